This is an optimization exercise on Yosys and OpenROAD, whose aim is small area, a short achievable clock period and few clock cycles per item, not a production implementation.
At most, simulation tests tie the RTL to the original design; equivalence was not proved.
Order is by start time. A run may have started before the one above it ended, and the first run may already hold edits.
Some runs may be left out. An edit can pass the tests and still lose a function that they never use.
Only the layout flow was run in run 2; the RTL was not checked for function there.
Power figures rest on the tool's default switching activity, not on a simulated workload.

## flow/run.sh

```bash
#!/bin/bash
# synth_recipe.tcl (not shown) runs the flow's synth.tcl, then flattens the netlist and writes it again
# the make line also repeats each setting of config.mk as NAME=value (left out here)
make -C /OpenROAD-flow-scripts/flow DESIGN_CONFIG=/design/flow/config.mk WORK_HOME=/design/flow/orfs CLKGATE_MAP_FILE= SYNTH_SCRIPT=/design/flow/synth_recipe.tcl finish
```

## flow/config.mk

```make
export PLATFORM = sky130hd
export DESIGN_NAME = calcpos
export DESIGN_NICKNAME = calcpos
export VERILOG_FILES = /design/flow/design.v
export SDC_FILE = /design/flow/constraint.sdc
export NUM_CORES = 4
export LEC_CHECK = 0
export CAP_MARGIN = 20
export CORE_MARGIN = 2
export CORE_UTILIZATION = 40
export SLEW_MARGIN = 20
```

## flow/constraint.sdc

```tcl
create_clock -name core_clock -period 15.0 [get_ports {clk}]
set_input_delay 3.0000 -clock core_clock [delete_from_list [all_inputs] [get_ports {clk}]]
set_output_delay 3.0000 -clock core_clock [all_outputs]
set_load 0.01 [all_outputs]
```

## flow/design.v

```verilog
module calcpos (
    input             clk,
    input             reset,
    input             sample_valid,
    input             trig,
    input      [19:0] adc_a,
    input      [19:0] adc_b,
    input      [19:0] adc_c,
    input      [19:0] adc_d,
    input      [15:0] cha_gain,
    input      [15:0] chb_gain,
    input      [15:0] chc_gain,
    input      [15:0] chd_gain,
    input      [31:0] cha_offset,
    input      [31:0] chb_offset,
    input      [31:0] chc_offset,
    input      [31:0] chd_offset,
    input      [31:0] divide,
    input      [31:0] kx,
    input      [31:0] ky,
    input      [31:0] xpos_offset,
    input      [31:0] ypos_offset,
    output reg        data_rdy,
    output reg [31:0] trignum,
    output reg [31:0] cha_mag,
    output reg [31:0] chb_mag,
    output reg [31:0] chc_mag,
    output reg [31:0] chd_mag,
    output reg [31:0] sum,
    output reg [31:0] xpos,
    output reg [31:0] ypos
);
  wire signed [47:0] adca_raw_wgain = $signed({{12{adc_a[19]}}, adc_a}) * $signed(cha_gain);
  wire signed [47:0] adcb_raw_wgain = $signed({{12{adc_b[19]}}, adc_b}) * $signed(chb_gain);
  wire signed [47:0] adcc_raw_wgain = $signed({{12{adc_c[19]}}, adc_c}) * $signed(chc_gain);
  wire signed [47:0] adcd_raw_wgain = $signed({{12{adc_d[19]}}, adc_d}) * $signed(chd_gain);
  wire [31:0] adca_corr = adca_raw_wgain[46:15] - cha_offset;
  wire [31:0] adcb_corr = adcb_raw_wgain[46:15] - chb_offset;
  wire [31:0] adcc_corr = adcc_raw_wgain[46:15] - chc_offset;
  wire [31:0] adcd_corr = adcd_raw_wgain[46:15] - chd_offset;
  wire [39:0] adc_data0 = {{8{adca_corr[31]}}, adca_corr};
  wire [39:0] adc_data1 = {{8{adcb_corr[31]}}, adcb_corr};
  wire [39:0] adc_data2 = {{8{adcc_corr[31]}}, adcc_corr};
  wire [39:0] adc_data3 = {{8{adcd_corr[31]}}, adcd_corr};
  reg [39:0] adc_sum0, adc_sum1, adc_sum2, adc_sum3;
  reg [39:0] adc_lat0, adc_lat1, adc_lat2, adc_lat3;
  reg [31:0] trigcnt;
  wire start = sample_valid & trig;
  always @(posedge clk) begin
    if (reset) begin
      trigcnt  <= 32'd0;
      adc_sum0 <= 40'd0;
      adc_sum1 <= 40'd0;
      adc_sum2 <= 40'd0;
      adc_sum3 <= 40'd0;
      adc_lat0 <= 40'd0;
      adc_lat1 <= 40'd0;
      adc_lat2 <= 40'd0;
      adc_lat3 <= 40'd0;
    end else if (sample_valid) begin
      if (trig) begin
        trigcnt  <= trigcnt + 32'd1;
        adc_lat0 <= adc_sum0;
        adc_lat1 <= adc_sum1;
        adc_lat2 <= adc_sum2;
        adc_lat3 <= adc_sum3;
        adc_sum0 <= adc_data0;
        adc_sum1 <= adc_data1;
        adc_sum2 <= adc_data2;
        adc_sum3 <= adc_data3;
      end else begin
        adc_sum0 <= adc_sum0 + adc_data0;
        adc_sum1 <= adc_sum1 + adc_data1;
        adc_sum2 <= adc_sum2 + adc_data2;
        adc_sum3 <= adc_sum3 + adc_data3;
      end
    end
  end
  localparam S_IDLE = 3'd0;
  localparam S_MAG  = 3'd1;   
  localparam S_SUMS = 3'd2;   
  localparam S_POS  = 3'd3;   
  localparam S_MUL  = 3'd4;   
  reg [2:0]  state;
  reg [1:0]  ch;         
  reg        axis;       
  reg [5:0]  bitcnt;     
  reg [31:0] rem;
  reg [39:0] dsr;        
  reg [31:0] dvs;        
  reg        qneg;       
  wire [32:0] trial    = {rem, dsr[39]} - {1'b0, dvs};
  wire        trial_ok = ~trial[32];
  wire [31:0] rem_next = trial_ok ? trial[31:0] : {rem[30:0], dsr[39]};
  wire [39:0] dsr_next = {dsr[38:0], trial_ok};
  reg [31:0] mag0, mag1, mag2, mag3;
  reg [31:0] sum_r, xnum, ynum;
  reg [31:0] fract;
  reg [1:0]  sat;        
  reg [39:0] lat_sel;
  always @(*) begin
    case (ch)
      2'd0: lat_sel = adc_lat0;
      2'd1: lat_sel = adc_lat1;
      2'd2: lat_sel = adc_lat2;
      default: lat_sel = adc_lat3;
    endcase
  end
  wire [39:0] lat_abs = lat_sel[39] ? (40'd0 - lat_sel) : lat_sel;
  wire [39:0] q_signed = qneg ? (40'd0 - dsr_next) : dsr_next;
  wire [31:0] num     = axis ? ynum : xnum;
  wire [31:0] num_abs = num[31] ? (32'd0 - num) : num;
  wire [31:0] sum_abs = sum_r[31] ? (32'd0 - sum_r) : sum_r;
  wire        pos_neg = num[31] ^ sum_r[31];
  wire [31:0] kmul = axis ? ky : kx;
  wire [31:0] pofs = axis ? ypos_offset : xpos_offset;
  wire signed [63:0] prod = $signed(fract) * $signed(kmul);
  reg  [31:0] pos_val;
  always @(*) begin
    case (sat)
      2'b01:   pos_val = kmul;
      2'b11:   pos_val = 32'd0 - kmul;
      2'b10:   pos_val = 32'd0;
      default: pos_val = prod[62:31] + pofs;
    endcase
  end
  always @(posedge clk) begin
    if (reset) begin
      state    <= S_IDLE;
      data_rdy <= 1'b0;
      ch       <= 2'd0;
      axis     <= 1'b0;
      bitcnt   <= 6'd0;
    end else begin
      data_rdy <= 1'b0;
      case (state)
        S_IDLE: begin
          if (start) begin
            state <= S_MAG;
            ch    <= 2'd0;
          end
          bitcnt <= 6'd0;
        end
        S_MAG: begin
          if (bitcnt == 6'd0) begin
            rem    <= 32'd0;
            dsr    <= lat_abs;
            dvs    <= divide;
            qneg   <= lat_sel[39];
            bitcnt <= 6'd40;
          end else begin
            rem    <= rem_next;
            dsr    <= dsr_next;
            bitcnt <= bitcnt - 6'd1;
            if (bitcnt == 6'd1) begin
              case (ch)
                2'd0: mag0 <= q_signed[31:0];
                2'd1: mag1 <= q_signed[31:0];
                2'd2: mag2 <= q_signed[31:0];
                default: mag3 <= q_signed[31:0];
              endcase
              ch <= ch + 2'd1;
              if (ch == 2'd3) state <= S_SUMS;
            end
          end
        end
        S_SUMS: begin
          ynum  <= (mag0 + mag1) - (mag2 + mag3);
          xnum  <= (mag0 + mag3) - (mag1 + mag2);
          sum_r <= mag0 + mag1 + mag2 + mag3;
          axis  <= 1'b0;
          state <= S_POS;
        end
        S_POS: begin
          if (bitcnt == 6'd0) begin
            if (sum_r == 32'd0) begin
              sat   <= 2'b10;
              state <= S_MUL;
            end else if (num_abs >= sum_abs) begin
              sat   <= pos_neg ? 2'b11 : 2'b01;
              state <= S_MUL;
            end else begin
              sat    <= 2'b00;
              rem    <= num_abs;
              dsr    <= 40'd0;
              dvs    <= sum_abs;
              qneg   <= pos_neg;
              bitcnt <= 6'd31;
            end
          end else begin
            rem    <= rem_next;
            dsr    <= dsr_next;
            bitcnt <= bitcnt - 6'd1;
            if (bitcnt == 6'd1) begin
              fract <= q_signed[31:0];
              state <= S_MUL;
            end
          end
        end
        S_MUL: begin
          bitcnt <= 6'd0;
          if (axis == 1'b0) begin
            xpos  <= pos_val;
            axis  <= 1'b1;
            state <= S_POS;
          end else begin
            ypos     <= pos_val;
            cha_mag  <= mag0;
            chb_mag  <= mag1;
            chc_mag  <= mag2;
            chd_mag  <= mag3;
            sum      <= sum_r;
            trignum  <= trigcnt;
            data_rdy <= 1'b1;
            state    <= S_IDLE;
          end
        end
        default: state <= S_IDLE;
      endcase
    end
  end
endmodule
```

==> flow_metrics.py, run 1 <==
metrics = {
    "yosys": {
        "synth_top_area_share": 0.338,
        "postSynthNetCount": 19900,
        "avgSynthCellArea_um2": 9.19,
        "synth_top_area_cell": "fa_1",
        "async_reset_ff_frac": 0,
        "netlist_top_cells_area": "fa_1, edfxtp_1, ha_1, inv_1, nand2_1",
        "post_synth_instance_area_um2": 146000,
        "synth_enable_flop_cells": 619,
        "synth.yosys.seq_area_share": 0.177,
        "synth-seq-cells": 984,
        "yosysMostFrequentCell": "inv_1",
        "postSynthCellCount": 15900,
        "synth-main-ff-cell": "edfxtp_1",
        "synth_cell_types": 105,
        "yosysWarnings": 1,
        "synthTopCellsByCount": "inv_1, fa_1, nand2_1, ha_1, a21oi_1",
    },
    "global_routing": {
        "grt_use_total": 0.239,
        "grt_pass1_vias": 114000,
        "grt-ovfl-total": 0,
        "antenna_found_initial": 35,
        "grt_pass1_wl_um": 685000,
        "grt_max_degree": 172,
    },
    "placement": {
        "numPortBuffers": 692,
        "dpl_worst_slack_ns": -0.0159,
        "place_congestion": 0.930,
        "dpl-instance-area_um2": 160000,
        "hpwl_um": 359000,
    },
    "worst_setup_path": {
        "worst-setup-path-type": "in -> reg",
        "crit_fanout": 22,
        "worst_ep_required_time_ns": 15.52,
        "cp-end-kind": "register",
        "slowest_stage": "mux2_2",
        "path_common_cell": "fa_1",
        "cp.arrival_ns": 14.71,
        "slowest_delay_ns": 0.68,
        "start_kind": "primary input",
    },
    "finish": {
        "fin_nets": 20500,
        "syn_to_final_growth_pct": 12.1,
        "n_fill_cell": 35600,
        "design_area_um2": 164000,
        "drive_gt1_frac": 0.0484,
    },
    "timing": {
        "slew_headroom": 0.103,
        "clock.fmax_ghz": 0.0705,
        "hold_violations": 0,
        "slew_viol_final": 0,
        "grt_setup_unrepaired": "no",
        "worstMarginPinSlew_ns": 1.34,
        "finalCriticalPeriod_ns": 14.18,
        "setup_viol": 0,
        "fin_worst_skew_ns": 0.0736,
        "setup_tns_ns": 0,
        "finalCritPeriodShare": 0.945,
        "setup_ws_ns": 0.818,
    },
    "cts": {
        "cts.clk_slew.worst_paths_ns": 0.06,
        "htreeDepth": 3,
        "cts_sinks": 984,
        "cts_tree": "yes",
        "root_buffer": "clkbuf_16",
        "hold_buffers": 0,
        "clock_path_buffers": 3,
        "cts_inserted_buffers": 108,
        "clk_latency_ns": 0.78,
    },
    "flow_run": {
        "cap_viol_max_count": 0,
    },
    "floorplanning": {
        "initial_utilization": 0.401,
        "coreArea_um2": 365000,
        "die_area_um2": 371000,
        "die_w_um": 609,
        "die_height_um": 609,
        "rows": 222,
        "io_pins": 693,
    },
    "drt": {
        "wl_per_cell_um": 20.6,
        "drc": 0,
        "drt-total-wl_um": 442000,
        "via_count": 111000,
        "drt-pass1-iter-count": 8,
        "drtIter0Drc": 8809,
        "antenna_left": 0,
        "vias_per_cell": 5.20,
    },
    "hold_path": {
        "hp-class": "reg -> reg",
    },
    "run_status": {
        "status": "finished clean",
    },
}
-- cell families after synthesis --
logic type	share of synthesized area
AO/OA/AOI/OAI	0.103
XOR/XNOR	0.0426
adder cells (fa/ha/maj)	0.429
buffers and inverters	0.0937
flip-flops	0.177
multiplexers	0.0101
AND/OR/NAND/NOR	0.144
-- path summary, 6_finish.rpt --
check,endpoint,slack [ns],startpoint,cells past startpoint
worst max-delay path,ypos[31],0.82,ky[7],46
worst min-delay path,chc_mag[31],0.42,mag2[31],0
worst max register to register,ypos[31],2.25,axis,42
worst min register to register,chc_mag[31],0.42,mag2[31],0
-- layer usage --
metal  up-vias  track usage  routed length (um)
met2      3466        0.388              203000
met1     55900        0.323              189000
li1      51400            -                   -
met5         -            0                 110
met3       609       0.0332               29900
met4        16       0.0926               19900
-- metrics by stage --
stage | instances | hold WS [ns] | utilization
final | 21400 | 0.420 | 0.450
after detailed placement | 21200 | 0.446 | 0.439
after floorplan | 15900 | 0.429 | -
after global placement | 21200 | 0.442 | 0.439
after CTS | 21400 | 0.425 | 0.450
after global routing | 21400 | 0.457 | 0.450
-- cells in the final DEF, fill, tap and decap left out, types with 401 or more instances in the layout --
master | netlist | final
xnor2_1 | 464 | 459
and2_1 | 700 | 698
buf_4 | 2 | 401
nand2_1 | 2183 | 2181
o21ai_0 | 440 | 439
a21oi_1 | 788 | 788
clkdlybuf4s50_1 | 0 | 688
nor2_1 | 673 | 671
fa_1 | 2476 | 2476
edfxtp_1 | 619 | 619
inv_1 | 2994 | 2993
ha_1 | 1064 | 1064
-- layout make-up --
type                    count  area (um2)  share of cell area
clock buffers             135        2900              0.0176
multi-input cells       11300      107000               0.652
well taps                4816        6030              0.0367
repair buffers           1101       10100              0.0616
flip-flops and latches    984       25900               0.158
inverters                2999       11300              0.0686
clock inverters            68         898             0.00547
diodes                     20        50.0            0.000305
-- flip-flops by register name (all words and copies together), names as in the netlist, 40 cells and up --
register	flops
adc_lat2	40
adc_sum1	40
adc_lat3	40
dsr	40
adc_sum0	40
adc_lat1	40
adc_sum3	40
adc_lat0	40
adc_sum2	40
-- critical path, delay by kind of cell --
family | cells | cell delay, ns
adder cells (fa/ha/maj) | 10 | 4.56
AO/OA/AOI/OAI | 16 | 3.64
XOR/XNOR | 2 | 0.27
AND/OR/NAND/NOR | 8 | 0.91
multiplexers | 1 | 0.68
buffers and inverters | 9 | 1.59
-- timing repair --
action,4_1_cts,5_1_grt
hold endpoints to repair,0,0
setup buffers,0,0
setup endpoints to repair,0,1
gates resized for setup,0,2
Testbench counts, summed over its fixed seeds: cycles 89,122, items 384.
Power of run 1 is left out: the tool's default activity adds up to more than one toggle a clock period on the data nets, which glitch-free logic cannot reach.
==> run 2: changes to the inputs <==
==> flow/design.v (replaced) <==
module calcpos (
    input             clk,
    input             reset,
    input             sample_valid,
    input             trig,
    input      [19:0] adc_a,
    input      [19:0] adc_b,
    input      [19:0] adc_c,
    input      [19:0] adc_d,
    input      [15:0] cha_gain,
    input      [15:0] chb_gain,
    input      [15:0] chc_gain,
    input      [15:0] chd_gain,
    input      [31:0] cha_offset,
    input      [31:0] chb_offset,
    input      [31:0] chc_offset,
    input      [31:0] chd_offset,
    input      [31:0] divide,
    input      [31:0] kx,
    input      [31:0] ky,
    input      [31:0] xpos_offset,
    input      [31:0] ypos_offset,
    output reg        data_rdy,
    output     [31:0] trignum,
    output     [31:0] cha_mag,
    output     [31:0] chb_mag,
    output     [31:0] chc_mag,
    output     [31:0] chd_mag,
    output     [31:0] sum,
    output     [31:0] xpos,
    output     [31:0] ypos
);
  localparam NB = 2;    
  localparam NG = 4;    
  reg        v1, t1, v2, t2;
  reg [31:0] trigcnt;
  wire       start = v1 & t1 & ~reset;    
  always @(posedge clk) begin
    if (reset) begin
      v1 <= 1'b0;
      t1 <= 1'b0;
      v2 <= 1'b0;
      t2 <= 1'b0;
      trigcnt <= 32'd0;
    end else begin
      v1 <= sample_valid;
      t1 <= trig;
      v2 <= v1;
      t2 <= t1;
      if (sample_valid & trig) trigcnt <= trigcnt + 32'd1;
    end
  end
  assign trignum = trigcnt;
  wire [19:0] adc_in [0:3];
  wire [15:0] gain_in [0:3];
  wire [31:0] ofs_in [0:3];
  assign adc_in[0] = adc_a;  assign gain_in[0] = cha_gain;  assign ofs_in[0] = cha_offset;
  assign adc_in[1] = adc_b;  assign gain_in[1] = chb_gain;  assign ofs_in[1] = chb_offset;
  assign adc_in[2] = adc_c;  assign gain_in[2] = chc_gain;  assign ofs_in[2] = chc_offset;
  assign adc_in[3] = adc_d;  assign gain_in[3] = chd_gain;  assign ofs_in[3] = chd_offset;
  localparam S_IDLE = 3'd0;
  localparam S_NORM = 3'd1;   
  localparam S_DIV  = 3'd2;   
  localparam S_FIX  = 3'd3;   
  localparam S_SUMS = 3'd4;   
  localparam S_ABS  = 3'd5;   
  localparam S_POS  = 3'd6;   
  localparam S_TAIL = 3'd7;   
  reg [2:0] state;
  reg [4:0] cnt;
  reg [31:0] dvs;             
  wire st_norm = (state == S_NORM);
  wire st_div  = (state == S_DIV);
  wire st_fix  = (state == S_FIX);
  wire st_sums = (state == S_SUMS);
  wire st_abs  = (state == S_ABS);
  wire st_pos  = (state == S_POS);
  wire st_tail = (state == S_TAIL);
  wire pos_first = st_pos & (cnt == 5'd16);
  wire pos_last  = st_pos & (cnt == 5'd1);
  wire [39:0] lat_v [0:3];      
  wire [71:0] lat_x [0:3];      
  wire [31:0] mag [0:3];
  wire [31:0] remq [0:3];
  wire [NB-1:0] qd [0:3];
  wire [31:0] rem_step [0:3];
  wire [31:0] num_w [0:1];      
  function [5:0] bitlen40(input [39:0] x);
    integer i;
    begin
      bitlen40 = 6'd0;
      for (i = 0; i < 40; i = i + 1)
        if (x[i]) bitlen40 = i + 1;
    end
  endfunction
  function [5:0] bitlen32(input [31:0] x);
    integer i;
    begin
      bitlen32 = 6'd0;
      for (i = 0; i < 32; i = i + 1)
        if (x[i]) bitlen32 = i + 1;
    end
  endfunction
  wire [5:0] len_d = bitlen40(lat_v[0] | lat_v[1] | lat_v[2] | lat_v[3]);
  wire [5:0] len_v = bitlen32(dvs);
  wire [6:0] nsteps = {1'b0, len_d} + 7'd1 - {1'b0, len_v};    
  wire [5:0] nsteps_r = nsteps[6] ? 6'd0 : ((nsteps[5:0] + NG - 1) & ~(NG - 1));
  wire [5:0] nshift = 6'd40 - nsteps_r;
  genvar g, j;
  generate
    for (g = 0; g < 4; g = g + 1) begin : chn
      reg [19:0] adc_r;
      reg [15:0] gain_r;
      reg [31:0] ofs_r;
      reg [31:0] corr;
      reg [39:0] acc;
      reg [39:0] dsr;     
      reg [31:0] rem;
      reg        qneg;
      always @(posedge clk) begin
        adc_r  <= adc_in[g];
        gain_r <= gain_in[g];
        ofs_r  <= ofs_in[g];
      end
      wire signed [35:0] prod = $signed(adc_r) * $signed(gain_r);
      always @(posedge clk) corr <= {{11{prod[35]}}, prod[35:15]} - ofs_r;
      wire [39:0] corr40 = {{8{corr[31]}}, corr};
      wire [39:0] acc_d = v2 ? (t2 ? corr40 : acc + corr40) : acc;
      always @(posedge clk) begin
        if (reset) acc <= 40'd0;
        else       acc <= acc_d;
      end
      assign lat_v[g] = dsr[39] ? {~dsr[38:0], 1'b1} : dsr;
      wire [39:0] lat_abs = dsr[39] ? (40'd0 - dsr) : dsr;
      assign lat_x[g] = {32'd0, lat_abs};
      wire [71:0] norm = lat_x[g] << nshift;
      wire [31:0] r [0:NB];
      wire [NB-1:0] q;
      assign r[0] = rem;
      for (j = 0; j < NB; j = j + 1) begin : stp
        wire bin = st_pos ? 1'b0 : dsr[39-j];
        wire [32:0] trial = {r[j], bin} - {1'b0, dvs};
        assign q[NB-1-j] = ~trial[32];
        assign r[j+1] = trial[32] ? {r[j][30:0], bin} : trial[31:0];
      end
      assign qd[g] = q;
      assign rem_step[g] = r[NB];
      assign remq[g] = rem;
      assign mag[g] = dsr[31:0];
      always @(posedge clk) begin
        if (start)
          dsr <= acc_d;
        else if (st_norm) begin
          dsr  <= norm[39:0];
          qneg <= dsr[39];
        end else if (st_div)
          dsr <= {dsr[39-NB:0], q};
        else if (st_fix)
          dsr <= {8'd0, qneg ? (32'd0 - dsr[31:0]) : dsr[31:0]};
      end
      if (g >= 2) begin : rg
        always @(posedge clk) begin
          if (st_norm) rem <= norm[71:40];
          else if (st_div) rem <= r[NB];
        end
      end else begin : rp
        always @(posedge clk) begin
          if (st_norm) rem <= norm[71:40];
          else if (st_div | st_pos) rem <= r[NB];
          else if (st_sums) rem <= num_w[g];
          else if (st_abs) rem <= rem[31] ? (32'd0 - rem) : rem;
        end
      end
    end
  endgenerate
  reg [31:0] sum_r;
  reg        negx, negy, zero;
  reg [32:0] kxr, kyr;          
  reg [63:0] bx, by;            
  reg [NB-1:0] dx, dy;
  wire [31:0] ma = mag[0], mb = mag[1], mc = mag[2], md = mag[3];
  wire [31:0] rx = remq[0], ry = remq[1];
  assign num_w[0] = (ma + md) - (mb + mc);
  assign num_w[1] = (ma + mb) - (mc + md);
  wire satx = (rx >= dvs);
  wire saty = (ry >= dvs);
  wire [32:0] kxs = negx ? (33'd0 - kxr) : kxr;
  wire [32:0] kys = negy ? (33'd0 - kyr) : kyr;
  always @(posedge clk) begin
    if (start) dvs <= divide;
    else if (st_abs) dvs <= sum_r[31] ? (32'd0 - sum_r) : sum_r;
  end
  always @(posedge clk) begin
    if (st_sums) sum_r <= ma + mb + mc + md;
    if (st_abs) begin
      negx <= rx[31] ^ sum_r[31];
      negy <= ry[31] ^ sum_r[31];
      zero <= (sum_r == 32'd0);
      kxr  <= {kx[31], kx};
      kyr  <= {ky[31], ky};
    end
    if (pos_first) begin
      kxr <= (zero | satx) ? 33'd0 : kxs;
      kyr <= (zero | saty) ? 33'd0 : kys;
      bx  <= {32'd0, zero ? 32'd0 : satx ? kxs[31:0] : xpos_offset};
      by  <= {32'd0, zero ? 32'd0 : saty ? kys[31:0] : ypos_offset};
    end else if ((st_pos | st_tail)) begin
      bx <= {bx[61:0], 2'b00} + {{29{tx[34]}}, tx};
      by <= {by[61:0], 2'b00} + {{29{ty[34]}}, ty};
    end
    if (st_pos) begin
      dx <= pos_last ? {qd[0][1], 1'b0} : qd[0];
      dy <= pos_last ? {qd[1][1], 1'b0} : qd[1];
    end
  end
  wire [34:0] kx2 = {kxr[32], kxr, 1'b0};
  wire [34:0] ky2 = {kyr[32], kyr, 1'b0};
  wire [34:0] tx = (dx[1] ? kx2 : 35'd0) + (dx[0] ? {{2{kxr[32]}}, kxr} : 35'd0);
  wire [34:0] ty = (dy[1] ? ky2 : 35'd0) + (dy[0] ? {{2{kyr[32]}}, kyr} : 35'd0);
  assign cha_mag = ma;
  assign chb_mag = mb;
  assign chc_mag = mc;
  assign chd_mag = md;
  assign sum  = sum_r;
  assign xpos = bx[63:32];
  assign ypos = by[63:32];
  always @(posedge clk) begin
    if (reset) begin
      state    <= S_IDLE;
      data_rdy <= 1'b0;
      cnt      <= 5'd0;
    end else begin
      data_rdy <= 1'b0;
      case (state)
        S_IDLE: if (start) state <= S_NORM;
        S_NORM: begin
          cnt   <= nsteps_r[5:1];
          state <= (nsteps_r == 6'd0) ? S_FIX : S_DIV;
        end
        S_DIV: begin
          cnt <= cnt - 5'd1;
          if (cnt == 5'd1) state <= S_FIX;
        end
        S_FIX:  state <= S_SUMS;
        S_SUMS: state <= S_ABS;
        S_ABS: begin
          state <= S_POS;
          cnt   <= 5'd16;
        end
        S_POS: begin
          cnt <= cnt - 5'd1;
          if (cnt == 5'd1) state <= S_TAIL;
        end
        default: begin   
          data_rdy <= 1'b1;
          state    <= S_IDLE;
        end
      endcase
    end
  end
endmodule
==> flow_metrics.py, run 2 <==
metrics = {
    "global_routing": {
        "antenna_found_initial": 50,
        "grt-ovfl-total": 0,
        "grt_pass1_vias": 133000,
        "grt_max_degree": 168,
        "grt_pass1_wl_um": 915000,
        "grt_use_total": 0.314,
    },
    "placement": {
        "numPortBuffers": 692,
        "place_congestion": 1.07,
        "hpwl_um": 497000,
    },
    "timing": {
        "setup_tns_ns": 0,
        "hold_slack_ns": 0.456,
        "finalCritPeriodShare": 0.750,
        "setup_viol": 0,
        "hold_violations": 0,
        "finalCriticalPeriod_ns": 11.25,
        "grt_setup_unrepaired": "no",
        "slew_headroom": 0.151,
        "clock.fmax_ghz": 0.0889,
        "worstMarginPinSlew_ns": 1.26,
        "slew_viol_final": 0,
        "fin_worst_skew_ns": 0.0717,
    },
    "cts": {
        "cts_inserted_buffers": 157,
        "htreeDepth": 4,
        "clock_path_buffers": 4,
        "cts_resized": 0,
        "clk_latency_ns": 0.92,
        "cts.clk_slew.worst_paths_ns": 0.07,
        "cts_tree": "yes",
        "cts_sinks": 1162,
        "hold_buffers": 0,
        "post_cts_buffers": 0,
        "root_buffer": "clkbuf_16",
    },
    "yosys": {
        "synth_top_area_share": 0.183,
        "post_synth_instance_area_um2": 154000,
        "synthTopCellsByCount": "nand2_1, inv_1, fa_1, ha_1, a21oi_1",
        "yosysMostFrequentCell": "nand2_1",
        "postSynthCellCount": 18400,
        "synth_cell_types": 108,
        "synth_enable_flop_cells": 493,
        "avgSynthCellArea_um2": 8.37,
        "postSynthNetCount": 21600,
        "yosysWarnings": 1,
        "synth_top_area_cell": "fa_1",
        "synth-main-ff-cell": "dfxtp_1",
        "netlist_top_cells_area": "fa_1, ha_1, edfxtp_1, dfxtp_1, nand2_1",
        "synth.yosys.seq_area_share": 0.183,
        "async_reset_ff_frac": 0,
        "synth-seq-cells": 1162,
    },
    "drt": {
        "wl_per_cell_um": 26.6,
        "drc": 0,
        "drt-pass1-iter-count": 9,
        "drtIter0Drc": 15000,
        "drt-total-wl_um": 631000,
        "vias_per_cell": 5.88,
        "via_count": 139000,
        "antenna_left": 0,
    },
    "worst_setup_path": {
        "ff2ff_path_depth": 33,
        "slowest_delay_ns": 0.84,
        "cp-endpoint": "chn[2].dsr[1]",
        "worst_ep_required_time_ns": 15.76,
        "crit_start": "chn[0].dsr[39]",
        "crit-reg2reg-launch": "chn[0].dsr[39]",
        "worst-setup-path-type": "reg -> reg",
        "slowest_stage": "edfxtp_1",
        "start_kind": "register",
        "rr_endpoint": "chn[2].dsr[1]",
        "cp-end-kind": "register",
        "crit_fanout": 60,
        "cp.arrival_ns": 12.01,
        "reg2reg_slack_ns": 3.75,
    },
    "finish": {
        "drive_gt1_frac": 0.0493,
        "largestRegisters": "chn.acc: 160 flops, chn.dsr: 160 flops",
        "syn_to_final_growth_pct": 10.7,
        "fin_nets": 21700,
        "layout_common_cells": "nand2_1, inv_1, fa_1",
        "mostFrequentLayoutCell": "nand2_1",
    },
    "floorplanning": {
        "die_height_um": 625,
        "die_area_um2": 391000,
        "coreArea_um2": 385000,
        "io_pins": 693,
        "rows": 228,
        "die_w_um": 625,
        "initial_utilization": 0.401,
    },
    "hold_path": {
        "hp-class": "reg -> reg",
    },
    "run_status": {
        "status": "finished clean",
    },
    "flow_run": {
        "cap_viol_max_count": 0,
    },
}
## run 2: changes by cell type after synthesis, sizes merged, moves of 221 or more
cell	previous run	this run
ha	1064	1286
mux2i	73	305
clkbuf	564	785
fa	2476	1415
nor2	673	1132
inv	2997	1954
a21oi	792	1180
dfxtp	365	669
o21ai	457	1129
## run 2: worst min path at each step
| stage | start | to | cells past startpoint |
|---|---|---|---|
| floorplan | chn[1].dsr[39] | chn[1].qneg | 0 |
| global placement | by[62] | by[62] | 2 |
| detailed placement | by[62] | by[62] | 2 |
| CTS | by[62] | by[62] | 2 |
| global route | by[63] | by[63] | 1 |
| finish | by[62] | by[62] | 2 |
## run 2: layout make-up
type	count	area, um2
fillers	38300	214000
multi-input cells	14200	115000
flip-flops and latches	1162	28200
repair buffers	998	9280
inverters	1960	7370
well taps	5060	6330
clock buffers	203	4410
clock inverters	80	746
diodes	18	45.0
## run 2: kinds of logic (layout without fill, tap and decap cells)
group	Yosys count	count (layout)	synth area share
AO/OA/AOI/OAI	4493	4493	0.186
XOR/XNOR	1098	1098	0.0628
adder cells (fa/ha/maj)	2702	2702	0.288
buffers and inverters	3039	3241	0.0788
flip-flops	1162	1162	0.183
multiplexers	464	464	0.0347
other	0	18	0
AND/OR/NAND/NOR	5486	5486	0.168
## run 2: per-stage QoR
stage | instances | cell area, um2 | utilization | worst slack, ns
final | 23700 | 171000 | 0.444 | 3.75
after CTS | 23700 | 171000 | 0.444 | 4.08
after floorplan | 18400 | 154000 | - | 5.72
after detailed placement | 23400 | 166000 | 0.430 | 4.14
after global routing | 23700 | 171000 | 0.444 | 3.31
after global placement | 23400 | 166000 | 0.430 | 4.32
## run 2: layer usage
| layer | vias to the layer above | track usage | share of wire |
|---|---|---|---|
| met5 | - | 0.00148 | 0.00030 |
| met2 | 6694 | 0.454 | 0.41 |
| li1 | 63300 | - | - |
| met3 | 1404 | 0.0842 | 0.11 |
| met4 | 28 | 0.184 | 0.071 |
| met1 | 68000 | 0.420 | 0.42 |
## run 2: critical path: cells and delay by family, from the launching register on
family                     cells  cell delay (ns)
DFF                            1             0.84
buffers and inverters          4             1.89
adders and majority gates      3             1.15
xor gates and xnor gates       1             0.20
and+or+nand+nor                6             2.71
AOI/OAI and AO/OA             19             4.24
Power of run 2 is not shown: the default activity estimate is doubtful for this run.
==> run 3: changes to the inputs <==
==> flow/design.v (replaced) <==
module calcpos (
    input             clk,
    input             reset,
    input             sample_valid,
    input             trig,
    input      [19:0] adc_a,
    input      [19:0] adc_b,
    input      [19:0] adc_c,
    input      [19:0] adc_d,
    input      [15:0] cha_gain,
    input      [15:0] chb_gain,
    input      [15:0] chc_gain,
    input      [15:0] chd_gain,
    input      [31:0] cha_offset,
    input      [31:0] chb_offset,
    input      [31:0] chc_offset,
    input      [31:0] chd_offset,
    input      [31:0] divide,
    input      [31:0] kx,
    input      [31:0] ky,
    input      [31:0] xpos_offset,
    input      [31:0] ypos_offset,
    output reg        data_rdy,
    output     [31:0] trignum,
    output     [31:0] cha_mag,
    output     [31:0] chb_mag,
    output     [31:0] chc_mag,
    output     [31:0] chd_mag,
    output     [31:0] sum,
    output     [31:0] xpos,
    output     [31:0] ypos
);
  reg        v1, t1, v2, t2;
  reg [31:0] trigcnt;
  wire       ld1 = v1 & t1;           
  wire       ld2 = v2 & t2;           
  always @(posedge clk) begin
    if (reset) begin
      v1 <= 1'b0;
      t1 <= 1'b0;
      v2 <= 1'b0;
      t2 <= 1'b0;
      trigcnt <= 32'd0;
    end else begin
      v1 <= sample_valid;
      t1 <= trig;
      v2 <= v1;
      t2 <= t1;
      if (sample_valid & trig) trigcnt <= trigcnt + 32'd1;
    end
  end
  assign trignum = trigcnt;
  wire [19:0] adc_in [0:3];
  wire [15:0] gain_in [0:3];
  wire [31:0] ofs_in [0:3];
  assign adc_in[0] = adc_a;  assign gain_in[0] = cha_gain;  assign ofs_in[0] = cha_offset;
  assign adc_in[1] = adc_b;  assign gain_in[1] = chb_gain;  assign ofs_in[1] = chb_offset;
  assign adc_in[2] = adc_c;  assign gain_in[2] = chc_gain;  assign ofs_in[2] = chc_offset;
  assign adc_in[3] = adc_d;  assign gain_in[3] = chd_gain;  assign ofs_in[3] = chd_offset;
  localparam S_IDLE = 3'd0;
  localparam S_DIV  = 3'd1;   
  localparam S_FIX  = 3'd2;   
  localparam S_SUMS = 3'd3;   
  localparam S_ABS  = 3'd4;   
  localparam S_POS  = 3'd5;   
  localparam S_TAIL = 3'd6;   
  reg [2:0]  state;
  reg [3:0]  cnt;
  reg [31:0] dvs;             
  reg [33:0] dvs3;            
  wire st_div  = (state == S_DIV);
  wire st_fix  = (state == S_FIX);
  wire st_sums = (state == S_SUMS);
  wire st_abs  = (state == S_ABS);
  wire st_pos  = (state == S_POS);
  wire st_tail = (state == S_TAIL);
  wire pos_first = st_pos & (cnt == 4'd8);
  wire pos_last  = st_pos & (cnt == 4'd1);
  function [33:0] r4;
    input [31:0] r;
    input [1:0]  b;
    input [31:0] d;
    input [33:0] d3;
    reg   [34:0] x, t1, t2, t3;
    begin
      x  = {1'b0, r, b};
      t1 = x - {3'b0, d};
      t2 = x - {2'b0, d, 1'b0};
      t3 = x - {1'b0, d3};
      if (!t3[34])      r4 = {2'd3, t3[31:0]};
      else if (!t2[34]) r4 = {2'd2, t2[31:0]};
      else if (!t1[34]) r4 = {2'd1, t1[31:0]};
      else              r4 = {2'd0, x[31:0]};
    end
  endfunction
  wire [31:0] mag [0:3];
  wire [31:0] remq [0:3];
  wire [3:0]  qd [0:3];
  wire [31:0] num_w [0:1];      
  wire [3:0]  lowd;            
  wire big_d  = |dvs[31:4];
  wire sh24   = &lowd & big_d;
  wire sh20   = &lowd & ~big_d;
  genvar g;
  generate
    for (g = 0; g < 4; g = g + 1) begin : chn
      reg [19:0] adc_r;
      reg [15:0] gain_r;
      reg [31:0] nofs_r;      
      always @(posedge clk) begin
        adc_r  <= adc_in[g];
        gain_r <= gain_in[g];
        nofs_r <= 32'd0 - ofs_in[g];
      end
      wire [16:0] gx = {gain_r, 1'b0};
      wire [46:0] row [0:8];
      wire [7:0]  ng;
      genvar i;
      for (i = 0; i < 8; i = i + 1) begin : bt
        wire [2:0]  bd  = gx[2*i+2:2*i];
        wire        one = bd[0] ^ bd[1];
        wire        two = (bd == 3'b100) | (bd == 3'b011);
        wire [20:0] pm  = one ? {adc_r[19], adc_r} : two ? {adc_r, 1'b0} : 21'd0;
        wire [20:0] px  = pm ^ {21{bd[2]}};
        assign ng[i] = bd[2];
        if (i == 0) begin : r0
          assign row[0] = {12'hfff, 1'b0, 1'b1, 1'b0, 1'b1, 1'b0, 1'b1, 1'b0, 1'b1,
                           1'b0, 1'b1, 1'b0, 1'b1, ~px[20], px[20], px[20:0]};
        end else begin : ri
          assign row[i] = ({26'd0, ~px[20], px[19:0]} << (2*i)) | ({46'd0, ng[i-1]} << (2*i-2));
        end
      end
      assign row[8] = {nofs_r, ng[7], 14'd0};
      wire [46:0] a0s = row[0] ^ row[1] ^ row[2];
      wire [46:0] a0c = ((row[0] & row[1]) | (row[0] & row[2]) | (row[1] & row[2])) << 1;
      wire [46:0] a1s = row[3] ^ row[4] ^ row[5];
      wire [46:0] a1c = ((row[3] & row[4]) | (row[3] & row[5]) | (row[4] & row[5])) << 1;
      wire [46:0] a2s = row[6] ^ row[7] ^ row[8];
      wire [46:0] a2c = ((row[6] & row[7]) | (row[6] & row[8]) | (row[7] & row[8])) << 1;
      wire [46:0] b0s = a0s ^ a0c ^ a1s;
      wire [46:0] b0c = ((a0s & a0c) | (a0s & a1s) | (a0c & a1s)) << 1;
      wire [46:0] b1s = a1c ^ a2s ^ a2c;
      wire [46:0] b1c = ((a1c & a2s) | (a1c & a2c) | (a2s & a2c)) << 1;
      wire [46:0] c0s = b0s ^ b0c ^ b1s;
      wire [46:0] c0c = ((b0s & b0c) | (b0s & b1s) | (b0c & b1s)) << 1;
      wire [46:0] es = c0s ^ c0c ^ b1c;
      wire [46:0] ec = ((c0s & c0c) | (c0s & b1c) | (c0c & b1c)) << 1;
      wire [15:0] lo = {1'b0, es[14:0]} + {1'b0, ec[14:0]};
      reg [31:0] ps, pc;
      reg        pci;
      always @(posedge clk) begin
        ps  <= es[46:15];
        pc  <= ec[46:15];
        pci <= lo[15];
      end
      wire [31:0] corr   = ps + pc + {31'd0, pci};
      wire [39:0] corr40 = {{8{corr[31]}}, corr};
      reg  [39:0] acc;
      always @(posedge clk) begin
        if (reset)   acc <= 40'd0;
        else if (v2) acc <= t2 ? corr40 : acc + corr40;
      end
      reg  [39:0] dsr;
      reg  [31:0] rem;
      reg         qneg;
      wire [39:0] lat_abs = acc[39] ? (40'd0 - acc) : acc;
      assign lowd[g] = acc[39] ? ((&acc[39:20]) & (|acc[19:0])) : ~(|acc[39:20]);
      wire [33:0] s1 = r4(rem, st_pos ? 2'b00 : dsr[39:38], dvs, dvs3);
      wire [33:0] s2 = r4(s1[31:0], st_pos ? 2'b00 : dsr[37:36], dvs, dvs3);
      assign qd[g] = {s1[33:32], s2[33:32]};
      assign remq[g] = rem;
      assign mag[g] = dsr[31:0];
      always @(posedge clk) begin
        if (ld2) begin
          qneg <= acc[39];
          dsr  <= sh24 ? {lat_abs[15:0], 24'd0} : sh20 ? {lat_abs[19:0], 20'd0} : lat_abs;
        end else if (st_div)
          dsr <= {dsr[35:0], s1[33:32], s2[33:32]};
        else if (st_fix)
          dsr <= {8'd0, qneg ? (32'd0 - dsr[31:0]) : dsr[31:0]};
      end
      if (g >= 2) begin : rg
        always @(posedge clk) begin
          if (ld2) rem <= sh24 ? {16'd0, lat_abs[31:16]} : sh20 ? {12'd0, lat_abs[39:20]} : 32'd0;
          else if (st_div) rem <= s2[31:0];
        end
      end else begin : rp
        always @(posedge clk) begin
          if (ld2) rem <= sh24 ? {16'd0, lat_abs[31:16]} : sh20 ? {12'd0, lat_abs[39:20]} : 32'd0;
          else if (st_div | st_pos) rem <= s2[31:0];
          else if (st_sums) rem <= num_w[g];
          else if (st_abs) rem <= rem[31] ? (32'd0 - rem) : rem;
        end
      end
    end
  endgenerate
  reg [31:0] sum_r;
  reg        negx, negy, zero;
  reg [32:0] kxr, kyr;          
  reg [34:0] kx3, ky3;          
  reg [63:0] bx, by;            
  reg [3:0]  dx, dy;
  wire [31:0] ma = mag[0], mb = mag[1], mc = mag[2], md = mag[3];
  wire [31:0] rx = remq[0], ry = remq[1];
  wire [31:0] s_ad = ma + md, s_bc = mb + mc, s_ab = ma + mb, s_cd = mc + md;
  assign num_w[0] = s_ad - s_bc;
  assign num_w[1] = s_ab - s_cd;
  wire satx = (rx >= dvs);
  wire saty = (ry >= dvs);
  wire [32:0] kxs = negx ? (33'd0 - kxr) : kxr;
  wire [32:0] kys = negy ? (33'd0 - kyr) : kyr;
  wire [34:0] kxs3 = {{2{kxs[32]}}, kxs} + {kxs[32], kxs, 1'b0};
  wire [34:0] kys3 = {{2{kys[32]}}, kys} + {kys[32], kys, 1'b0};
  wire [31:0] sum_abs = sum_r[31] ? (32'd0 - sum_r) : sum_r;
  always @(posedge clk) begin
    if (ld1) dvs <= divide;
    else if (st_abs) dvs <= sum_abs;
    if (ld2 | st_abs) dvs3 <= {2'b00, ld2 ? dvs : sum_abs} + {1'b0, ld2 ? dvs : sum_abs, 1'b0};
  end
  function [36:0] kmul;       
    input [1:0]  d;
    input [32:0] k;
    input [34:0] k3;
    begin
      case (d)
        2'd0: kmul = 37'd0;
        2'd1: kmul = {{4{k[32]}}, k};
        2'd2: kmul = {{3{k[32]}}, k, 1'b0};
        default: kmul = {{2{k3[34]}}, k3};
      endcase
    end
  endfunction
  wire [36:0] hx = kmul(dx[3:2], kxr, kx3);
  wire [36:0] lx = kmul(dx[1:0], kxr, kx3);
  wire [36:0] hy = kmul(dy[3:2], kyr, ky3);
  wire [36:0] ly = kmul(dy[1:0], kyr, ky3);
  always @(posedge clk) begin
    if (st_sums) sum_r <= s_ad + s_bc;
    if (st_abs) begin
      negx <= rx[31] ^ sum_r[31];
      negy <= ry[31] ^ sum_r[31];
      zero <= (sum_r == 32'd0);
      kxr  <= {kx[31], kx};
      kyr  <= {ky[31], ky};
    end
    if (pos_first) begin
      kxr <= (zero | satx) ? 33'd0 : kxs;
      kyr <= (zero | saty) ? 33'd0 : kys;
      kx3 <= (zero | satx) ? 35'd0 : kxs3;
      ky3 <= (zero | saty) ? 35'd0 : kys3;
      bx  <= {32'd0, zero ? 32'd0 : satx ? kxs[31:0] : xpos_offset};
      by  <= {32'd0, zero ? 32'd0 : saty ? kys[31:0] : ypos_offset};
    end else if (st_pos | st_tail) begin
      bx <= {bx[59:0], 4'd0} + {{25{hx[36]}}, hx, 2'b00} + {{27{lx[36]}}, lx};
      by <= {by[59:0], 4'd0} + {{25{hy[36]}}, hy, 2'b00} + {{27{ly[36]}}, ly};
    end
    if (st_pos) begin
      dx <= pos_last ? {qd[0][3:1], 1'b0} : qd[0];
      dy <= pos_last ? {qd[1][3:1], 1'b0} : qd[1];
    end
  end
  assign cha_mag = ma;
  assign chb_mag = mb;
  assign chc_mag = mc;
  assign chd_mag = md;
  assign sum  = sum_r;
  assign xpos = bx[63:32];
  assign ypos = by[63:32];
  always @(posedge clk) begin
    if (reset) begin
      state    <= S_IDLE;
      data_rdy <= 1'b0;
      cnt      <= 4'd0;
    end else begin
      data_rdy <= 1'b0;
      case (state)
        S_IDLE: if (ld2) begin
          state <= S_DIV;
          cnt   <= sh24 ? 4'd4 : sh20 ? 4'd5 : 4'd10;
        end
        S_DIV: begin
          cnt <= cnt - 4'd1;
          if (cnt == 4'd1) state <= S_FIX;
        end
        S_FIX:  state <= S_SUMS;
        S_SUMS: state <= S_ABS;
        S_ABS: begin
          state <= S_POS;
          cnt   <= 4'd8;
        end
        S_POS: begin
          cnt <= cnt - 4'd1;
          if (cnt == 4'd1) state <= S_TAIL;
        end
        default: begin   
          data_rdy <= 1'b1;
          state    <= S_IDLE;
        end
      endcase
    end
  end
endmodule
==> flow_metrics.py, run 3 <==
metrics = {
    "global_routing": {
        "grt_pass1_vias": 149000,
        "grt-ovfl-total": 0,
        "antenna_found_initial": 65,
        "grt_use_total": 0.296,
        "grt_max_degree": 155,
        "grt_pass1_wl_um": 976000,
    },
    "timing": {
        "setup_viol": 0,
        "finalCritPeriodShare": 0.727,
        "slew_headroom": 0.0775,
        "worstMarginPinSlew_ns": 1.37,
        "clock.fmax_ghz": 0.0918,
        "fin_worst_skew_ns": 0.0602,
        "hold_violations": 0,
        "slew_viol_final": 0,
        "setup_tns_ns": 0,
        "setup_ws_ns": 4.10,
        "hold_slack_ns": 0.419,
        "finalCriticalPeriod_ns": 10.90,
        "grt_setup_unrepaired": "no",
    },
    "floorplanning": {
        "rows": 239,
        "initial_utilization": 0.402,
        "die_height_um": 657,
        "coreArea_um2": 424000,
        "io_pins": 693,
        "die_w_um": 657,
        "die_area_um2": 431000,
    },
    "flow_run": {
        "cap_viol_max_count": 0,
    },
    "cts": {
        "clock_path_buffers": 4,
        "root_buffer": "clkbuf_16",
        "cts_inserted_buffers": 180,
        "cts_tree": "yes",
        "clk_latency_ns": 0.94,
        "hold_buffers": 0,
        "cts_sinks": 1401,
        "post_cts_buffers": 0,
        "cts_resized": 0,
        "cts.clk_slew.worst_paths_ns": 0.06,
        "htreeDepth": 4,
    },
    "placement": {
        "numPortBuffers": 692,
        "dpl_worst_slack_ns": 4.51,
        "place_congestion": 1.01,
        "dpl.cell_count": 25800,
        "dpl-instance-area_um2": 183000,
        "hpwl_um": 515000,
    },
    "worst_setup_path": {
        "reg2reg_slack_ns": 4.10,
        "cp.arrival_ns": 11.54,
        "crit_fanout": 51,
        "rr_endpoint": "chn[2].rem[2]",
        "cp-end-kind": "register",
        "worst-setup-path-type": "reg -> reg",
        "ff2ff_path_depth": 29,
        "start_kind": "register",
        "cp-endpoint": "chn[2].rem[2]",
        "worst_ep_required_time_ns": 15.64,
        "crit_start": "state[1]",
        "slowest_delay_ns": 0.85,
        "crit-reg2reg-launch": "state[1]",
        "slowest_stage": "o311ai_0",
    },
    "yosys": {
        "yosysMostFrequentCell": "ha_1",
        "post_synth_instance_area_um2": 170000,
        "yosysWarnings": 1,
        "synth_cell_types": 114,
        "postSynthNetCount": 23200,
        "avgSynthCellArea_um2": 8.44,
        "synth-seq-cells": 1401,
        "synth_top_area_cell": "ha_1",
        "synth-main-ff-cell": "dfxtp_1",
        "synthTopCellsByCount": "ha_1, xnor2_1, a21oi_1, nand2_1, nor2_1",
        "netlist_top_cells_area": "ha_1, edfxtp_1, dfxtp_1, fa_1, xnor2_1",
        "synth_enable_flop_cells": 601,
        "async_reset_ff_frac": 0,
        "postSynthCellCount": 20200,
        "synth_top_area_share": 0.131,
        "synth.yosys.seq_area_share": 0.200,
    },
    "finish": {
        "fin_nets": 23300,
        "layout_common_cells": "ha_1, xnor2_1, a21oi_1",
        "drive_gt1_frac": 0.0517,
        "mostFrequentLayoutCell": "ha_1",
        "final_cells": 26200,
        "syn_to_final_growth_pct": 10.9,
        "design_area_um2": 189000,
        "largestRegisters": "chn.acc: 160 flops, chn.dsr: 160 flops",
    },
    "drt": {
        "antenna_left": 0,
        "wl_per_cell_um": 25.4,
        "drc": 0,
        "drt-total-wl_um": 665000,
        "drtIter0Drc": 14600,
        "via_count": 156000,
        "drt-pass1-iter-count": 8,
        "vias_per_cell": 5.96,
    },
    "pwr": {
        "p_leak_nw": 79.6,
        "powerDensity_nw_per_um2": 110,
        "peakVddDrop_v": 0.000101,
    },
    "hold_path": {
        "hp-class": "reg -> reg",
    },
    "run_status": {
        "status": "finished clean",
    },
}
## run 3: cell count changes after synthesis, sizes merged, moves of 134 or more
cell   delta
inv     -679
ha      +499
a22o    +153
fa      -658
and2    -562
nand2   -666
a22oi   +539
nor2    +210
nor3    +134
a21o    +304
xnor2   +962
xor2    +262
a21oi   +298
## run 3: worst min-delay path by stage
stage,start,to,slack [ns],cells past startpoint
2_1_floorplan,chn[0].nofs_r[31],chn[0].ps[31],0.40,1
3_3_place_gp,chn[3].nofs_r[31],chn[3].ps[31],0.41,1
3_5_place_dp,chn[3].nofs_r[31],chn[3].ps[31],0.41,1
4_1_cts,chn[3].nofs_r[31],chn[3].ps[31],0.42,1
5_1_grt,chn[3].nofs_r[31],chn[3].ps[31],0.44,1
6_report,chn[3].nofs_r[31],chn[3].ps[31],0.42,1
## run 3: layer usage
layer | vias up | GRT usage | wire, um
met1 | 75200 | 0.362 | 264000
met5 | - | 0 | 150
met3 | 1483 | 0.0549 | 51900
met4 | 22 | 0.203 | 53100
li1 | 73500 | - | -
met2 | 6060 | 0.473 | 296000
## run 3: logic make-up after synthesis
kind of cell	after synthesis	synth area share
flops	1401	0.200
mux	370	0.0228
simple gates	4894	0.137
xor+xnor	2321	0.119
fa+ha+maj	2542	0.220
compound gates	6314	0.244
buf+inv	2366	0.0569
## run 3: final cells by class
type	count	area, um2
fill	42100	235000
antenna	53	133
tap	5663	7090
clock buffer	248	5270
clock inverter	81	968
timing repair buffer	1055	9670
inverter	1283	4830
sequential	1401	34100
multi-input combinational	16400	127000
## run 3: power breakdown
| part | switching (mW) | internal (mW) | leakage (nW) |
|---|---|---|---|
| combinational | 6.49 | 4.74 | 64.4 |
| clock | 1.94 | 2.76 | 3.07 |
| sequential | 0.342 | 4.45 | 12.1 |
## run 3: through the flow
stage               utilization  total power [mW]
floorplan                     -              13.1
global placement          0.431              15.9
detailed placement        0.431              16.1
CTS                       0.445              20.9
global route              0.446              22.6
finish                    0.446              20.7
## run 3: worst max-delay path, delay by kind of cell, from the launching register on
kind,cells,cell delay (ns)
flip-flops,1,0.65
AO/OA/AOI/OAI,17,5.78
buffers and inverters,2,1.06
adder cells (fa/ha/maj),3,0.97
AND/OR/NAND/NOR,5,1.10
multiplexers,2,1.02
Testbench counts for the RTL of run 3, summed over its fixed seeds: cycles 7,553, items 384.
==> run 4: changes to the inputs <==
==> flow/design.v (replaced) <==
module calcpos (
    input             clk,
    input             reset,
    input             sample_valid,
    input             trig,
    input      [19:0] adc_a,
    input      [19:0] adc_b,
    input      [19:0] adc_c,
    input      [19:0] adc_d,
    input      [15:0] cha_gain,
    input      [15:0] chb_gain,
    input      [15:0] chc_gain,
    input      [15:0] chd_gain,
    input      [31:0] cha_offset,
    input      [31:0] chb_offset,
    input      [31:0] chc_offset,
    input      [31:0] chd_offset,
    input      [31:0] divide,
    input      [31:0] kx,
    input      [31:0] ky,
    input      [31:0] xpos_offset,
    input      [31:0] ypos_offset,
    output reg        data_rdy,
    output     [31:0] trignum,
    output     [31:0] cha_mag,
    output     [31:0] chb_mag,
    output     [31:0] chc_mag,
    output     [31:0] chd_mag,
    output     [31:0] sum,
    output     [31:0] xpos,
    output     [31:0] ypos
);
  localparam NQ   = 4;             
  localparam INREG = 0;            
  localparam NPOS = (NQ == 4) ? 8 : 11;       
  localparam NB   = NQ * NPOS;                
  localparam DW   = (NQ == 4) ? 40 : 42;      
  wire        sv, tg;
  wire [19:0] adc_in [0:3];
  wire [15:0] gain_in [0:3];
  wire [31:0] ofs_in [0:3];
  reg  [31:0] trigcnt;
  generate
    if (INREG) begin : ir
      reg        v0, t0;
      reg [19:0] a0, a1, a2, a3;
      reg [15:0] g0, g1, g2, g3;
      reg [31:0] o0, o1, o2, o3;
      always @(posedge clk) begin
        if (reset) begin
          v0 <= 1'b0;
          t0 <= 1'b0;
        end else begin
          v0 <= sample_valid;
          t0 <= trig;
        end
        a0 <= adc_a; a1 <= adc_b; a2 <= adc_c; a3 <= adc_d;
        g0 <= cha_gain; g1 <= chb_gain; g2 <= chc_gain; g3 <= chd_gain;
        o0 <= cha_offset; o1 <= chb_offset; o2 <= chc_offset; o3 <= chd_offset;
      end
      assign sv = v0;
      assign tg = t0;
      assign adc_in[0] = a0;  assign gain_in[0] = g0;  assign ofs_in[0] = o0;
      assign adc_in[1] = a1;  assign gain_in[1] = g1;  assign ofs_in[1] = o1;
      assign adc_in[2] = a2;  assign gain_in[2] = g2;  assign ofs_in[2] = o2;
      assign adc_in[3] = a3;  assign gain_in[3] = g3;  assign ofs_in[3] = o3;
    end else begin : nr
      assign sv = sample_valid;
      assign tg = trig;
      assign adc_in[0] = adc_a;  assign gain_in[0] = cha_gain;  assign ofs_in[0] = cha_offset;
      assign adc_in[1] = adc_b;  assign gain_in[1] = chb_gain;  assign ofs_in[1] = chb_offset;
      assign adc_in[2] = adc_c;  assign gain_in[2] = chc_gain;  assign ofs_in[2] = chc_offset;
      assign adc_in[3] = adc_d;  assign gain_in[3] = chd_gain;  assign ofs_in[3] = chd_offset;
    end
  endgenerate
  reg  v2, t2;
  wire ld1 = sv & tg;            
  wire ld2 = v2 & t2;            
  always @(posedge clk) begin
    if (reset) begin
      v2 <= 1'b0;
      t2 <= 1'b0;
      trigcnt <= 32'd0;
    end else begin
      v2 <= sv;
      t2 <= tg;
      if (sample_valid & trig) trigcnt <= trigcnt + 32'd1;
    end
  end
  assign trignum = trigcnt;
  localparam S_IDLE = 3'd0;
  localparam S_DIV  = 3'd1;   
  localparam S_SUMS = 3'd2;   
  localparam S_POS  = 3'd3;   
  reg [2:0]  state;
  reg [3:0]  cnt;
  reg [31:0] dvs;             
  reg [33:0] dvs3;            
  wire st_div  = (state == S_DIV);
  wire st_sums = (state == S_SUMS);
  wire st_pos  = (state == S_POS);
  wire pos_first = st_pos & (cnt == NPOS);
  wire pos_last  = st_pos & (cnt == 4'd1);
  function [33:0] r4;
    input [31:0] r;
    input [1:0]  b;
    input [31:0] d;
    input [33:0] d3;
    reg   [34:0] x, t1, t2, t3;
    begin
      x  = {1'b0, r, b};
      t1 = x - {3'b0, d};
      t2 = x - {2'b0, d, 1'b0};
      t3 = x - {1'b0, d3};
      if (!t3[34])      r4 = {2'd3, t3[31:0]};
      else if (!t2[34]) r4 = {2'd2, t2[31:0]};
      else if (!t1[34]) r4 = {2'd1, t1[31:0]};
      else              r4 = {2'd0, x[31:0]};
    end
  endfunction
  function [32:0] r2;
    input [31:0] r;
    input        b;
    input [31:0] d;
    reg   [32:0] t;
    begin
      t = {r, b} - {1'b0, d};
      r2 = t[32] ? {1'b0, r[30:0], b} : {1'b1, t[31:0]};
    end
  endfunction
  wire [31:0]   qv [0:3];        
  wire [3:0]    qs;              
  wire [31:0]   remq [0:3];
  wire [NQ-1:0] qd [0:3];
  wire [31:0]   rem_sums [0:1];  
  wire [3:0]    lowd;            
  wire d16  = |dvs[31:4];
  wire d128 = |dvs[31:7];
  genvar g;
  generate
    for (g = 0; g < 4; g = g + 1) begin : chn
      wire [19:0] adc_r  = adc_in[g];
      wire [15:0] gain_r = gain_in[g];
      wire [31:0] ofs_r  = ofs_in[g];
      wire [16:0] gx = {gain_r, 1'b0};
      wire [46:0] row [0:8];
      wire [7:0]  ng;
      genvar i;
      for (i = 0; i < 8; i = i + 1) begin : bt
        wire [2:0]  bd  = gx[2*i+2:2*i];
        wire        one = bd[0] ^ bd[1];
        wire        two = (bd == 3'b100) | (bd == 3'b011);
        wire [20:0] pm  = one ? {adc_r[19], adc_r} : two ? {adc_r, 1'b0} : 21'd0;
        wire [20:0] px  = pm ^ {21{bd[2]}};
        assign ng[i] = bd[2];
        if (i == 0) begin : r0
          assign row[0] = {12'hfff, 1'b0, 1'b1, 1'b0, 1'b1, 1'b0, 1'b1, 1'b0, 1'b1,
                           1'b0, 1'b1, 1'b0, 1'b1, ~px[20], px[20], px[20:0]};
        end else begin : ri
          assign row[i] = ({26'd0, ~px[20], px[19:0]} << (2*i)) | ({46'd0, ng[i-1]} << (2*i-2));
        end
      end
      assign row[8] = {~ofs_r, ng[7], 14'd0};
      wire [46:0] a0s = row[0] ^ row[1] ^ row[2];
      wire [46:0] a0c = ((row[0] & row[1]) | (row[0] & row[2]) | (row[1] & row[2])) << 1;
      wire [46:0] a1s = row[3] ^ row[4] ^ row[5];
      wire [46:0] a1c = ((row[3] & row[4]) | (row[3] & row[5]) | (row[4] & row[5])) << 1;
      wire [46:0] a2s = row[6] ^ row[7] ^ row[8];
      wire [46:0] a2c = ((row[6] & row[7]) | (row[6] & row[8]) | (row[7] & row[8])) << 1;
      wire [46:0] b0s = a0s ^ a0c ^ a1s;
      wire [46:0] b0c = ((a0s & a0c) | (a0s & a1s) | (a0c & a1s)) << 1;
      wire [46:0] b1s = a1c ^ a2s ^ a2c;
      wire [46:0] b1c = ((a1c & a2s) | (a1c & a2c) | (a2s & a2c)) << 1;
      wire [46:0] c0s = b0s ^ b0c ^ b1s;
      wire [46:0] c0c = ((b0s & b0c) | (b0s & b1s) | (b0c & b1s)) << 1;
      wire [46:0] es = c0s ^ c0c ^ b1c;
      wire [46:0] ec = ((c0s & c0c) | (c0s & b1c) | (c0c & b1c)) << 1;
      reg [46:0] ps;
      reg [46:1] pc;
      always @(posedge clk) begin
        ps <= es;
        pc <= ec[46:1];
      end
      wire [46:0] pf = ps + {pc, 1'b0} + 47'h000000008000;
      wire [30:0] chi = pf[46:16];
      wire        pb15 = pf[15];
      wire [31:0] corr   = {chi, pb15};
      wire [39:0] corr40 = {{8{corr[31]}}, corr};
      reg  [39:0] acc;
      always @(posedge clk) begin
        if (reset)   acc <= 40'd0;
        else if (v2) acc <= t2 ? corr40 : acc + corr40;
      end
      reg  [DW-1:0] dsr;
      reg  [31:0]   rem;
      reg           qneg;
      wire [39:0] lat_abs = acc[39] ? (40'd0 - acc) : acc;
      assign lowd[g] = acc[39] ? ((&acc[39:20]) & (|acc[19:0])) : ~(|acc[39:20]);
      wire [31:0] rn;
      wire [NQ-1:0] q;
      wire [33:0] sa = r4(rem, dsr[DW-1:DW-2], dvs, dvs3);
      if (NQ == 4) begin : q4
        wire [33:0] sb = r4(sa[31:0], dsr[DW-3:DW-4], dvs, dvs3);
        assign q  = {sa[33:32], sb[33:32]};
        assign rn = sb[31:0];
      end else begin : q3
        wire [32:0] sb = r2(sa[31:0], dsr[DW-3], dvs);
        assign q  = {sa[33:32], sb[32]};
        assign rn = sb[31:0];
      end
      assign qd[g]   = q;
      assign remq[g] = rem;
      assign qv[g]   = dsr[31:0];
      assign qs[g]   = qneg;
      wire [DW+31:0] lx = {{(DW-8){1'b0}}, lat_abs};
      wire [DW+31:0] ldv;
      if (NQ == 4) begin : a4
        assign ldv = (&lowd & d16) ? (lx << 24) : &lowd ? (lx << 20) : lx;
      end else begin : a3
        assign ldv = (&lowd & d128) ? (lx << 27) : (&lowd & d16) ? (lx << 24) :
                     &lowd ? (lx << 21) : lx;
      end
      always @(posedge clk) begin
        if (ld2) begin
          qneg <= acc[39];
          dsr  <= ldv[DW-1:0];
        end else if (st_div)
          dsr <= {dsr[DW-NQ-1:0], q};
        else if (st_sums)
          dsr <= {{(DW-32){1'b0}}, qneg ? (32'd0 - dsr[31:0]) : dsr[31:0]};
      end
      if (g >= 2) begin : rg
        always @(posedge clk) begin
          if (ld2) rem <= ldv[DW+31:DW];
          else if (st_div) rem <= rn;
        end
      end else begin : rp
        always @(posedge clk) begin
          if (ld2) rem <= ldv[DW+31:DW];
          else if (st_div | st_pos) rem <= rn;
          else if (st_sums) rem <= rem_sums[g];
        end
      end
    end
  endgenerate
  function [63:0] csa4;       
    input [31:0] a, b, c, d;
    reg   [31:0] s1, c1, s2, c2;
    begin
      s1 = a ^ b ^ c;
      c1 = ((a & b) | (a & c) | (b & c)) << 1;
      s2 = s1 ^ c1 ^ d;
      c2 = ((s1 & c1) | (s1 & d) | (c1 & d)) << 1;
      csa4 = {c2, s2};
    end
  endfunction
  wire [31:0] ma = qv[0] ^ {32{qs[0]}};
  wire [31:0] mb = qv[1] ^ {32{qs[1]}};
  wire [31:0] mc = qv[2] ^ {32{qs[2]}};
  wire [31:0] md = qv[3] ^ {32{qs[3]}};
  wire [63:0] ssum = csa4(ma, mb, mc, md);
  wire [2:0]  nneg = qs[0] + qs[1] + qs[2] + qs[3];
  wire [63:0] sxn = csa4(ma, md, ~mb, ~mc);
  wire [63:0] syn = csa4(ma, mb, ~mc, ~md);
  wire [3:0]  xcor = 4'd2 + qs[0] + qs[3] - qs[1] - qs[2];
  wire [3:0]  ycor = 4'd2 + qs[0] + qs[1] - qs[2] - qs[3];
  wire [31:0] sum_p = ssum[31:0] + ssum[63:32] + {29'd0, nneg};
  wire [31:0] sum_n = ~ssum[31:0] + ~ssum[63:32] + 32'd2 - {29'd0, nneg};
  wire [31:0] xn_p  = sxn[31:0] + sxn[63:32] + {{28{xcor[3]}}, xcor};
  wire [31:0] xn_n  = ~sxn[31:0] + ~sxn[63:32] + 32'd2 - {{28{xcor[3]}}, xcor};
  wire [31:0] yn_p  = syn[31:0] + syn[63:32] + {{28{ycor[3]}}, ycor};
  wire [31:0] yn_n  = ~syn[31:0] + ~syn[63:32] + 32'd2 - {{28{ycor[3]}}, ycor};
  wire [33:0] sum3_p = {2'b00, sum_p} + {1'b0, sum_p, 1'b0};
  wire [33:0] sum3_n = {2'b00, sum_n} + {1'b0, sum_n, 1'b0};
  assign rem_sums[0] = xn_p[31] ? xn_n : xn_p;
  assign rem_sums[1] = yn_p[31] ? yn_n : yn_p;
  reg [31:0] sum_r;
  reg        negx, negy, zero;
  reg [32:0] kxr, kyr;          
  reg [34:0] kx3, ky3;          
  localparam BW = 32 + NB;      
  reg [BW-1:0] bx, by;          
  reg [NQ-1:0] dx, dy;
  wire [31:0] rx = remq[0], ry = remq[1];
  wire satx = (rx >= dvs);
  wire saty = (ry >= dvs);
  wire [32:0] kxs = negx ? (33'd0 - kxr) : kxr;
  wire [32:0] kys = negy ? (33'd0 - kyr) : kyr;
  wire [34:0] kxs3 = negx ? (35'd0 - kx3) : kx3;
  wire [34:0] kys3 = negy ? (35'd0 - ky3) : ky3;
  always @(posedge clk) begin
    if (ld1) dvs <= divide;
    else if (st_sums) dvs <= sum_p[31] ? sum_n : sum_p;
    if (ld2) dvs3 <= {2'b00, dvs} + {1'b0, dvs, 1'b0};
    else if (st_sums) dvs3 <= sum_p[31] ? sum3_n : sum3_p;
  end
  function [36:0] kmul;       
    input [1:0]  d;
    input [32:0] k;
    input [34:0] k3;
    begin
      case (d)
        2'd0: kmul = 37'd0;
        2'd1: kmul = {{4{k[32]}}, k};
        2'd2: kmul = {{3{k[32]}}, k, 1'b0};
        default: kmul = {{2{k3[34]}}, k3};
      endcase
    end
  endfunction
  wire [36:0] lx = kmul(dx[1:0], kxr, kx3);
  wire [36:0] ly = kmul(dy[1:0], kyr, ky3);
  wire [BW-1:0] hxe, hye;
  generate
    if (NQ == 4) begin : h4
      wire [36:0] hx = kmul(dx[3:2], kxr, kx3);
      wire [36:0] hy = kmul(dy[3:2], kyr, ky3);
      assign hxe = {{(BW-39){hx[36]}}, hx, 2'b00};
      assign hye = {{(BW-39){hy[36]}}, hy, 2'b00};
    end else begin : h3
      assign hxe = dx[2] ? {{(BW-35){kxr[32]}}, kxr, 2'b00} : {BW{1'b0}};
      assign hye = dy[2] ? {{(BW-35){kyr[32]}}, kyr, 2'b00} : {BW{1'b0}};
    end
  endgenerate
  wire [BW-1:0] bx_next = {bx[BW-NQ-1:0], {NQ{1'b0}}} + hxe + {{(BW-37){lx[36]}}, lx};
  wire [BW-1:0] by_next = {by[BW-NQ-1:0], {NQ{1'b0}}} + hye + {{(BW-37){ly[36]}}, ly};
  always @(posedge clk) begin
    if (st_sums) begin
      sum_r <= sum_p;
      negx  <= xn_p[31] ^ sum_p[31];
      negy  <= yn_p[31] ^ sum_p[31];
      zero  <= (sum_p == 32'd0);
      kxr   <= {kx[31], kx};
      kyr   <= {ky[31], ky};
      kx3   <= {{3{kx[31]}}, kx} + {{2{kx[31]}}, kx, 1'b0};
      ky3   <= {{3{ky[31]}}, ky} + {{2{ky[31]}}, ky, 1'b0};
    end
    if (pos_first) begin
      kxr <= (zero | satx) ? 33'd0 : kxs;
      kyr <= (zero | saty) ? 33'd0 : kys;
      kx3 <= (zero | satx) ? 35'd0 : kxs3;
      ky3 <= (zero | saty) ? 35'd0 : kys3;
      bx  <= {{(BW-32){1'b0}}, zero ? 32'd0 : satx ? kxs[31:0] : xpos_offset};
      by  <= {{(BW-32){1'b0}}, zero ? 32'd0 : saty ? kys[31:0] : ypos_offset};
    end else if (st_pos) begin
      bx <= bx_next;
      by <= by_next;
    end
    if (st_pos) begin
      dx <= pos_last ? (qd[0] & ~((1 << (NB - 31)) - 1)) : qd[0];
      dy <= pos_last ? (qd[1] & ~((1 << (NB - 31)) - 1)) : qd[1];
    end
  end
  assign cha_mag = qv[0];
  assign chb_mag = qv[1];
  assign chc_mag = qv[2];
  assign chd_mag = qv[3];
  assign sum  = sum_r;
  assign xpos = bx_next[BW-1:BW-32];
  assign ypos = by_next[BW-1:BW-32];
  wire [3:0] ndiv;
  generate
    if (NQ == 4) begin : n4
      assign ndiv = (&lowd & d16) ? 4'd4 : &lowd ? 4'd5 : 4'd10;
    end else begin : n3
      assign ndiv = (&lowd & d128) ? 4'd5 : (&lowd & d16) ? 4'd6 : &lowd ? 4'd7 : 4'd14;
    end
  endgenerate
  always @(posedge clk) begin
    if (reset) begin
      state    <= S_IDLE;
      data_rdy <= 1'b0;
      cnt      <= 4'd0;
    end else begin
      data_rdy <= 1'b0;
      case (state)
        S_IDLE: if (ld2) begin
          state <= S_DIV;
          cnt   <= ndiv;
        end
        S_DIV: begin
          cnt <= cnt - 4'd1;
          if (cnt == 4'd1) begin
            state <= S_SUMS;
          end
        end
        S_SUMS: begin
          state <= S_POS;
          cnt   <= NPOS;
        end
        S_POS: begin
          cnt <= cnt - 4'd1;
          if (cnt == 4'd1) begin
            data_rdy <= 1'b1;
            state    <= S_IDLE;
          end
        end
        default: state <= S_IDLE;
      endcase
    end
  end
endmodule
--- a/flow/config.mk
+++ b/flow/config.mk
@@ -8,4 +8,5 @@
 export CAP_MARGIN = 20
 export CORE_MARGIN = 2
 export CORE_UTILIZATION = 40
+export SETUP_SLACK_MARGIN = 5
 export SLEW_MARGIN = 20
==> flow_metrics.py, run 4 <==
metrics = {
    "run_status": {
        "status": "finished clean",
    },
    "cts": {
        "clock_path_buffers": 4,
        "clk_latency_ns": 0.97,
        "htreeDepth": 4,
        "cts_tree": "yes",
        "cts_sinks": 1198,
        "cts.clk_slew.worst_paths_ns": 0.06,
        "cts_inserted_buffers": 166,
        "root_buffer": "clkbuf_16",
    },
    "yosys": {
        "synth_top_area_cell": "ha_1",
        "netlist_top_cells_area": "ha_1, edfxtp_1, fa_1, xnor2_1, dfxtp_1",
        "post_synth_instance_area_um2": 178000,
        "synth-main-ff-cell": "edfxtp_1",
        "async_reset_ff_frac": 0,
        "postSynthNetCount": 24800,
        "synth.yosys.seq_area_share": 0.169,
        "synth-seq-cells": 1198,
        "yosysMostFrequentCell": "ha_1",
        "synth_enable_flop_cells": 601,
        "yosysWarnings": 1,
        "postSynthCellCount": 21200,
        "synth_top_area_share": 0.158,
        "synth_cell_types": 105,
        "avgSynthCellArea_um2": 8.38,
        "synthTopCellsByCount": "ha_1, inv_1, xnor2_1, a21oi_1, nor2_1",
    },
    "worst_setup_path": {
        "worst_ep_required_time_ns": 12.00,
        "crit_fanout": 39,
        "start_kind": "register",
        "cp-end-kind": "output port",
        "crit-reg2reg-launch": "dvs3[0]",
        "crit_start": "dy[0]",
        "cp.arrival_ns": 6.79,
        "worst-setup-path-type": "reg -> out",
    },
    "timing": {
        "setup_ws_ns": 5.21,
        "setup_viol": 0,
        "slew_viol_final": 0,
        "fin_worst_skew_ns": 0.0945,
        "worstMarginPinSlew_ns": 1.24,
        "clock.fmax_ghz": 0.102,
        "finalCriticalPeriod_ns": 9.79,
        "setup_tns_ns": 0,
        "hold_violations": 0,
        "grt_setup_unrepaired": "yes",
        "slew_headroom": 0.174,
        "finalCritPeriodShare": 0.652,
    },
    "drt": {
        "drt-pass1-iter-count": 8,
        "drt-total-wl_um": 678000,
        "vias_per_cell": 5.96,
        "antenna_left": 0,
        "drc": 0,
        "via_count": 163000,
        "drtIter0Drc": 16000,
        "wl_per_cell_um": 24.8,
    },
    "floorplanning": {
        "coreArea_um2": 442000,
        "rows": 244,
        "initial_utilization": 0.402,
        "die_height_um": 671,
        "die_w_um": 671,
        "die_area_um2": 450000,
        "io_pins": 693,
    },
    "placement": {
        "place_congestion": 1.04,
        "dpl-instance-area_um2": 190000,
        "hpwl_um": 532000,
        "numPortBuffers": 692,
        "dpl_worst_slack_ns": 4.96,
    },
    "global_routing": {
        "grt_pass1_vias": 155000,
        "grt_pass1_wl_um": 1000000,
        "antenna_found_initial": 46,
        "grt-ovfl-total": 0,
        "grt_max_degree": 151,
        "grt_use_total": 0.290,
    },
    "flow_run": {
        "cap_viol_max_count": 0,
    },
    "finish": {
        "fin_nets": 24900,
        "final_util": 0.444,
        "n_fill_cell": 44000,
        "drive_gt1_frac": 0.0486,
        "syn_to_final_growth_pct": 10.3,
        "layout_common_cells": "ha_1, inv_1, xnor2_1",
        "design_area_um2": 196000,
        "largest_register": "chn.ps",
        "largest_reg_flops": 172,
        "largestRegisters": "chn.ps: 172 flops, chn.pc: 168 flops",
        "mostFrequentLayoutCell": "ha_1",
    },
    "hold_path": {
        "hp-class": "reg -> reg",
        "hold_start": "bx[49]",
    },
}
## run 4: kinds of logic after synthesis
kind of cell / count (synthesis) / synth area share
multiplexers: 328 / 0.0196
buffers and inverters: 2757 / 0.0612
flip-flops: 1198 / 0.169
XOR/XNOR: 2432 / 0.120
adder cells (fa/ha/maj): 3138 / 0.258
AND/OR/NAND/NOR: 4742 / 0.127
AO/OA/AOI/OAI: 6604 / 0.245
## run 4: layer usage
metal  share of wire  track usage
met1            0.41        0.366
met2            0.44        0.461
met3           0.078       0.0479
met4           0.071        0.180
met5         0.00011            0
## run 4: worst paths after layout
check | end | slack, ns | cells after the start
max | ypos[31] | 5.21 | 22
min | bx[49] | 0.48 | 2
max reg2reg | chn[2].rem[27] | 5.27 | 27
min reg2reg | bx[49] | 0.48 | 2
## run 4: what timing repair did
item | in CTS | in global routing
pin swaps | 0 | 4
endpoints found under the setup margin | 23 | 60
setup buffers | 0 | 3
gates resized for setup | 15 | 38
hold buffers | 0 | 0
## run 4: area by class of cell
class                      instances  area, um2  area share
sequential                      1198      30000       0.153
tap                             5904       7390      0.0377
antenna                           37       92.6    0.000472
timing repair buffer             988       9370      0.0478
clock buffer                     197       4430      0.0226
clock inverter                   104       1100     0.00563
inverter                        1689       6350      0.0324
multi-input combinational      17200     137000       0.701
## run 4: critical path: stages, from the launching register on
cell and delay (ns):
edfxtp_1 0.37, buf_12 0.23, nor2b_2 0.20, buf_6 0.30, a22oi_1 0.25, inv_1 0.12
buf_6 0.32, fa_1 0.48, ha_1 0.37, a21o_1 0.20, a21o_1 0.17, a21o_1 0.19
a21o_1 0.17, a21o_1 0.16, a21o_1 0.16, a21o_1 0.19, o21ai_0 0.18, a21bo_2 0.18
a21oi_1 0.12, or4_1 0.51, a31oi_2 0.21, xnor2_1 0.15, clkdlybuf4s50_1 0.56
## run 4: through the flow
stage	instances	hold WS, ns
6_report	27400	0.480
2_1_floorplan	21200	0.429
3_5_place_dp	27000	0.471
4_1_cts	27300	0.483
5_1_grt	27300	0.502
3_3_place_gp	27000	0.466
Testbench counts for the RTL of run 4, summed over its fixed seeds: cycles 6,017, items 384.
Power of run 4 is left out: the tool's default activity adds up to more than one toggle a clock period on the data nets, which glitch-free logic cannot reach.
==> run 5: changes to the inputs <==
--- a/flow/design.v
+++ b/flow/design.v
@@ -31,48 +31,20 @@
     output     [31:0] ypos
 );
   localparam NQ   = 4;             
-  localparam INREG = 0;            
-  localparam NPOS = (NQ == 4) ? 8 : 11;       
-  localparam NB   = NQ * NPOS;                
-  localparam DW   = (NQ == 4) ? 40 : 42;      
+  localparam NPOS = 8;             
+  localparam NB   = NQ * NPOS;     
+  localparam DW   = 40;            
   wire        sv, tg;
   wire [19:0] adc_in [0:3];
   wire [15:0] gain_in [0:3];
   wire [31:0] ofs_in [0:3];
   reg  [31:0] trigcnt;
-  generate
-    if (INREG) begin : ir
-      reg        v0, t0;
-      reg [19:0] a0, a1, a2, a3;
-      reg [15:0] g0, g1, g2, g3;
-      reg [31:0] o0, o1, o2, o3;
-      always @(posedge clk) begin
-        if (reset) begin
-          v0 <= 1'b0;
-          t0 <= 1'b0;
-        end else begin
-          v0 <= sample_valid;
-          t0 <= trig;
-        end
-        a0 <= adc_a; a1 <= adc_b; a2 <= adc_c; a3 <= adc_d;
-        g0 <= cha_gain; g1 <= chb_gain; g2 <= chc_gain; g3 <= chd_gain;
-        o0 <= cha_offset; o1 <= chb_offset; o2 <= chc_offset; o3 <= chd_offset;
-      end
-      assign sv = v0;
-      assign tg = t0;
-      assign adc_in[0] = a0;  assign gain_in[0] = g0;  assign ofs_in[0] = o0;
-      assign adc_in[1] = a1;  assign gain_in[1] = g1;  assign ofs_in[1] = o1;
-      assign adc_in[2] = a2;  assign gain_in[2] = g2;  assign ofs_in[2] = o2;
-      assign adc_in[3] = a3;  assign gain_in[3] = g3;  assign ofs_in[3] = o3;
-    end else begin : nr
-      assign sv = sample_valid;
-      assign tg = trig;
-      assign adc_in[0] = adc_a;  assign gain_in[0] = cha_gain;  assign ofs_in[0] = cha_offset;
-      assign adc_in[1] = adc_b;  assign gain_in[1] = chb_gain;  assign ofs_in[1] = chb_offset;
-      assign adc_in[2] = adc_c;  assign gain_in[2] = chc_gain;  assign ofs_in[2] = chc_offset;
-      assign adc_in[3] = adc_d;  assign gain_in[3] = chd_gain;  assign ofs_in[3] = chd_offset;
-    end
-  endgenerate
+  assign sv = sample_valid;
+  assign tg = trig;
+  assign adc_in[0] = adc_a;  assign gain_in[0] = cha_gain;  assign ofs_in[0] = cha_offset;
+  assign adc_in[1] = adc_b;  assign gain_in[1] = chb_gain;  assign ofs_in[1] = chb_offset;
+  assign adc_in[2] = adc_c;  assign gain_in[2] = chc_gain;  assign ofs_in[2] = chc_offset;
+  assign adc_in[3] = adc_d;  assign gain_in[3] = chd_gain;  assign ofs_in[3] = chd_offset;
   reg  v2, t2;
   wire ld1 = sv & tg;            
   wire ld2 = v2 & t2;            
@@ -118,24 +90,18 @@
       else              r4 = {2'd0, x[31:0]};
     end
   endfunction
-  function [32:0] r2;
-    input [31:0] r;
-    input        b;
-    input [31:0] d;
-    reg   [32:0] t;
-    begin
-      t = {r, b} - {1'b0, d};
-      r2 = t[32] ? {1'b0, r[30:0], b} : {1'b1, t[31:0]};
-    end
-  endfunction
   wire [31:0]   qv [0:3];        
   wire [3:0]    qs;              
   wire [31:0]   remq [0:3];
   wire [NQ-1:0] qd [0:3];
   wire [31:0]   rem_sums [0:1];  
-  wire [3:0]    lowd;            
-  wire d16  = |dvs[31:4];
-  wire d128 = |dvs[31:7];
+  wire [3:0]    lt16, lt17, lt18, lt19, lt20, lt21, lt22, lt23, lt24;   
+  wire m2 = |dvs[31:1];
+  wire m3 = |dvs[31:2];
+  wire m4 = |dvs[31:3];
+  wire m5 = |dvs[31:4];
+  wire q16 = &lt16 | (&lt17 & m2) | (&lt18 & m3) | (&lt19 & m4) | (&lt20 & m5);
+  wire q20 = &lt20 | (&lt21 & m2) | (&lt22 & m3) | (&lt23 & m4) | (&lt24 & m5);
   genvar g;
   generate
     for (g = 0; g < 4; g = g + 1) begin : chn
@@ -195,31 +161,28 @@
       reg  [31:0]   rem;
       reg           qneg;
       wire [39:0] lat_abs = acc[39] ? (40'd0 - acc) : acc;
-      assign lowd[g] = acc[39] ? ((&acc[39:20]) & (|acc[19:0])) : ~(|acc[39:20]);
+      assign lt16[g] = acc[39] ? ((&acc[39:16]) & (|acc[15:0])) : ~(|acc[39:16]);
+      assign lt17[g] = acc[39] ? ((&acc[39:17]) & (|acc[16:0])) : ~(|acc[39:17]);
+      assign lt18[g] = acc[39] ? ((&acc[39:18]) & (|acc[17:0])) : ~(|acc[39:18]);
+      assign lt19[g] = acc[39] ? ((&acc[39:19]) & (|acc[18:0])) : ~(|acc[39:19]);
+      assign lt20[g] = acc[39] ? ((&acc[39:20]) & (|acc[19:0])) : ~(|acc[39:20]);
+      assign lt21[g] = acc[39] ? ((&acc[39:21]) & (|acc[20:0])) : ~(|acc[39:21]);
+      assign lt22[g] = acc[39] ? ((&acc[39:22]) & (|acc[21:0])) : ~(|acc[39:22]);
+      assign lt23[g] = acc[39] ? ((&acc[39:23]) & (|acc[22:0])) : ~(|acc[39:23]);
+      assign lt24[g] = acc[39] ? ((&acc[39:24]) & (|acc[23:0])) : ~(|acc[39:24]);
       wire [31:0] rn;
       wire [NQ-1:0] q;
       wire [33:0] sa = r4(rem, dsr[DW-1:DW-2], dvs, dvs3);
-      if (NQ == 4) begin : q4
-        wire [33:0] sb = r4(sa[31:0], dsr[DW-3:DW-4], dvs, dvs3);
-        assign q  = {sa[33:32], sb[33:32]};
-        assign rn = sb[31:0];
-      end else begin : q3
-        wire [32:0] sb = r2(sa[31:0], dsr[DW-3], dvs);
-        assign q  = {sa[33:32], sb[32]};
-        assign rn = sb[31:0];
-      end
+      wire [33:0] sb = r4(sa[31:0], dsr[DW-3:DW-4], dvs, dvs3);
+      assign q  = {sa[33:32], sb[33:32]};
+      assign rn = sb[31:0];
       assign qd[g]   = q;
       assign remq[g] = rem;
       assign qv[g]   = dsr[31:0];
       assign qs[g]   = qneg;
       wire [DW+31:0] lx = {{(DW-8){1'b0}}, lat_abs};
       wire [DW+31:0] ldv;
-      if (NQ == 4) begin : a4
-        assign ldv = (&lowd & d16) ? (lx << 24) : &lowd ? (lx << 20) : lx;
-      end else begin : a3
-        assign ldv = (&lowd & d128) ? (lx << 27) : (&lowd & d16) ? (lx << 24) :
-                     &lowd ? (lx << 21) : lx;
-      end
+      assign ldv = q16 ? (lx << 24) : q20 ? (lx << 20) : lx;
       always @(posedge clk) begin
         if (ld2) begin
           qneg <= acc[39];
@@ -310,17 +273,10 @@
   wire [36:0] lx = kmul(dx[1:0], kxr, kx3);
   wire [36:0] ly = kmul(dy[1:0], kyr, ky3);
   wire [BW-1:0] hxe, hye;
-  generate
-    if (NQ == 4) begin : h4
-      wire [36:0] hx = kmul(dx[3:2], kxr, kx3);
-      wire [36:0] hy = kmul(dy[3:2], kyr, ky3);
-      assign hxe = {{(BW-39){hx[36]}}, hx, 2'b00};
-      assign hye = {{(BW-39){hy[36]}}, hy, 2'b00};
-    end else begin : h3
-      assign hxe = dx[2] ? {{(BW-35){kxr[32]}}, kxr, 2'b00} : {BW{1'b0}};
-      assign hye = dy[2] ? {{(BW-35){kyr[32]}}, kyr, 2'b00} : {BW{1'b0}};
-    end
-  endgenerate
+  wire [36:0] hx = kmul(dx[3:2], kxr, kx3);
+  wire [36:0] hy = kmul(dy[3:2], kyr, ky3);
+  assign hxe = {{(BW-39){hx[36]}}, hx, 2'b00};
+  assign hye = {{(BW-39){hy[36]}}, hy, 2'b00};
   wire [BW-1:0] bx_next = {bx[BW-NQ-1:0], {NQ{1'b0}}} + hxe + {{(BW-37){lx[36]}}, lx};
   wire [BW-1:0] by_next = {by[BW-NQ-1:0], {NQ{1'b0}}} + hye + {{(BW-37){ly[36]}}, ly};
   always @(posedge clk) begin
@@ -357,14 +313,7 @@
   assign sum  = sum_r;
   assign xpos = bx_next[BW-1:BW-32];
   assign ypos = by_next[BW-1:BW-32];
-  wire [3:0] ndiv;
-  generate
-    if (NQ == 4) begin : n4
-      assign ndiv = (&lowd & d16) ? 4'd4 : &lowd ? 4'd5 : 4'd10;
-    end else begin : n3
-      assign ndiv = (&lowd & d128) ? 4'd5 : (&lowd & d16) ? 4'd6 : &lowd ? 4'd7 : 4'd14;
-    end
-  endgenerate
+  wire [3:0] ndiv = q16 ? 4'd4 : q20 ? 4'd5 : 4'd10;
   always @(posedge clk) begin
     if (reset) begin
       state    <= S_IDLE;
==> flow/flow/run.sh (new file) <==
#!/bin/bash
set -euo pipefail
sed 's/ CLKGATE_MAP_FILE= / CLKGATE_MAP_FILE= SETUP_SLACK_MARGIN=7 /' standard.sh > standard_margin.sh
grep -q 'SETUP_SLACK_MARGIN=7' standard_margin.sh
bash standard_margin.sh > make.log 2>&1
==> flow/standard.sh (new file) <==
#!/bin/bash
# synth_recipe.tcl (not shown) runs the flow's synth.tcl, then flattens the netlist and writes it again
# the make line also repeats each setting of config.mk as NAME=value (left out here)
make -C /OpenROAD-flow-scripts/flow DESIGN_CONFIG=/design/flow/config.mk WORK_HOME=/design/flow/orfs CLKGATE_MAP_FILE= SYNTH_SCRIPT=/design/flow/synth_recipe.tcl "${@:-finish}"
--- a/flow/config.mk
+++ b/flow/config.mk
@@ -8,5 +8,4 @@
 export CAP_MARGIN = 20
 export CORE_MARGIN = 2
 export CORE_UTILIZATION = 40
-export SETUP_SLACK_MARGIN = 5
 export SLEW_MARGIN = 20
removed: flow/run.sh
==> flow_metrics.py, run 5 <==
metrics = {
    "floorplanning": {
        "initial_utilization": 0.401,
        "io_pins": 693,
        "die_w_um": 669,
        "rows": 244,
        "die_height_um": 669,
        "coreArea_um2": 441000,
        "die_area_um2": 448000,
    },
    "cts": {
        "htreeDepth": 4,
        "cts_tree": "yes",
        "clock_path_buffers": 4,
        "cts_inserted_buffers": 165,
        "cts_sinks": 1198,
        "hold_buffers": 0,
        "cts.clk_slew.worst_paths_ns": 0.06,
        "root_buffer": "clkbuf_16",
        "clk_latency_ns": 0.93,
    },
    "yosys": {
        "postSynthCellCount": 21100,
        "synth_top_area_cell": "ha_1",
        "synth.yosys.seq_area_share": 0.169,
        "synth-main-ff-cell": "edfxtp_1",
        "avgSynthCellArea_um2": 8.38,
        "synth_enable_flop_cells": 601,
        "post_synth_instance_area_um2": 177000,
        "synth_top_area_share": 0.160,
        "netlist_top_cells_area": "ha_1, edfxtp_1, fa_1, xnor2_1, dfxtp_1",
        "async_reset_ff_frac": 0,
        "synth-seq-cells": 1198,
        "yosysMostFrequentCell": "ha_1",
        "postSynthNetCount": 24700,
        "yosysWarnings": 1,
        "synthTopCellsByCount": "ha_1, inv_1, a21oi_1, xnor2_1, nor2_1",
        "synth_cell_types": 104,
    },
    "timing": {
        "hold_violations": 0,
        "slew_viol_final": 0,
        "setup_tns_ns": 0,
        "fin_worst_skew_ns": 0.0880,
        "slew_headroom": 0.218,
        "finalCritPeriodShare": 0.617,
        "clock.fmax_ghz": 0.108,
        "worstMarginPinSlew_ns": 1.17,
        "setup_viol": 0,
        "finalCriticalPeriod_ns": 9.26,
        "grt_setup_unrepaired": "yes",
    },
    "placement": {
        "dpl.cell_count": 26900,
        "place_congestion": 1.02,
        "hpwl_um": 529000,
        "numPortBuffers": 692,
    },
    "worst_setup_path": {
        "crit-reg2reg-launch": "dx[0]",
        "worst_ep_required_time_ns": 12.00,
        "crit_start": "dy[1]",
        "cp-endpoint": "ypos[23]",
        "cp.arrival_ns": 6.26,
        "worst-setup-path-type": "reg -> out",
        "ff2ff_path_depth": 61,
        "rr_endpoint": "bx[7]",
        "cp-end-kind": "output port",
        "start_kind": "register",
        "reg2reg_slack_ns": 5.92,
        "crit_fanout": 38,
    },
    "flow_run": {
        "cap_viol_max_count": 0,
    },
    "finish": {
        "largestRegisters": "chn.ps: 172 flops, chn.pc: 168 flops",
        "largest_register": "chn.ps",
        "fin_nets": 25400,
        "mostFrequentLayoutCell": "ha_1",
        "drive_gt1_frac": 0.104,
        "largest_reg_flops": 172,
        "syn_to_final_growth_pct": 16.6,
        "layout_common_cells": "ha_1, inv_1, a21oi_1",
        "n_fill_cell": 42600,
        "final_cells": 27900,
    },
    "drt": {
        "drc": 0,
        "drt-total-wl_um": 702000,
        "via_count": 165000,
        "vias_per_cell": 5.93,
        "drt-pass1-iter-count": 7,
        "drtIter0Drc": 16900,
        "antenna_left": 0,
        "wl_per_cell_um": 25.2,
    },
    "hold_path": {
        "holdPathStages": 2,
        "hp-class": "reg -> reg",
    },
    "global_routing": {
        "grt_pass1_wl_um": 1020000,
        "grt-ovfl-total": 0,
        "grt_pass1_vias": 157000,
        "grt_max_degree": 179,
        "grt_use_total": 0.296,
        "antenna_found_initial": 63,
    },
    "run_status": {
        "status": "finished clean",
    },
}
## run 5: cell types whose count changed in the layout (fill, tap and decap cells not counted), sizes merged, moves of 31 or more
cell / before / now
a21boi: 49 / 80
nor2: 1344 / 1421
xnor2: 1521 / 1488
clkdlybuf4s50: 690 / 625
a21o: 752 / 720
a22o: 153 / 208
o211ai: 197 / 146
o21ai: 1316 / 1282
a21oi: 1508 / 1579
mux2i: 170 / 230
buf: 298 / 932
o22ai: 215 / 174
inv: 1690 / 1737
nand2: 1313 / 1245
## run 5: critical path: stages (launching register included)
cell and delay (ns):
edfxtp_1 0.42, buf_8 0.22, nor2b_4 0.28, o21ai_2 0.12, buf_4 0.16, buf_4 0.12, nand2_1 0.11, fa_1 0.47
ha_4 0.35, nand2_1 0.11, nor2_2 0.24, nand3_4 0.14, buf_6 0.15, nor2_1 0.22, and3b_1 0.41, a31oi_2 0.13
o21ai_4 0.14, a2111oi_4 0.12, o41ai_2 0.38, buf_4 0.19, a21oi_4 0.06, nor2b_4 0.17, o21a_1 0.15, nor2_2 0.06
xnor2_2 0.24, buf_2 0.18
## run 5: logic make-up after synthesis
kind of cell,Yosys count,synth area share
AO/OA/AOI/OAI,6475,0.239
XOR/XNOR,2393,0.118
adder cells (fa/ha/maj),3158,0.261
buffers and inverters,2837,0.0633
flip-flops,1198,0.169
multiplexers,400,0.0238
AND/OR/NAND/NOR,4658,0.125
## run 5: metal layers
| metal | GRT usage | vias to the layer above | share of wire |
|---|---|---|---|
| li1 | - | 77000 | - |
| met2 | 0.462 | 7112 | 0.44 |
| met4 | 0.199 | 6 | 0.080 |
| met3 | 0.0504 | 1652 | 0.080 |
| met1 | 0.374 | 79500 | 0.40 |
| met5 | 0 | - | 0.000056 |
## run 5: worst min-delay path by stage
stage	startpoint	slack (ns)	to
after floorplan	chn[2].acc[39]	0.42	chn[2].qneg
after global placement	bx[45]	0.47	bx[45]
after detailed placement	by[48]	0.47	by[48]
after CTS	by[46]	0.48	by[46]
after global routing	bx[50]	0.50	bx[50]
final	bx[45]	0.48	bx[45]
## run 5: area by class of cell
| cell class | instances | area (um2) | area share |
|---|---|---|---|
| diodes | 46 | 115 | 0.000558 |
| well taps | 5904 | 7390 | 0.0358 |
| clock buffers | 211 | 4550 | 0.0221 |
| repair inverters | 3 | 22.5 | 0.000109 |
| multi-input cells | 17100 | 141000 | 0.685 |
| clock inverters | 90 | 1030 | 0.00498 |
| flip-flops and latches | 1198 | 30000 | 0.145 |
| repair buffers | 1575 | 15300 | 0.0741 |
| inverters | 1748 | 6620 | 0.0321 |
## run 5: through the flow
step / setup slack, ns / cell area [um2] / utilization / hold WS [ns]
after floorplan: 6.85 / 177000 / - / 0.420
after detailed placement: 4.74 / 190000 / 0.430 / 0.472
after CTS: 6.15 / 202000 / 0.457 / 0.483
final: 5.74 / 206000 / 0.468 / 0.476
after global placement: 4.87 / 190000 / 0.430 / 0.465
after global routing: 5.63 / 206000 / 0.468 / 0.501
## run 5: timing repair
item	in CTS	in global routing
endpoints found under the setup margin	284	261
gates resized for setup	983	533
buffers inserted	359	203
pin swaps	258	267
gates cloned	26	12
Testbench counts for the RTL of run 5, summed over its fixed seeds: cycles 5,920, items 384.
Power of run 5 is left out for the same reason.
==> run 6: changes to the inputs <==
--- a/flow/design.v
+++ b/flow/design.v
@@ -47,7 +47,8 @@
   assign adc_in[3] = adc_d;  assign gain_in[3] = chd_gain;  assign ofs_in[3] = chd_offset;
   reg  v2, t2;
   wire ld1 = sv & tg;            
-  wire ld2 = v2 & t2;            
+  wire idle;
+  wire ld2 = ((ld1 & ~v2) | (v2 & t2)) & idle & ~reset;
   always @(posedge clk) begin
     if (reset) begin
       v2 <= 1'b0;
@@ -68,6 +69,9 @@
   reg [3:0]  cnt;
   reg [31:0] dvs;             
   reg [33:0] dvs3;            
+  reg [31:0] dvm;             
+  reg [33:0] dvm3;            
+  assign idle  = (state == S_IDLE);
   wire st_div  = (state == S_DIV);
   wire st_sums = (state == S_SUMS);
   wire st_pos  = (state == S_POS);
@@ -96,10 +100,10 @@
   wire [NQ-1:0] qd [0:3];
   wire [31:0]   rem_sums [0:1];  
   wire [3:0]    lt16, lt17, lt18, lt19, lt20, lt21, lt22, lt23, lt24;   
-  wire m2 = |dvs[31:1];
-  wire m3 = |dvs[31:2];
-  wire m4 = |dvs[31:3];
-  wire m5 = |dvs[31:4];
+  wire m2 = |divide[31:1];
+  wire m3 = |divide[31:2];
+  wire m4 = |divide[31:3];
+  wire m5 = |divide[31:4];
   wire q16 = &lt16 | (&lt17 & m2) | (&lt18 & m3) | (&lt19 & m4) | (&lt20 & m5);
   wire q20 = &lt20 | (&lt21 & m2) | (&lt22 & m3) | (&lt23 & m4) | (&lt24 & m5);
   genvar g;
@@ -172,8 +176,10 @@
       assign lt24[g] = acc[39] ? ((&acc[39:24]) & (|acc[23:0])) : ~(|acc[39:24]);
       wire [31:0] rn;
       wire [NQ-1:0] q;
-      wire [33:0] sa = r4(rem, dsr[DW-1:DW-2], dvs, dvs3);
-      wire [33:0] sb = r4(sa[31:0], dsr[DW-3:DW-4], dvs, dvs3);
+      wire [31:0] dv  = (g < 2) ? dvs : dvm;
+      wire [33:0] dv3 = (g < 2) ? dvs3 : dvm3;
+      wire [33:0] sa = r4(rem, dsr[DW-1:DW-2], dv, dv3);
+      wire [33:0] sb = r4(sa[31:0], dsr[DW-3:DW-4], dv, dv3);
       assign q  = {sa[33:32], sb[33:32]};
       assign rn = sb[31:0];
       assign qd[g]   = q;
@@ -195,13 +201,13 @@
       if (g >= 2) begin : rg
         always @(posedge clk) begin
           if (ld2) rem <= ldv[DW+31:DW];
-          else if (st_div) rem <= rn;
+          else rem <= rn;
         end
       end else begin : rp
         always @(posedge clk) begin
           if (ld2) rem <= ldv[DW+31:DW];
-          else if (st_div | st_pos) rem <= rn;
           else if (st_sums) rem <= rem_sums[g];
+          else rem <= rn;
         end
       end
     end
@@ -254,8 +260,10 @@
   always @(posedge clk) begin
     if (ld1) dvs <= divide;
     else if (st_sums) dvs <= sum_p[31] ? sum_n : sum_p;
-    if (ld2) dvs3 <= {2'b00, dvs} + {1'b0, dvs, 1'b0};
+    if (ld1) dvs3 <= {2'b00, divide} + {1'b0, divide, 1'b0};
     else if (st_sums) dvs3 <= sum_p[31] ? sum3_n : sum3_p;
+    if (ld1) dvm <= divide;
+    if (ld1) dvm3 <= {2'b00, divide} + {1'b0, divide, 1'b0};
   end
   function [36:0] kmul;       
     input [1:0]  d;
==> flow/run.sh (new file) <==
#!/bin/bash
# synth_recipe.tcl (not shown) runs the flow's synth.tcl, then flattens the netlist and writes it again
# the make line also repeats each setting of config.mk as NAME=value (left out here)
make -C /OpenROAD-flow-scripts/flow DESIGN_CONFIG=/design/flow/config.mk WORK_HOME=/design/flow/orfs CLKGATE_MAP_FILE= SYNTH_SCRIPT=/design/flow/synth_recipe.tcl finish
--- a/flow/config.mk
+++ b/flow/config.mk
@@ -8,4 +8,5 @@
 export CAP_MARGIN = 20
 export CORE_MARGIN = 2
 export CORE_UTILIZATION = 40
+export SETUP_SLACK_MARGIN = 5
 export SLEW_MARGIN = 20
removed: flow/flow/run.sh
removed: flow/standard.sh
==> flow_metrics.py, run 6 <==
metrics = {
    "finish": {
        "design_area_um2": 198000,
        "n_fill_cell": 44100,
        "largest_reg_flops": 172,
        "seq_area_um2": 30700,
        "layout_common_cells": "ha_1, inv_1, a21oi_1",
        "drive_gt1_frac": 0.0495,
        "mostFrequentLayoutCell": "ha_1",
        "multi_input_area_um2": 137000,
        "fin_nets": 25100,
        "largestRegisters": "chn.ps: 172 flops, chn.pc: 168 flops",
        "largest_register": "chn.ps",
        "syn_to_final_growth_pct": 10.7,
        "final_cells": 27600,
    },
    "worst_setup_path": {
        "crit_cells": 22,
        "slowest_delay_ns": 0.55,
        "cp-end-kind": "output port",
        "path_delay_family": "compound AO/OA/AOI/OAI gates",
        "worst-setup-path-type": "reg -> out",
        "crit-reg2reg-launch": "dvs[2]",
        "ff2ff_path_depth": 30,
        "slowest_stage": "clkdlybuf4s50_1",
        "start_kind": "register",
        "reg2reg_slack_ns": 5.33,
        "crit_start": "dy[0]",
        "rr_endpoint": "chn[0].rem[3]",
        "cp-endpoint": "ypos[29]",
        "crit_fanout": 39,
        "path_common_cell": "a21o_1",
        "worst_ep_required_time_ns": 12.00,
        "path_buf_inv": 3,
        "path_cells": "buf_12 > nor2b_2 > buf_6 > a22o_1 > ha_1 > ha_1 > fa_1 > a21o_1 > a21o_1 > a2111oi_2 > a21oi_1 > a31o_2 > a21oi_4 > o21ai_2 > a21oi_2 > a211o_1 > o21a_1 > o31ai_2 > a21o_1 > a21oi_1 > xnor2_1 > clkdlybuf4s50_1",
        "cp.arrival_ns": 6.82,
    },
    "yosys": {
        "post_synth_instance_area_um2": 179000,
        "synth_enable_flop_cells": 537,
        "netlist_top_cells_area": "ha_1, fa_1, edfxtp_1, dfxtp_1, xnor2_1",
        "synth-main-ff-cell": "dfxtp_1",
        "yosysMostFrequentCell": "ha_1",
        "avgSynthCellArea_um2": 8.36,
        "postSynthCellCount": 21400,
        "postSynthNetCount": 25000,
        "async_reset_ff_frac": 0,
        "synth.yosys.seq_area_share": 0.171,
        "synth_cell_types": 97,
        "synth_top_area_share": 0.158,
        "synth_top_area_cell": "ha_1",
        "synth-seq-cells": 1262,
        "yosysWarnings": 1,
        "synthTopCellsByCount": "ha_1, inv_1, a21oi_1, xnor2_1, nor2_1",
    },
    "cts": {
        "cts_tree": "yes",
        "cts_inserted_buffers": 176,
        "clock_path_buffers": 4,
        "htreeDepth": 4,
        "hold_buffers": 0,
        "cts.clk_slew.worst_paths_ns": 0.06,
        "cts_sinks": 1262,
        "root_buffer": "clkbuf_16",
        "clk_latency_ns": 0.99,
    },
    "timing": {
        "setup_ws_ns": 5.18,
        "worstMarginPinSlew_ns": 1.26,
        "finalCritPeriodShare": 0.655,
        "clock.fmax_ghz": 0.102,
        "slew_viol_final": 0,
        "hold_violations": 0,
        "slew_headroom": 0.151,
        "setup_viol": 0,
        "fin_worst_skew_ns": 0.112,
        "finalCriticalPeriod_ns": 9.82,
        "setup_tns_ns": 0,
        "grt_setup_unrepaired": "yes",
    },
    "floorplanning": {
        "io_pins": 693,
        "die_height_um": 673,
        "initial_utilization": 0.402,
        "coreArea_um2": 445000,
        "die_area_um2": 453000,
        "die_w_um": 673,
        "rows": 245,
    },
    "hold_path": {
        "hp-class": "reg -> reg",
        "hold_start": "by[59]",
    },
    "global_routing": {
        "antenna_found_initial": 62,
        "grt_pass1_wl_um": 985000,
        "grt-ovfl-total": 0,
        "grt_pass1_vias": 152000,
        "grt_max_degree": 115,
        "grt_use_total": 0.283,
    },
    "drt": {
        "drt-met1-wl_um": 295000,
        "drt-total-wl_um": 668000,
        "drtIter0Drc": 15600,
        "wl_met2_um": 283000,
        "drc": 0,
        "vias_per_cell": 5.88,
        "top_layer": "met5",
        "via_count": 162000,
        "wl_per_cell_um": 24.2,
        "drt-pass1-iter-count": 7,
        "antenna_left": 0,
        "wl_met3_um": 52200,
    },
    "placement": {
        "place_congestion": 0.991,
        "dpl-instance-area_um2": 191000,
        "hpwl_um": 539000,
        "dpl.cell_count": 27200,
        "dpl_worst_slack_ns": 4.87,
        "numPortBuffers": 692,
    },
    "run_status": {
        "status": "finished clean",
    },
    "flow_run": {
        "cap_viol_max_count": 0,
    },
}
[run 6: through the flow]
step,utilization,hold slack [ns]
global placement,0.429,0.453
CTS,0.444,0.470
floorplan,-,0.442
finish,0.445,0.465
global route,0.445,0.506
detailed placement,0.429,0.462
[run 6: kinds of logic after synthesis]
family	count (synthesis)	share of synthesized area
XOR/XNOR	2419	0.118
flip-flops	1262	0.171
buffers and inverters	2920	0.0641
multiplexers	386	0.0227
AND/OR/NAND/NOR	4716	0.125
AO/OA/AOI/OAI	6563	0.241
adder cells (fa/ha/maj)	3148	0.257
[run 6: metal layers]
layer	vias to the layer above	global-route usage
li1	77000	-
met1	78100	0.391
met2	6128	0.429
met3	1045	0.0455
met4	28	0.136
met5	-	0
[run 6: timing repair]
item                                    CTS  global route
endpoints found under the setup margin   53           108
pin swaps                                 2            10
buffers inserted                          2             6
cloned                                    0             2
gates resized for setup                  39            48
[run 6: cell type report]
| cell class | instances | share of cell area |
|---|---|---|
| antenna | 31 | 0.000392 |
| clock buffer | 235 | 0.0251 |
| clock inverter | 89 | 0.00667 |
| sequential | 1262 | 0.155 |
| multi-input combinational | 17200 | 0.693 |
| tap | 5928 | 0.0374 |
| inverter | 1823 | 0.0346 |
| timing repair buffer | 998 | 0.0477 |
[run 6: tightest hold or removal path, delay by kind of cell (launching register included)]
family	cells	cell delay [ns]
flip-flops	1	0.31
AO/OA/AOI/OAI	1	0.06
buffers and inverters	1	0.05
[run 6: worst min path at each step]
stage	cells past startpoint	to	slack (ns)
floorplan	2	by[59]	0.44
global placement	2	by[59]	0.45
detailed placement	2	by[59]	0.46
CTS	2	by[59]	0.47
global route	2	by[49]	0.51
finish	2	by[59]	0.47
Testbench counts for the RTL of run 6, summed over its fixed seeds: cycles 5,544, items 384.
Power of run 6 is left out for the same reason.
==> run 7: changes to the inputs <==
==> flow/flow/run.sh (new file) <==
#!/bin/bash
set -euo pipefail
sed 's/ CLKGATE_MAP_FILE= / CLKGATE_MAP_FILE= SETUP_SLACK_MARGIN=7 /' standard.sh > standard_margin.sh
grep -q 'SETUP_SLACK_MARGIN=7' standard_margin.sh
bash standard_margin.sh > make.log 2>&1
==> flow/standard.sh (new file) <==
#!/bin/bash
# synth_recipe.tcl (not shown) runs the flow's synth.tcl, then flattens the netlist and writes it again
# the make line also repeats each setting of config.mk as NAME=value (left out here)
make -C /OpenROAD-flow-scripts/flow DESIGN_CONFIG=/design/flow/config.mk WORK_HOME=/design/flow/orfs CLKGATE_MAP_FILE= SYNTH_SCRIPT=/design/flow/synth_recipe.tcl "${@:-finish}"
--- a/flow/config.mk
+++ b/flow/config.mk
@@ -5,8 +5,8 @@
 export SDC_FILE = /design/flow/constraint.sdc
 export NUM_CORES = 4
 export LEC_CHECK = 0
+export ABC_AREA = 1
 export CAP_MARGIN = 20
 export CORE_MARGIN = 2
 export CORE_UTILIZATION = 40
-export SETUP_SLACK_MARGIN = 5
 export SLEW_MARGIN = 20
removed: flow/run.sh
==> flow_metrics.py, run 7 <==
metrics = {
    "run_status": {
        "status": "finished clean",
    },
    "worst_setup_path": {
        "slowest_stage": "edfxtp_1",
        "path_buf_inv": 8,
        "crit_fanout": 4,
        "worst_ep_required_time_ns": 12.00,
        "slowest_delay_ns": 0.47,
        "worst-setup-path-type": "reg -> out",
        "path_cells": "clkinvlp_4 > nor2_4 > buf_6 > inv_6 > o21ai_4 > o21bai_4 > buf_12 > buf_16 > fa_1 > ha_4 > a21oi_4 > inv_2 > a31oi_2 > o21ai_1 > nor2_2 > nand3_4 > nand2_2 > o211ai_1 > nand2_1 > o211ai_1 > buf_4 > a31oi_4 > xor2_1 > buf_2",
        "path_delay_family": "compound AO/OA/AOI/OAI gates",
        "start_kind": "register",
        "cp-end-kind": "output port",
        "cp.arrival_ns": 5.22,
        "path_common_cell": "o211ai_1",
    },
    "drt": {
        "vias_per_cell": 5.67,
        "drtIter0Drc": 22100,
        "antenna_left": 0,
        "drc": 0,
        "via_count": 203000,
        "drt-total-wl_um": 868000,
        "wl_per_cell_um": 24.3,
        "drt-pass1-iter-count": 7,
    },
    "floorplanning": {
        "io_pins": 693,
        "die_height_um": 705,
        "coreArea_um2": 489000,
        "die_w_um": 705,
        "initial_utilization": 0.401,
        "rows": 257,
        "die_area_um2": 497000,
    },
    "yosys": {
        "synth-seq-cells": 1262,
        "synth_enable_flop_cells": 537,
        "yosysMostFrequentCell": "nand2_1",
        "synth_top_area_share": 0.144,
        "postSynthNetCount": 32300,
        "avgSynthCellArea_um2": 6.84,
        "synth.yosys.seq_area_share": 0.156,
        "netlist_top_cells_area": "ha_1, nand2_1, fa_1, edfxtp_1, inv_1",
        "yosysWarnings": 1,
        "async_reset_ff_frac": 0,
        "synth_top_area_cell": "ha_1",
        "post_synth_instance_area_um2": 196000,
        "synth-main-ff-cell": "dfxtp_1",
        "postSynthCellCount": 28700,
        "synthTopCellsByCount": "nand2_1, inv_1, a21oi_1, o21ai_0, ha_1",
        "synth_cell_types": 85,
    },
    "global_routing": {
        "grt_use_total": 0.333,
        "grt-ovfl-total": 0,
        "grt_pass1_vias": 188000,
        "grt_pass1_wl_um": 1260000,
        "antenna_found_initial": 80,
        "grt_max_degree": 96,
    },
    "finish": {
        "mostFrequentLayoutCell": "nand2_1",
        "fin_nets": 32700,
        "final_util": 0.455,
        "syn_to_final_growth_pct": 13.4,
        "largestRegisters": "chn.ps: 172 flops, chn.pc: 168 flops",
        "largest_register": "chn.ps",
        "drive_gt1_frac": 0.0634,
        "layout_common_cells": "nand2_1, inv_1, a21oi_1",
        "largest_reg_flops": 172,
    },
    "timing": {
        "finalCriticalPeriod_ns": 8.22,
        "clock.fmax_ghz": 0.122,
        "grt_setup_unrepaired": "yes",
        "setup_viol": 0,
        "fin_worst_skew_ns": 0.0936,
        "setup_ws_ns": 6.78,
        "slew_headroom": 0.0936,
        "finalCritPeriodShare": 0.548,
        "worstMarginPinSlew_ns": 1.35,
        "setup_tns_ns": 0,
        "hold_violations": 0,
        "slew_viol_final": 0,
    },
    "flow_run": {
        "cap_viol_max_count": 0,
    },
    "cts": {
        "cts_inserted_buffers": 176,
        "htreeDepth": 4,
        "clk_latency_ns": 0.98,
        "cts_tree": "yes",
        "clock_path_buffers": 4,
        "cts_sinks": 1262,
        "root_buffer": "clkbuf_16",
        "cts.clk_slew.worst_paths_ns": 0.06,
    },
    "placement": {
        "numPortBuffers": 692,
        "hpwl_um": 714000,
        "dpl_worst_slack_ns": 5.11,
        "place_congestion": 1.03,
    },
    "hold_path": {
        "hp-class": "reg -> reg",
    },
}
==> run 7: changes by cell type in the layout (fill, tap and decap cells not counted), moves of 264 or more <==
cell / before / now
a211oi_1: 309 / 45
nor2_1: 1408 / 2038
a21oi_1: 1567 / 2435
inv_1: 1789 / 3889
nand3_1: 319 / 1108
a21o_1: 694 / 165
xnor2_1: 1514 / 614
xor2_1: 900 / 1535
a22oi_1: 578 / 41
nand2_1: 1238 / 5994
o21ai_0: 1284 / 2310
==> run 7: area by class of cell <==
cell class	count	area, um2
Timing Repair Buffer	1208	11300
Sequential cell	1262	30600
Multi-Input combinational cell	22400	151000
Clock buffer	219	4770
Tap cell	6475	8100
Fill cell	50500	267000
Timing Repair inverter	4	33.8
Clock inverter	105	1270
Antenna cell	49	123
Inverter	4020	15200
==> run 7: stage by stage <==
step / instances / instance area [um2] / hold WS, ns
2_1_floorplan: 28700 / 196000 / 0.406
3_3_place_gp: 35100 / 209000 / 0.482
3_5_place_dp: 35100 / 209000 / 0.484
4_1_cts: 35600 / 220000 / 0.498
5_1_grt: 35800 / 223000 / 0.525
6_report: 35800 / 223000 / 0.497
==> run 7: metal layers <==
layer / track usage / part of all wire
met4: 0.132 / 0.045
met3: 0.0706 / 0.096
met2: 0.486 / 0.41
met5: 0 / 0.000052
met1: 0.476 / 0.45
==> run 7: cell families (layout without fill, tap and decap cells) <==
| logic type | Yosys count | in the layout | share of synthesized area |
|---|---|---|---|
| xor gates and xnor gates | 2202 | 2202 | 0.0983 |
| and+or+nand+nor | 10400 | 10400 | 0.220 |
| DFF | 1262 | 1262 | 0.156 |
| adders and majority gates | 3148 | 3148 | 0.235 |
| buffers and inverters | 5032 | 5556 | 0.0999 |
| AOI/OAI and AO/OA | 6643 | 6643 | 0.191 |
| muxes | 15 | 15 | 0.000790 |
| other | 0 | 49 | 0 |
==> run 7: tightest hold or removal path: stages (launching register included) <==
cell,delay [ns]
dfxtp_1,0.33
nand2_1,0.07
a21oi_1,0.05
==> run 7: final timing paths <==
kind	start	to	slack, ns	depth (start not counted)
worst max-delay path	dx[3]	xpos[29]	6.78	24
worst max register to register	chn[2].qneg	dvs3[29]	7.14	26
worst min register to register	cnt[0]	cnt[0]	0.50	2
worst min-delay path	cnt[0]	cnt[0]	0.50	2
==> run 7: repair_timing <==
| item | CTS | global route |
|---|---|---|
| setup endpoints to repair | 122 | 187 |
| hold endpoints to repair | 0 | 0 |
| gates resized for setup | 692 | 508 |
| hold buffers | 0 | 0 |
| gates cloned | 10 | 1 |
| setup buffers | 173 | 95 |
| pin swaps | 125 | 208 |
Power of run 7 is left out for the same reason.
==> run 8: changes to the inputs <==
--- a/flow/design.v
+++ b/flow/design.v
@@ -65,6 +65,7 @@
   localparam S_DIV  = 3'd1;   
   localparam S_SUMS = 3'd2;   
   localparam S_POS  = 3'd3;   
+  localparam S_TAIL = 3'd4;   
   reg [2:0]  state;
   reg [3:0]  cnt;
   reg [31:0] dvs;             
@@ -75,6 +76,7 @@
   wire st_div  = (state == S_DIV);
   wire st_sums = (state == S_SUMS);
   wire st_pos  = (state == S_POS);
+  wire st_tail = (state == S_TAIL);
   wire pos_first = st_pos & (cnt == NPOS);
   wire pos_last  = st_pos & (cnt == 4'd1);
   function [33:0] r4;
@@ -305,7 +307,7 @@
       ky3 <= (zero | saty) ? 35'd0 : kys3;
       bx  <= {{(BW-32){1'b0}}, zero ? 32'd0 : satx ? kxs[31:0] : xpos_offset};
       by  <= {{(BW-32){1'b0}}, zero ? 32'd0 : saty ? kys[31:0] : ypos_offset};
-    end else if (st_pos) begin
+    end else if (st_pos | st_tail) begin
       bx <= bx_next;
       by <= by_next;
     end
@@ -319,8 +321,8 @@
   assign chc_mag = qv[2];
   assign chd_mag = qv[3];
   assign sum  = sum_r;
-  assign xpos = bx_next[BW-1:BW-32];
-  assign ypos = by_next[BW-1:BW-32];
+  assign xpos = bx[BW-1:BW-32];
+  assign ypos = by[BW-1:BW-32];
   wire [3:0] ndiv = q16 ? 4'd4 : q20 ? 4'd5 : 4'd10;
   always @(posedge clk) begin
     if (reset) begin
@@ -346,12 +348,12 @@
         end
         S_POS: begin
           cnt <= cnt - 4'd1;
-          if (cnt == 4'd1) begin
-            data_rdy <= 1'b1;
-            state    <= S_IDLE;
-          end
+          if (cnt == 4'd1) state <= S_TAIL;
+        end
+        default: begin   
+          data_rdy <= 1'b1;
+          state    <= S_IDLE;
         end
-        default: state <= S_IDLE;
       endcase
     end
   end
==> flow/flow/run.sh (replaced) <==
#!/bin/bash
set -euo pipefail
sed 's/ CLKGATE_MAP_FILE= / CLKGATE_MAP_FILE= SETUP_SLACK_MARGIN=8 /' standard.sh > standard_margin.sh
grep -q 'SETUP_SLACK_MARGIN=8' standard_margin.sh
bash standard_margin.sh > make.log 2>&1
==> flow_metrics.py, run 8 <==
metrics = {
    "hold_path": {
        "hold_start": "trigcnt[3]",
        "hp-class": "reg -> reg",
    },
    "worst_setup_path": {
        "crit-reg2reg-launch": "chn[0].qneg",
        "crit_start": "chn[0].qneg",
        "cp-end-kind": "register",
        "start_kind": "register",
        "worst-setup-path-type": "reg -> reg",
        "cp.arrival_ns": 7.54,
        "path_cells": "buf_4 > clkbuf_16 > xnor2_1 > fa_1 > fa_1 > ha_1 > ha_1 > nand2_1 > nor3_2 > nand2_1 > nor4b_1 > nand2_1 > nand2_1 > nand2_1 > nand2_4 > buf_8 > ha_1 > nand4_1 > nor4_4",
        "path_delay_family": "simple AND/OR/NAND/NOR gates",
        "worst_ep_required_time_ns": 15.59,
        "path_common_cell": "nand2_1",
        "slowest_stage": "nor4_4",
        "path_buf_inv": 3,
        "slowest_delay_ns": 0.98,
        "crit_fanout": 29,
    },
    "yosys": {
        "async_reset_ff_frac": 0,
        "yosysMostFrequentCell": "nand2_1",
        "synth-main-ff-cell": "dfxtp_1",
        "post_synth_instance_area_um2": 200000,
        "synth-seq-cells": 1271,
        "synth_top_area_share": 0.141,
        "synth_enable_flop_cells": 537,
        "synth_cell_types": 92,
        "avgSynthCellArea_um2": 6.78,
        "yosysWarnings": 1,
        "postSynthNetCount": 33100,
        "postSynthCellCount": 29500,
        "synth.yosys.seq_area_share": 0.154,
        "synth_top_area_cell": "ha_1",
        "netlist_top_cells_area": "ha_1, nand2_1, fa_1, edfxtp_1, inv_1",
        "synthTopCellsByCount": "nand2_1, inv_1, a21oi_1, o21ai_0, ha_1",
    },
    "timing": {
        "hold_violations": 0,
        "slew_viol_final": 0,
        "setup_tns_ns": 0,
        "finalCritPeriodShare": 0.464,
        "setup_viol": 0,
        "fin_worst_skew_ns": 0.0748,
        "worstMarginPinSlew_ns": 1.17,
        "slew_headroom": 0.218,
        "finalCriticalPeriod_ns": 6.95,
        "clock.fmax_ghz": 0.144,
        "grt_setup_unrepaired": "yes",
    },
    "finish": {
        "syn_to_final_growth_pct": 11.7,
        "drive_gt1_frac": 0.0500,
        "largestRegisters": "chn.ps: 172 flops, chn.pc: 168 flops",
        "largest_register": "chn.ps",
        "mostFrequentLayoutCell": "nand2_1",
        "largest_reg_flops": 172,
        "layout_common_cells": "nand2_1, inv_1, a21oi_1",
        "fin_nets": 33400,
    },
    "global_routing": {
        "grt_pass1_vias": 193000,
        "grt_max_degree": 168,
        "antenna_found_initial": 39,
        "grt-ovfl-total": 0,
        "grt_use_total": 0.335,
        "grt_pass1_wl_um": 1290000,
    },
    "floorplanning": {
        "coreArea_um2": 498000,
        "die_w_um": 711,
        "die_height_um": 711,
        "initial_utilization": 0.402,
        "die_area_um2": 506000,
        "rows": 259,
        "io_pins": 693,
    },
    "drt": {
        "drc": 0,
        "via_count": 208000,
        "drt-pass1-iter-count": 10,
        "antenna_left": 0,
        "drtIter0Drc": 23000,
        "drt-total-wl_um": 893000,
        "vias_per_cell": 5.69,
        "wl_per_cell_um": 24.4,
    },
    "cts": {
        "htreeDepth": 4,
        "clk_latency_ns": 0.98,
        "cts_tree": "yes",
        "cts_inserted_buffers": 177,
        "root_buffer": "clkbuf_16",
        "cts.clk_slew.worst_paths_ns": 0.06,
        "clock_path_buffers": 4,
        "cts_sinks": 1271,
    },
    "run_status": {
        "status": "finished clean",
    },
    "flow_run": {
        "cap_viol_max_count": 0,
    },
    "placement": {
        "numPortBuffers": 692,
        "hpwl_um": 726000,
        "place_congestion": 1.08,
    },
}
## run 8: final timing paths
kind | endpoint | slack, ns | cells past startpoint
worst max-delay path | zero | 8.05 | 19
worst min-delay path | trigcnt[3] | 0.48 | 2
worst max register to register | zero | 8.05 | 19
worst min register to register | trigcnt[3] | 0.48 | 2
## run 8: kinds of logic (layout without fill, tap and decap cells)
| logic type | after synthesis | count (layout) | share of synthesized area |
|---|---|---|---|
| other | 0 | 24 | 0 |
| buffers and inverters | 5329 | 5720 | 0.105 |
| flip-flops | 1271 | 1271 | 0.154 |
| AO/OA/AOI/OAI | 6699 | 6699 | 0.188 |
| AND/OR/NAND/NOR | 10900 | 11000 | 0.228 |
| adder cells (fa/ha/maj) | 3144 | 3144 | 0.230 |
| XOR/XNOR | 2138 | 2138 | 0.0936 |
| multiplexers | 11 | 11 | 0.000575 |
## run 8: area by class of cell
cell class / count / area (um2)
Multi-Input combinational cell: 22900 / 151000
Clock inverter: 95 / 1030
Fill cell: 52000 / 275000
Timing Repair inverter: 2 / 15.0
Sequential cell: 1271 / 30800
Antenna cell: 24 / 60.1
Timing Repair Buffer: 1139 / 11000
Inverter: 4251 / 16100
Clock buffer: 233 / 4880
Tap cell: 6655 / 8330
## run 8: worst register-to-register path: cells and delay by family (launching register included)
family / cells / cell delay (ns)
xor+xnor: 1 / 0.74
flops: 1 / 0.43
buf+inv: 3 / 0.66
simple gates: 10 / 2.68
fa+ha+maj: 5 / 2.12
## run 8: metrics by stage
stage          hold WS, ns  instances  utilization  instance area [um2]  worst slack, ns
5_1_grt              0.500      36600        0.449               223000             7.83
4_1_cts              0.482      36400        0.442               220000             7.82
3_3_place_gp         0.468      36100        0.427               212000             5.65
6_report             0.483      36600        0.449               224000             8.05
2_1_floorplan        0.403      29500            -               200000             8.03
3_5_place_dp         0.473      36100        0.427               213000             5.62
## run 8: what timing repair did
item,4_1_cts,5_1_grt
hold buffers,0,0
pin swaps,21,81
gates resized for setup,255,401
hold endpoints to repair,0,0
gates cloned,10,8
buffers inserted,50,132
setup endpoints to repair,434,389
## run 8: per-layer routing
layer	vias to the layer above	track usage	wire, um
met4	12	0.148	46100
met2	9829	0.490	364000
met3	1513	0.0789	93900
li1	98700	-	-
met1	98400	0.466	388000
met5	-	0	86
Testbench counts for the RTL of run 8, summed over its fixed seeds: cycles 5,928, items 384.
Power of run 8 is left out for the same reason.
==> run 9: changes to the inputs <==
--- a/flow/design.v
+++ b/flow/design.v
@@ -65,7 +65,6 @@
   localparam S_DIV  = 3'd1;   
   localparam S_SUMS = 3'd2;   
   localparam S_POS  = 3'd3;   
-  localparam S_TAIL = 3'd4;   
   reg [2:0]  state;
   reg [3:0]  cnt;
   reg [31:0] dvs;             
@@ -76,7 +75,6 @@
   wire st_div  = (state == S_DIV);
   wire st_sums = (state == S_SUMS);
   wire st_pos  = (state == S_POS);
-  wire st_tail = (state == S_TAIL);
   wire pos_first = st_pos & (cnt == NPOS);
   wire pos_last  = st_pos & (cnt == 4'd1);
   function [33:0] r4;
@@ -307,7 +305,7 @@
       ky3 <= (zero | saty) ? 35'd0 : kys3;
       bx  <= {{(BW-32){1'b0}}, zero ? 32'd0 : satx ? kxs[31:0] : xpos_offset};
       by  <= {{(BW-32){1'b0}}, zero ? 32'd0 : saty ? kys[31:0] : ypos_offset};
-    end else if (st_pos | st_tail) begin
+    end else if (st_pos) begin
       bx <= bx_next;
       by <= by_next;
     end
@@ -321,8 +319,8 @@
   assign chc_mag = qv[2];
   assign chd_mag = qv[3];
   assign sum  = sum_r;
-  assign xpos = bx[BW-1:BW-32];
-  assign ypos = by[BW-1:BW-32];
+  assign xpos = bx_next[BW-1:BW-32];
+  assign ypos = by_next[BW-1:BW-32];
   wire [3:0] ndiv = q16 ? 4'd4 : q20 ? 4'd5 : 4'd10;
   always @(posedge clk) begin
     if (reset) begin
@@ -348,12 +346,12 @@
         end
         S_POS: begin
           cnt <= cnt - 4'd1;
-          if (cnt == 4'd1) state <= S_TAIL;
-        end
-        default: begin   
-          data_rdy <= 1'b1;
-          state    <= S_IDLE;
+          if (cnt == 4'd1) begin
+            data_rdy <= 1'b1;
+            state    <= S_IDLE;
+          end
         end
+        default: state <= S_IDLE;
       endcase
     end
   end
==> flow_metrics.py, run 9 <==
metrics = {
    "finish": {
        "largestRegisters": "chn.ps: 172 flops, chn.pc: 168 flops",
        "seq_area_um2": 30600,
        "largest_reg_flops": 172,
        "syn_to_final_growth_pct": 17.2,
        "layout_common_cells": "nand2_1, inv_1, a21oi_1",
        "mostFrequentLayoutCell": "nand2_1",
        "n_fill_cell": 49900,
        "fin_nets": 33000,
        "largest_register": "chn.ps",
        "drive_gt1_frac": 0.0908,
        "multi_input_area_um2": 155000,
    },
    "yosys": {
        "synthSimpleGateAreaFrac": 0.220,
        "synth-seq-cells": 1262,
        "yosysWarnings": 1,
        "postSynthCellCount": 28700,
        "synth_top_family_by_area": "adder cells",
        "synth.area.mux_share": 0.000790,
        "async_reset_ff_frac": 0,
        "synth_top_area_share": 0.144,
        "synth_fa_ha_area_frac": 0.235,
        "synthTopCellsByCount": "nand2_1, inv_1, a21oi_1, o21ai_0, ha_1",
        "synth-compound-area-share": 0.191,
        "synth_enable_flop_cells": 537,
        "synth.yosys.seq_area_share": 0.156,
        "post_synth_instance_area_um2": 196000,
        "synth_cell_types": 85,
        "synth-main-ff-cell": "dfxtp_1",
        "yosysMostFrequentCell": "nand2_1",
        "synth_xor_area_frac": 0.0983,
        "netlist_top_cells_area": "ha_1, nand2_1, fa_1, edfxtp_1, inv_1",
        "synth_top_area_cell": "ha_1",
        "postSynthNetCount": 32300,
        "avgSynthCellArea_um2": 6.84,
    },
    "cts": {
        "clk_latency_ns": 0.98,
        "clock_path_buffers": 4,
        "cts_sinks": 1262,
        "cts_tree": "yes",
        "cts.clk_slew.worst_paths_ns": 0.06,
        "root_buffer": "clkbuf_16",
        "htreeDepth": 4,
        "cts_inserted_buffers": 177,
    },
    "timing": {
        "fin_worst_skew_ns": 0.124,
        "slew_headroom": 0.130,
        "finalCritPeriodShare": 0.536,
        "setup_tns_ns": 0,
        "setup_viol": 0,
        "worstMarginPinSlew_ns": 1.30,
        "finalCriticalPeriod_ns": 8.04,
        "hold_violations": 0,
        "clock.fmax_ghz": 0.124,
        "hold_slack_ns": 0.488,
        "slew_viol_final": 0,
        "grt_setup_unrepaired": "yes",
    },
    "worst_setup_path": {
        "slowest_stage": "fa_1",
        "crit-reg2reg-launch": "chn[2].qneg",
        "start_kind": "register",
        "worst_ep_required_time_ns": 12.00,
        "crit_fanout": 6,
        "path_common_cell": "nor2_4",
        "path_delay_family": "compound AO/OA/AOI/OAI gates",
        "rr_endpoint": "dvs3[30]",
        "cp.arrival_ns": 5.04,
        "cp-end-kind": "output port",
        "path_buf_inv": 7,
        "worst-setup-path-type": "reg -> out",
        "ff2ff_path_depth": 35,
        "slowest_delay_ns": 0.46,
        "reg2reg_slack_ns": 7.89,
    },
    "floorplanning": {
        "die_area_um2": 497000,
        "rows": 257,
        "coreArea_um2": 489000,
        "initial_utilization": 0.401,
        "die_w_um": 705,
        "die_height_um": 705,
        "io_pins": 693,
    },
    "drt": {
        "drt-total-wl_um": 875000,
        "vias_per_cell": 5.69,
        "drt-pass1-iter-count": 7,
        "antenna_left": 0,
        "drc": 0,
        "drtIter0Drc": 23100,
        "via_count": 205000,
        "wl_per_cell_um": 24.3,
    },
    "global_routing": {
        "antenna_found_initial": 68,
        "grt_use_total": 0.335,
        "grt_pass1_wl_um": 1270000,
        "grt-ovfl-total": 0,
        "grt_pass1_vias": 190000,
        "grt_max_degree": 156,
    },
    "placement": {
        "numPortBuffers": 692,
        "place_congestion": 1.03,
        "hpwl_um": 706000,
    },
    "hold_path": {
        "hold_start": "cnt[0]",
        "holdPathStages": 2,
        "min_to": "cnt[0]",
        "hp-class": "reg -> reg",
    },
    "run_status": {
        "status": "finished clean",
    },
    "flow_run": {
        "cap_viol_max_count": 0,
    },
}
==> run 9: per-layer routing <==
layer / global-route usage / vias to the layer above / wire length [um]
li1: - / 97200 / -
met1: 0.476 / 97300 / 389000
met2: 0.491 / 9279 / 362000
met3: 0.0735 / 1407 / 86000
met4: 0.128 / 10 / 38300
met5: 0 / - / 62
==> run 9: repair_timing <==
item,CTS,global route
gates cloned,17,6
resized for setup,1488,761
pin swaps,307,371
hold buffers,0,0
setup buffers,342,233
setup endpoints to repair,499,453
==> run 9: cells by family (layout without fill, tap and decap cells) <==
| kind of cell | count (synthesis) | in the layout |
|---|---|---|
| compound gates | 6643 | 6643 |
| xor+xnor | 2202 | 2202 |
| fa+ha+maj | 3148 | 3148 |
| buf+inv | 5032 | 5852 |
| flops | 1262 | 1262 |
| mux | 15 | 15 |
| other cells | 0 | 53 |
| simple gates | 10400 | 10400 |
==> run 9: worst max-delay path by stage <==
stage	from	to	slack, ns	depth (start not counted)
after global routing	dx[2]	xpos[30]	6.77	25
after global placement	dx[3]	xpos[30]	5.30	23
final	dx[2]	xpos[30]	6.96	25
after floorplan	dx[1]	xpos[30]	7.93	23
after CTS	dy[1]	ypos[9]	6.97	24
after detailed placement	dx[3]	xpos[30]	5.28	23
==> run 9: through the flow <==
step,cells,worst slack (ns),cell area (um2),utilization
after floorplan,28700,7.93,197000,-
after global placement,35100,5.30,209000,0.427
after detailed placement,35100,5.28,209000,0.427
after CTS,35800,6.97,225000,0.459
after global routing,36100,6.77,230000,0.470
final,36100,6.96,230000,0.470
==> run 9: worst reg2reg max path, delay by kind of cell, from the launching register on <==
| kind | cells | cell delay (ns) |
|---|---|---|
| flip-flops | 1 | 0.40 |
| XOR/XNOR | 2 | 0.49 |
| AND/OR/NAND/NOR | 9 | 0.83 |
| adder cells (fa/ha/maj) | 7 | 2.86 |
| buffers and inverters | 10 | 1.16 |
| AO/OA/AOI/OAI | 7 | 1.00 |
==> run 9: cell type report <==
type,count,area share
multi-input cells,22400,0.674
flip-flops and latches,1262,0.133
inverters,4020,0.0669
repair buffers,1500,0.0622
well taps,6475,0.0352
clock buffers,225,0.0221
clock inverters,98,0.00544
diodes,53,0.000576
repair inverters,9,0.000277
Testbench counts for the RTL of run 9, summed over its fixed seeds: cycles 5,544, items 384.
Power of run 9 is left out for the same reason.

-- re-timing with driven ports --
In the flow no input, the clock included, has a driving cell. The finished layouts below were timed again as built, in two steps.
Step 1: set_driving_cell puts a clkbuf_16 on clk and a buf_2 on each other input, an assumption about the parent block.
Step 2 also shifts input and output timing later by t, the mid clock arrival at the registers, as if the neighbouring blocks saw the same clock.
Three values: ideal, step 1, step 2; two values: the first two.
run	shift t [ns]	setup slack, ns	worst register clock-pin slew, ns	worst data-port slew with drivers (ns)	pins driven straight from the clock port
run 1	0.822	0.818 / 0.851 / 0.030	0.07 / 0.07	0.22	1
run 2	1.006	3.751 / 3.751 / 3.751	0.07 / 0.07	0.10	1
run 3	1.034	4.102 / 4.102 / 4.102	0.08 / 0.08	0.15	1
run 4	1.042	5.214 / 5.096 / 5.267	0.07 / 0.07	0.17	1
run 5	1.013	5.739 / 5.616 / 5.923	0.08 / 0.08	0.18	1
run 6	1.051	5.178 / 5.058 / 5.329	0.08 / 0.08	0.42	1
run 7	1.069	6.780 / 6.645 / 6.147	0.07 / 0.07	0.19	1
run 8	1.068	8.047 / 8.047 / 7.092	0.08 / 0.08	0.19	1
run 9	1.052	6.955 / 6.825 / 6.957	0.07 / 0.07	0.18	1
After both steps setup and hold are still met in every run listed. For run 8, which loses most, drivers alone change the setup slack by 0.000 ns; drivers and shift together by -0.955 ns.
